From an optimization exercise on the open Yosys and OpenROAD flow, aimed at small area; shortcuts taken in it are not production practice. Function was checked by simulation only, so behaviour that the tests miss may differ from the original. The runs stand in the order in which they began. Some may have run side by side, so a run need not build on the results above it, and the first need not be the original design. The series may have gaps, and a smaller design here may also do less where the tests do not look. Power and IR drop assume default switching activity.

==> flow/design.v <==
module nerv #(
	parameter [31:0] RESET_ADDR = 32'h 0000_0000,
	parameter integer NUMREGS = 32
) (
	input clock,
	input reset,
	output trap,
    output logic [31:0] x10,
	output [31:0] imem_addr,
	input  [31:0] imem_data,
	output        dmem_valid,
	output [31:0] dmem_addr,
	output [ 3:0] dmem_wstrb,
	output [31:0] dmem_wdata,
	input  [31:0] dmem_rdata
);
	logic mem_wr_enable;
	logic [31:0] mem_wr_addr;
	logic [31:0] mem_wr_data;
	logic [3:0] mem_wr_strb;
	logic mem_rd_enable;
	logic [31:0] mem_rd_addr;
	logic [4:0] mem_rd_reg;
	logic [4:0] mem_rd_func;
	logic mem_rd_enable_q;
	logic [4:0] mem_rd_reg_q;
	logic [4:0] mem_rd_func_q;
	always @(posedge clock) begin
		mem_rd_enable_q <= mem_rd_enable;
		mem_rd_reg_q <= mem_rd_reg;
		mem_rd_func_q <= mem_rd_func;
		if (reset) begin
			mem_rd_enable_q <= 0;
		end
	end
	assign dmem_valid = mem_wr_enable || mem_rd_enable;
	assign dmem_addr  = mem_wr_enable ? mem_wr_addr : mem_rd_enable ? mem_rd_addr : 32'h 0;
	assign dmem_wstrb = mem_wr_enable ? mem_wr_strb : mem_rd_enable ? 4'h 0 : 4'h 0;
	assign dmem_wdata = mem_wr_enable ? mem_wr_data : 32'h 0;
	logic [31:0] regfile [0:NUMREGS-1];
	wire [31:0] insn;
	logic [31:0] npc;
	logic [31:0] pc;
	logic [31:0] imem_addr_q;  
	always @(posedge clock) begin
		imem_addr_q <= imem_addr;
	end
	assign imem_addr = (trap || mem_rd_enable) ? imem_addr_q : npc;
	assign insn = imem_data;
	logic isPCload;  
	logic load_freeze;  
	always_comb begin
		isPCload = (insn_opcode == 7'b0000011 && !load_freeze) ? 1:0;
	end
	always @(posedge clock) begin
		if (isPCload && !load_freeze)
			load_freeze <= 1;
		else if (load_freeze)  
			load_freeze <= 0;  
	end
	logic stall;
	always_comb begin
		case (insn_opcode)  
			7'b0100011:  
			begin
				stall = insn_rd_q == 0 ? 0 :((insn_rd_q == insn_rs1) || (insn_rd_q == insn_rs2));
				if (insn_opcode_q == 7'b1100011 || insn_opcode_q == 7'b0100011) stall = 0;
			end 
			7'b0000011,  
			7'b1100111:  
			begin
				stall = insn_rd_q == 0 ? 0 :(insn_rd_q == insn_rs1);
				if (insn_opcode_q == 7'b1100011 || insn_opcode_q == 7'b0100011) stall = 0;
			end
			default: stall = 0;
		endcase
	end
	logic Asrc;
	logic Bsrc;
	always_comb begin
		Asrc = 0;
		Bsrc = 0;
		case (insn_opcode)  
			7'b0110011,  
			7'b1100011:  
			begin
				if ( (insn_rd_q != 0 && mem_rd_enable_q == 0 ) && !(insn_opcode_q == 7'b1100011 || insn_opcode_q == 7'b0100011) )begin
					Asrc = (insn_rd_q == insn_rs1) ? 1 : 0;
					Bsrc = (insn_rd_q == insn_rs2) ? 1 : 0;
				end
			end 
			7'b0010011:  
			begin
				if ( (insn_rd_q != 0 && mem_rd_enable_q == 0 ) && !(insn_opcode_q == 7'b1100011 || insn_opcode_q == 7'b0100011) )begin
					Asrc = (insn_rd_q == insn_rs1) ? 1 : 0;
					Bsrc = 0;
				end
			end
		endcase
	end
	logic kill;
	logic [31:0] insn_q;  
	logic [31:0] ppc;
	always @(posedge clock) begin
		if ((stall || kill) && !reset && !reset_q) begin
			insn_q <= 32'h 00000013;
		end else begin
			insn_q <= insn;
			ppc <= pc;
		end
	end
	logic [31:0] rs1_value_q;
	logic [31:0] rs2_value_q;
	always @(posedge clock) begin
		if (Asrc) begin
			rs1_value_q <= next_rd;
			if (insn_opcode_q == OPCODE_LOAD)
				rs1_value_q <= mem_rdata;
		end else begin
			rs1_value_q <= !insn_rs1 ? 0 : regfile[insn_rs1];
		end 
		if (Bsrc) begin
			rs2_value_q <= next_rd;
			if (insn_opcode_q == OPCODE_LOAD)
				rs2_value_q <= mem_rdata;
		end else begin
			rs2_value_q <= !insn_rs2 ? 0 : regfile[insn_rs2];
		end 
	end
	wire [6:0] insn_funct7;
	wire [4:0] insn_rs2;
	wire [4:0] insn_rs1;
	wire [2:0] insn_funct3;
	wire [4:0] insn_rd;
	wire [6:0] insn_opcode;
	assign {insn_funct7, insn_rs2, insn_rs1, insn_funct3, insn_rd, insn_opcode} = insn;
	wire [6:0] insn_funct7_q;
	wire [4:0] insn_rs2_q;
	wire [4:0] insn_rs1_q;
	wire [2:0] insn_funct3_q;
	wire [4:0] insn_rd_q;
	wire [6:0] insn_opcode_q;
	assign {insn_funct7_q, insn_rs2_q, insn_rs1_q, insn_funct3_q, insn_rd_q, insn_opcode_q} = insn_q;
	wire [11:0] imm_i;
	assign imm_i = insn[31:20];
	wire [11:0] imm_s;
	assign imm_s[11:5] = insn_funct7, imm_s[4:0] = insn_rd;
	wire [12:0] imm_b;
	assign {imm_b[12], imm_b[10:5]} = insn_funct7, {imm_b[4:1], imm_b[11]} = insn_rd, imm_b[0] = 1'b0;
	wire [20:0] imm_j;
	assign {imm_j[20], imm_j[10:1], imm_j[11], imm_j[19:12], imm_j[0]} = {insn[31:12], 1'b0};
	logic [31:0] imm_i_sext_q;  
	logic [31:0] imm_s_sext_q;  
	logic [31:0] imm_b_sext_q;  
	logic [31:0] imm_j_sext_q;  
	always @(posedge clock) begin
		imm_i_sext_q <= $signed(imm_i);
		imm_s_sext_q <= $signed(imm_s);
		imm_b_sext_q <= $signed(imm_b);
		imm_j_sext_q <= $signed(imm_j);
	end
	localparam OPCODE_LOAD       = 7'b 00_000_11;
	localparam OPCODE_STORE      = 7'b 01_000_11;
	localparam OPCODE_MADD       = 7'b 10_000_11;
	localparam OPCODE_BRANCH     = 7'b 11_000_11;
	localparam OPCODE_LOAD_FP    = 7'b 00_001_11;
	localparam OPCODE_STORE_FP   = 7'b 01_001_11;
	localparam OPCODE_MSUB       = 7'b 10_001_11;
	localparam OPCODE_JALR       = 7'b 11_001_11;
	localparam OPCODE_CUSTOM_0   = 7'b 00_010_11;
	localparam OPCODE_CUSTOM_1   = 7'b 01_010_11;
	localparam OPCODE_NMSUB      = 7'b 10_010_11;
	localparam OPCODE_RESERVED_0 = 7'b 11_010_11;
	localparam OPCODE_MISC_MEM   = 7'b 00_011_11;
	localparam OPCODE_AMO        = 7'b 01_011_11;
	localparam OPCODE_NMADD      = 7'b 10_011_11;
	localparam OPCODE_JAL        = 7'b 11_011_11;
	localparam OPCODE_OP_IMM     = 7'b 00_100_11;
	localparam OPCODE_OP         = 7'b 01_100_11;
	localparam OPCODE_OP_FP      = 7'b 10_100_11;
	localparam OPCODE_SYSTEM     = 7'b 11_100_11;
	localparam OPCODE_AUIPC      = 7'b 00_101_11;
	localparam OPCODE_LUI        = 7'b 01_101_11;
	localparam OPCODE_RESERVED_1 = 7'b 10_101_11;
	localparam OPCODE_RESERVED_2 = 7'b 11_101_11;
	localparam OPCODE_OP_IMM_32  = 7'b 00_110_11;
	localparam OPCODE_OP_32      = 7'b 01_110_11;
	localparam OPCODE_CUSTOM_2   = 7'b 10_110_11;
	localparam OPCODE_CUSTOM_3   = 7'b 11_110_11;
	logic next_wr;
	logic [31:0] next_rd;
	logic illinsn;
	logic trapped;
	logic trapped_q;
	assign trap = trapped;
	always_comb begin
		npc = pc + 4;
		next_wr = 0;
		next_rd = 0;
		illinsn = 0;
		mem_wr_enable = 0;
		mem_wr_addr = 'h0;
		mem_wr_data = 'h0;
		mem_wr_strb = 'h0;
		mem_rd_enable = 0;
		mem_rd_addr = 'h0;
		mem_rd_reg = 'h0;
		mem_rd_func = 'h0;
		kill = 0;
		case (insn_opcode_q)
			OPCODE_LUI: begin
				next_wr = 1;
				next_rd = insn_q[31:12] << 12;
			end
			OPCODE_AUIPC: begin
				next_wr = 1;
				next_rd = (insn_q[31:12] << 12) + pc;
			end
			OPCODE_JAL: begin
				kill = 1;
				next_wr = 1;
				next_rd = ppc+4;
				npc = ppc + imm_j_sext_q;
				if (npc & 32'b 11) begin
					illinsn = 1;
					npc = npc & ~32'b 11;
				end
			end
			OPCODE_JALR: begin
				case (insn_funct3_q)
					3'b 000  : begin
						kill = 1;
						next_wr = 1;
						next_rd = ppc+4;
						npc = (rs1_value_q + imm_i_sext_q) & ~32'b 1;
					end
					default: illinsn = 1;
				endcase
				if (npc & 32'b 11) begin
					illinsn = 1;
					npc = npc & ~32'b 11;
				end
			end
			OPCODE_BRANCH: begin
				case (insn_funct3_q)
					3'b 000  : begin if (rs1_value_q == rs2_value_q) begin kill = 1; npc = ppc + imm_b_sext_q; end end
					3'b 001  : begin if (rs1_value_q != rs2_value_q) begin kill = 1; npc = ppc + imm_b_sext_q; end end
					3'b 100  : begin if ($signed(rs1_value_q) < $signed(rs2_value_q)) begin kill = 1; npc = ppc + imm_b_sext_q; end end
					3'b 101  : begin if ($signed(rs1_value_q) >= $signed(rs2_value_q)) begin kill = 1; npc = ppc + imm_b_sext_q; end end
					3'b 110  : begin if (rs1_value_q < rs2_value_q) begin kill = 1; npc = ppc + imm_b_sext_q; end end
					3'b 111  : begin if (rs1_value_q >= rs2_value_q) begin kill = 1; npc = ppc + imm_b_sext_q; end end
					default: illinsn = 1;
				endcase
				if (npc & 32'b 11) begin
					illinsn = 1;
					npc = npc & ~32'b 11;
				end
			end
			OPCODE_LOAD: begin
				mem_rd_addr = rs1_value_q + imm_i_sext_q;
				casez ({insn_funct3_q, mem_rd_addr[1:0]})
					5'b 000_zz  ,
					5'b 001_z0  ,
					5'b 010_00  ,
					5'b 100_zz  ,
					5'b 101_z0  : begin
						mem_rd_enable = 1;
						mem_rd_reg = insn_rd_q;
						mem_rd_func = {mem_rd_addr[1:0], insn_funct3_q};
						mem_rd_addr = {mem_rd_addr[31:2], 2'b 00};
					end
					default: illinsn = 1;
				endcase
			end
			OPCODE_STORE: begin
				mem_wr_addr = rs1_value_q + imm_s_sext_q;
				casez ({insn_funct3_q, mem_wr_addr[1:0]})
					5'b 000_zz  ,
					5'b 001_z0  ,
					5'b 010_00  : begin
						mem_wr_enable = 1;
						mem_wr_data = rs2_value_q;
						mem_wr_strb = 4'b 1111;
						case (insn_funct3_q)
							3'b 000  : begin mem_wr_strb = 4'b 0001; end
							3'b 001  : begin mem_wr_strb = 4'b 0011; end
							3'b 010  : begin mem_wr_strb = 4'b 1111; end
						endcase
						mem_wr_data = mem_wr_data << (8*mem_wr_addr[1:0]);
						mem_wr_strb = mem_wr_strb << mem_wr_addr[1:0];
						mem_wr_addr = {mem_wr_addr[31:2], 2'b 00};
					end
					default: illinsn = 1;
				endcase
			end
			OPCODE_OP_IMM: begin
				if ((stall && !reset && !reset_q))
					npc = npc - 4;  
				casez ({insn_funct7_q, insn_funct3_q})
					10'b zzzzzzz_000  : begin next_wr = 1; next_rd = rs1_value_q + imm_i_sext_q; end
					10'b zzzzzzz_010  : begin next_wr = 1; next_rd = $signed(rs1_value_q) < $signed(imm_i_sext_q); end
					10'b zzzzzzz_011  : begin next_wr = 1; next_rd = rs1_value_q < imm_i_sext_q; end
					10'b zzzzzzz_100  : begin next_wr = 1; next_rd = rs1_value_q ^ imm_i_sext_q; end
					10'b zzzzzzz_110  : begin next_wr = 1; next_rd = rs1_value_q | imm_i_sext_q; end
					10'b zzzzzzz_111  : begin next_wr = 1; next_rd = rs1_value_q & imm_i_sext_q; end
					10'b 0000000_001  : begin next_wr = 1; next_rd = rs1_value_q << insn_q[24:20]; end
					10'b 0000000_101  : begin next_wr = 1; next_rd = rs1_value_q >> insn_q[24:20]; end
					10'b 0100000_101  : begin next_wr = 1; next_rd = $signed(rs1_value_q) >>> insn_q[24:20]; end
					default: illinsn = 1;
				endcase
			end
			OPCODE_OP: begin
				if ((stall && !reset && !reset_q))
					npc = npc - 4;  
				case ({insn_funct7_q, insn_funct3_q})
					10'b 0000000_000  : begin next_wr = 1; next_rd = rs1_value_q + rs2_value_q; end
					10'b 0100000_000  : begin next_wr = 1; next_rd = rs1_value_q - rs2_value_q; end
					10'b 0000000_001  : begin next_wr = 1; next_rd = rs1_value_q << rs2_value_q[4:0]; end
					10'b 0000000_010  : begin next_wr = 1; next_rd = $signed(rs1_value_q) < $signed(rs2_value_q); end
					10'b 0000000_011  : begin next_wr = 1; next_rd = rs1_value_q < rs2_value_q; end
					10'b 0000000_100  : begin next_wr = 1; next_rd = rs1_value_q ^ rs2_value_q; end
					10'b 0000000_101  : begin next_wr = 1; next_rd = rs1_value_q >> rs2_value_q[4:0]; end
					10'b 0100000_101  : begin next_wr = 1; next_rd = $signed(rs1_value_q) >>> rs2_value_q[4:0]; end
					10'b 0000000_110  : begin next_wr = 1; next_rd = rs1_value_q | rs2_value_q; end
					10'b 0000000_111  : begin next_wr = 1; next_rd = rs1_value_q & rs2_value_q; end
					default: illinsn = 1;
				endcase
			end
			default: illinsn = 1;
		endcase
		if (!isPCload && load_freeze) begin
			npc = pc ;
		end 
		if (mem_rd_enable_q) begin
			next_wr = 0;
			illinsn = 0;
			mem_rd_enable = 0;
			mem_wr_enable = 0;
		end
		if (reset || reset_q) begin
			npc = RESET_ADDR;
			next_wr = 0;
			illinsn = 0;
			mem_rd_enable = 0;
			mem_wr_enable = 0;
		end
	end
	logic reset_q;
	logic [31:0] mem_rdata;
	always_comb begin
		mem_rdata = dmem_rdata >> (8*mem_rd_func_q[4:3]);
		case (mem_rd_func_q[2:0])
			3'b 000  : begin mem_rdata = $signed(mem_rdata[7:0]); end
			3'b 001  : begin mem_rdata = $signed(mem_rdata[15:0]); end
			3'b 100  : begin mem_rdata = mem_rdata[7:0]; end
			3'b 101  : begin mem_rdata = mem_rdata[15:0]; end
		endcase
	end
	always @(posedge clock) begin
		reset_q <= reset;
		trapped_q <= trapped;
		if (!trapped && !reset && !reset_q) begin
			if (illinsn)
				trapped <= 1;
			if (!stall ) begin
				pc <= npc;
			end 
			if (mem_rd_enable_q || next_wr)
				regfile[mem_rd_enable_q ? mem_rd_reg_q : insn_rd_q] <= mem_rd_enable_q ? mem_rdata : next_rd;
			x10 <= regfile[10];
		end
		if (reset || reset_q) begin
			pc <= RESET_ADDR - (reset ? 4 : 0);
			trapped <= 0;
		end
	end
endmodule
==> flow/run.sh <==
#!/bin/bash
# synth_recipe.tcl (not shown) runs the flow's synth.tcl, then flattens the netlist and writes it again
# the make line also repeats each setting of config.mk as NAME=value (left out here)
make -C /OpenROAD-flow-scripts/flow DESIGN_CONFIG=/design/flow/config.mk WORK_HOME=/design/flow/orfs CLKGATE_MAP_FILE= SYNTH_SCRIPT=/design/flow/synth_recipe.tcl finish
==> flow/config.mk <==
export PLATFORM = sky130hd
export DESIGN_NAME = nerv
export DESIGN_NICKNAME = nerv
export VERILOG_FILES = /design/flow/design.v
export SDC_FILE = /design/flow/constraint.sdc
export NUM_CORES = 4
export LEC_CHECK = 0
export CAP_MARGIN = 20
export CORE_MARGIN = 2
export CORE_UTILIZATION = 40
export SLEW_MARGIN = 20
==> flow/constraint.sdc <==
create_clock -name core_clock -period 10.0 [get_ports {clock}]
set_input_delay 2.0000 -clock core_clock [delete_from_list [all_inputs] [get_ports {clock}]]
set_output_delay 2.0000 -clock core_clock [all_outputs]
set_load 0.01 [all_outputs]
==> key figures, run 1 <==
Routing
  – Routed wire length: 389 mm
  – Remaining antenna violation count: 0
  – 1st-iter DRT viols: 10,600
  – Via count: 71,600
  – Drt pass-1 iters: 7
  – Vias per cell: 6.88
  – Routed WL per cell: 37.4 µm
  – Detailed-route DRC error count: 0

Die
  – Starting Density: 40.3%
  – Die Y: 461 µm
  – Num ports: 200
  – # rows: 167
  – Die ar.: 212,000 µm²
  – Core ar.: 207,000 µm²
  – Die width: 461 µm

Global routing
  – Global-route usage over all layers: 35.8%
  – Global route overflow: 0
  – First-pass GRT wire length: 536 mm
  – Initial antenna violation count: 30
  – Largest net degree at the start of global routing: 91
  – Vias in the first global route: 68,200

Place
  – Area after DPL: 89,200 µm²
  – GP Congestion: 1.06
  – Port buffer count: 197
  – Detailed Place HPWL: 270 mm

STA
  – Slew headroom: 11.3%
  – Final worst path period share: 89.7%
  – Clk_skew: 0.0610 ns
  – Least-Margin Pin Slew: 1.32 ns
  – Fmax: 111 MHz
  – Final Max Tran Viols: 0
  – Setup TNS Final: 0 ns
  – Final Setup Violations: 0
  – Hold Worst Slack: 0.449 ns
  – Tmin final: 8.97 ns
  – RSZ-0062 raised after global routing: no
  – Final hold viol count: 0

CTS
  – Worst-path clk slew: 0.08 ns
  – CTS sink cnt: 1,287
  – Postcts setup bufs: 0
  – H-tree levels: 4
  – Clock Latency Late Sink: 0.82 ns
  – CTS tree: done
  – CTS Hold Buffers Added: 0
  – Clock Tree Buf Depth: 3
  – Root Buffer: clkbuf_16
  – PostCTS Resize Cnt: 0
  – Cts bufs inserted: 146

Yosys
  – Ys flop type: edfxtp_1
  – Seq/Total Area, Yosys: 44.4%
  – Count of cell types in the netlist: 96
  – #FFs+latches synth: 1,287
  – Post-Syn Area: 83,400 µm²
  – Cell taking the most area after synthesis: edfxtp_1
  – Post-synth EDFFs: 1,120
  – Top post-synthesis cells by area: edfxtp_1 (40%), mux4_2 (11%), mux2i_1 (5.9%), dfxtp_1 (4.0%), ha_1 (3.9%)
  – Mean post-synth cell area: 11.1 µm²
  – Asr flop ratio synth: 0%
  – Top-count cell post-synth: edfxtp_1
  – Syn Inst Count: 7,478
  – Synthesis Warnings: 1
  – Synth top cells by count: edfxtp_1 (1,120), nor2_1 (628), o21ai_0 (583)
  – Area share of the largest cell type after synthesis: 40.3%

Worst setup path
  – Crit path largest cell delay: 0.83 ns
  – Critical path arrival: 6.97 ns
  – Crit path buf inv count: 2
  – Worst-path cell chain: inv_1 -> ha_1 -> or3_1 -> or4_1 -> nor3_1 -> nand2_1 -> o21ai_0 -> a211oi_1 -> o21a_1 -> a31oi_2 -> a2111oi_0 -> o41ai_1 -> clkdlybuf4s50_1
  – Worst Setup Path Type: reg -> out
  – Critical Path RT: 8.00 ns
  – CP max FO: 10
  – Top delay family on crit path: compound AO/OA/AOI/OAI gates
  – Worst path slowest cell: a31oi_2
  – Worst Setup Start Kind: register
  – CP endpoint kind: primary output

Pwr
  – Power per cell area: 163 nW/µm²
  – Seq pwr share: 39.0%
  – VDD IR max: 0.000173 V
  – Logic gate share of total power: 25.5%
  – Switching pwr: 0.00511 W
  – Internal power: 0.0103 W
  – Switching Fraction: 33.3%
  – Power share of the clock group: 35.4%
  – Power Total: 0.0154 W
  – Leak Pwr: 32.6 nW

Final layout
  – Core Util, Final: 45.4%
  – Layout Nets: 7,822
  – Fillers: 19,000
  – Fraction of layout cells with a size suffix above 1: 16.3%
  – Synthesis-to-finish area growth: 12.8%
  – Cell area after layout: 94,000 µm²

Run
  – MaxCap Viol Count: 0

Outcome
  – Status: finished clean

Worst hold path
  – Worst min path class: reg -> reg
## power groups by stage
stage | sequential (W) | clock [W] | combinational, W
after global routing | 0.00600 | 0.00569 | 0.00404
after detailed placement | 0.00610 | 0 | 0.00375
after global placement | 0.00610 | 0 | 0.00377
final | 0.00600 | 0.00544 | 0.00393
after floorplan | 0.00606 | 0 | 0.00226
after CTS | 0.00599 | 0.00550 | 0.00377
## registers in the layout, indices dropped and copies added, names as in the netlist
signal / cells
regfile: 1024
imem_addr_q: 32
insn_q: 32
pc: 32
ppc: 32
rs1_value_q: 32
rs2_value_q: 32
x10: 32
imm_s_sext_q: 11
imm_j_sext_q: 8
imm_i_sext_q: 5
mem_rd_func_q: 5
mem_rd_reg_q: 5
imm_b_sext_q: 1
load_freeze: 1
mem_rd_enable_q: 1
reset_q: 1
trapped: 1
## layer usage
| layer | vias up | part of all wire, % | global-route usage [%] |
|---|---|---|---|
| met5 | - | 0.025 | 0 |
| met4 | 14 | 7.7 | 23.1 |
| met3 | 1111 | 10 | 7.79 |
| met2 | 4818 | 45 | 55.0 |
| met1 | 36300 | 38 | 45.5 |
| li1 | 29400 | - | - |
## final timing paths
kind                                      start               to  slack [ns]  cells past startpoint
worst max-delay path             rs2_value_q[5]    imem_addr[17]        1.03                     13
worst min-delay path            imem_addr_q[25]  imem_addr_q[25]        0.45                      2
worst max register to register   rs1_value_q[1]  regfile[30][23]        3.17                     16
worst min register to register  imem_addr_q[25]  imem_addr_q[25]        0.45                      2
## worst reg2reg max path, delay by kind of cell (launching register included)
kind                     cells  cell delay, ns
XOR/XNOR                     1            0.29
flip-flops                   1            0.31
AO/OA/AOI/OAI                8            3.86
buffers and inverters        4            1.23
AND/OR/NAND/NOR              1            0.18
multiplexers                 1            0.24
adder cells (fa/ha/maj)      1            0.45
## cells in the final DEF (no fill, tap or decap), drive strengths merged, types with 54 or more instances in the layout
cell type      synthesis  layout
a31oi                 57      57
clkdlybuf4s50          0     187
a21o                  72      72
a211oi                74      74
o221ai                60      60
a22oi                154     154
o21ai                591     591
nand4                 54      54
mux4                 414     414
dfxtp                167     167
mux2                 157     157
nor2                 628     628
nand2                410     410
edfxtp              1120    1120
nor3                 108     108
and2                  61      61
a21oi                522     522
o211ai               135     135
clkinv                 5      58
xor2                  69      69
buf                  129     276
inv                  175     182
a221oi               180     180
clkbuf               474     183
ha                   262     262
mux2i                492     492
xnor2                130     130
nand3                101     101
## cell families after synthesis
group,Yosys count,share of synthesized area [%]
fa+ha+maj,269,4.10
xor+xnor,199,2.09
mux,1063,19.2
other cells,1,0.00450
flops,1287,44.4
buf+inv,783,3.59
compound gates,2268,17.9
simple gates,1608,8.78
## stage by stage
stage | setup WS, ns | std cells
after floorplan | 3.02 | 7479
after global placement | 1.34 | 10100
after detailed placement | 1.40 | 10100
after CTS | 1.08 | 10400
after global routing | 0.847 | 10400
final | 1.03 | 10400
## area by class of cell
cell class              instances  area (µm²)  share of cell area (%)
multi-input cells            5409       44000                    46.8
flip-flops and latches       1287       37000                    39.3
repair buffers                463        4040                    4.30
clock buffers                 183        3900                    4.14
well taps                    2788        3490                    3.71
clock inverters                82         858                   0.913
inverters                     180         676                   0.718
diodes                         16        40.0                  0.0426
==> inputs of run 2 (changes only) <==
==> flow/design.v (replaced) <==
module nerv #(
	parameter [31:0] RESET_ADDR = 32'h 0000_0000,
	parameter integer NUMREGS = 32
) (
	input clock,
	input reset,
	output trap,
	output logic [31:0] x10,
	output [31:0] imem_addr,
	input  [31:0] imem_data,
	output        dmem_valid,
	output [31:0] dmem_addr,
	output [ 3:0] dmem_wstrb,
	output [31:0] dmem_wdata,
	input  [31:0] dmem_rdata
);
	localparam OPCODE_LOAD   = 7'b 00_000_11;
	localparam OPCODE_STORE  = 7'b 01_000_11;
	localparam OPCODE_BRANCH = 7'b 11_000_11;
	localparam OPCODE_JALR   = 7'b 11_001_11;
	localparam OPCODE_JAL    = 7'b 11_011_11;
	localparam OPCODE_OP_IMM = 7'b 00_100_11;
	localparam OPCODE_OP     = 7'b 01_100_11;
	localparam OPCODE_AUIPC  = 7'b 00_101_11;
	localparam OPCODE_LUI    = 7'b 01_101_11;
	logic        reset_q;
	logic        trapped;
	logic [31:2] pc;           
	logic [31:2] ppc;          
	logic [31:2] imem_addr_q;
	logic [31:0] insn_q;       
	logic [31:0] rs1_value_q;
	logic [31:0] rs2_value_q;
	logic        load_freeze;
	logic        mem_rd_enable_q;
	logic [4:0]  mem_rd_reg_q;
	logic [4:0]  mem_rd_func_q;
	logic [31:0] regfile [1:31];
	wire running = !trapped && !reset && !reset_q;
	wire in_reset = reset || reset_q;
	assign trap = trapped;
	wire [31:0] insn = imem_data;
	wire [6:0] f_opcode = insn[6:0];
	wire [4:0] f_rs1 = insn[19:15];
	wire [4:0] f_rs2 = insn[24:20];
	wire [6:0] opcode_q = insn_q[6:0];
	wire [4:0] rd_q     = insn_q[11:7];
	wire [2:0] funct3_q = insn_q[14:12];
	wire [6:0] funct7_q = insn_q[31:25];
	wire q_lui    = opcode_q == OPCODE_LUI;
	wire q_auipc  = opcode_q == OPCODE_AUIPC;
	wire q_jal    = opcode_q == OPCODE_JAL;
	wire q_jalr   = opcode_q == OPCODE_JALR;
	wire q_branch = opcode_q == OPCODE_BRANCH;
	wire q_load   = opcode_q == OPCODE_LOAD;
	wire q_store  = opcode_q == OPCODE_STORE;
	wire q_opimm  = opcode_q == OPCODE_OP_IMM;
	wire q_op     = opcode_q == OPCODE_OP;
	wire q_nowrite = q_branch || q_store;
	wire hz1 = rd_q != 0 && rd_q == f_rs1 && !q_nowrite;
	wire hz2 = rd_q != 0 && rd_q == f_rs2 && !q_nowrite;
	wire f_store = f_opcode == OPCODE_STORE;
	wire f_lj    = f_opcode == OPCODE_LOAD || f_opcode == OPCODE_JALR;
	wire f_rr    = f_opcode == OPCODE_OP || f_opcode == OPCODE_BRANCH;
	wire f_ri    = f_opcode == OPCODE_OP_IMM;
	wire stall = f_store ? (hz1 || hz2) : f_lj ? hz1 : 1'b0;
	wire Asrc = (f_rr || f_ri) && hz1 && !mem_rd_enable_q;
	wire Bsrc = f_rr && hz2 && !mem_rd_enable_q;
	wire [31:0] imm_i = {{20{insn_q[31]}}, insn_q[31:20]};
	wire [31:0] imm_s = {{20{insn_q[31]}}, insn_q[31:25], insn_q[11:7]};
	wire [31:2] imm_b = {{20{insn_q[31]}}, insn_q[7], insn_q[30:25], insn_q[11:9]};
	wire        imm_b1 = insn_q[8];
	wire [31:2] imm_j = {{12{insn_q[31]}}, insn_q[19:12], insn_q[20], insn_q[30:22]};
	wire        imm_j1 = insn_q[21];
	wire use_rs2 = q_op || q_branch;
	wire [31:0] op2 = use_rs2 ? rs2_value_q : q_store ? imm_s : imm_i;
	wire is_sub = q_branch || ((q_op || q_opimm) && funct3_q[2:1] == 2'b01) ||
	              (q_op && funct3_q == 3'b000 && funct7_q[5]);
	wire [32:0] sum = {1'b0, rs1_value_q} + {1'b0, op2 ^ {32{is_sub}}} + {32'b0, is_sub};
	wire [31:0] add_res = sum[31:0];
	wire ltu = !sum[32];
	wire lt  = (rs1_value_q[31] != op2[31]) ? rs1_value_q[31] : sum[31];
	wire eq  = add_res == 32'b0;
	wire [4:0] shamt = q_op ? rs2_value_q[4:0] : insn_q[24:20];
	wire sh_left = !funct3_q[2];
	logic [31:0] sh_in, sh_out, sh_res;
	always_comb begin
		for (int k = 0; k < 32; k++)
			sh_in[k] = sh_left ? rs1_value_q[31-k] : rs1_value_q[k];
		sh_out = $signed({funct7_q[5] && !sh_left && rs1_value_q[31], sh_in}) >>> shamt;
		for (int k = 0; k < 32; k++)
			sh_res[k] = sh_left ? sh_out[31-k] : sh_out[k];
	end
	logic alu_valid;
	logic [31:0] alu_res;
	always_comb begin
		case (funct3_q)
			3'b000: alu_res = add_res;
			3'b001: alu_res = sh_res;
			3'b010: alu_res = {31'b0, lt};
			3'b011: alu_res = {31'b0, ltu};
			3'b100: alu_res = rs1_value_q ^ op2;
			3'b101: alu_res = sh_res;
			3'b110: alu_res = rs1_value_q | op2;
			3'b111: alu_res = rs1_value_q & op2;
		endcase
		if (q_op)
			alu_valid = funct7_q == 7'b0000000 ||
			            (funct7_q == 7'b0100000 && (funct3_q == 3'b000 || funct3_q == 3'b101));
		else
			alu_valid = (funct3_q != 3'b001 && funct3_q != 3'b101) ||
			            funct7_q == 7'b0000000 ||
			            (funct7_q == 7'b0100000 && funct3_q == 3'b101);
	end
	wire [31:2] tgt_base = q_auipc ? pc : ppc;
	wire [31:2] tgt_imm  = q_auipc ? {insn_q[31:12], 10'b0} : q_jal ? imm_j : imm_b;
	wire [31:2] tgt = tgt_base + tgt_imm;
	wire [31:2] pc_inc  = pc + 30'd1;
	wire [31:2] ppc_inc = ppc + 30'd1;
	logic branch_taken;
	always_comb begin
		case (funct3_q)
			3'b000: branch_taken = eq;
			3'b001: branch_taken = !eq;
			3'b100: branch_taken = lt;
			3'b101: branch_taken = !lt;
			3'b110: branch_taken = ltu;
			3'b111: branch_taken = !ltu;
			default: branch_taken = 1'b0;
		endcase
	end
	wire branch_f3_ok = funct3_q[2:1] != 2'b01;
	wire ld_ok = (funct3_q == 3'b000 || funct3_q == 3'b100) ||
	             ((funct3_q == 3'b001 || funct3_q == 3'b101) && !add_res[0]) ||
	             (funct3_q == 3'b010 && add_res[1:0] == 2'b00);
	wire st_ok = funct3_q == 3'b000 ||
	             (funct3_q == 3'b001 && !add_res[0]) ||
	             (funct3_q == 3'b010 && add_res[1:0] == 2'b00);
	wire jalr_ok = funct3_q == 3'b000;
	wire q_jump = q_jal || (q_jalr && jalr_ok) || (q_branch && branch_f3_ok && branch_taken);
	wire kill = q_jump;
	wire [31:2] jump_tgt = q_jalr ? add_res[31:2] : tgt;
	wire jump_mis = q_jal ? imm_j1 : q_jalr ? add_res[1] : imm_b1;
	logic illinsn;
	logic next_wr;
	logic [31:0] next_rd;
	always_comb begin
		illinsn = 1'b0;
		next_wr = 1'b0;
		next_rd = 32'b0;
		if (q_lui) begin
			next_wr = 1'b1;
			next_rd = {insn_q[31:12], 12'b0};
		end else if (q_auipc) begin
			next_wr = 1'b1;
			next_rd = {tgt, 2'b00};
		end else if (q_jal) begin
			next_wr = 1'b1;
			next_rd = {ppc_inc, 2'b0};
			illinsn = jump_mis;
		end else if (q_jalr) begin
			if (jalr_ok) begin
				next_wr = 1'b1;
				next_rd = {ppc_inc, 2'b0};
				illinsn = jump_mis;
			end else
				illinsn = 1'b1;
		end else if (q_branch) begin
			illinsn = !branch_f3_ok || (branch_taken && jump_mis);
		end else if (q_load) begin
			illinsn = !ld_ok;
		end else if (q_store) begin
			illinsn = !st_ok;
		end else if (q_op || q_opimm) begin
			next_wr = alu_valid;
			next_rd = alu_valid ? alu_res : 32'b0;
			illinsn = !alu_valid;
		end else
			illinsn = 1'b1;
	end
	wire mem_rd = q_load && ld_ok;
	wire mem_wr = q_store && st_ok;
	wire mem_rd_enable = mem_rd && !mem_rd_enable_q && !in_reset;
	wire mem_wr_enable = mem_wr && !mem_rd_enable_q && !in_reset;
	logic [31:2] npc;
	always_comb begin
		if (in_reset)
			npc = RESET_ADDR[31:2];
		else if (load_freeze)
			npc = pc;
		else if (q_jump)
			npc = jump_tgt;
		else if (stall && (q_op || q_opimm))
			npc = pc;
		else
			npc = pc_inc;
	end
	assign imem_addr = {(trapped || mem_rd_enable) ? imem_addr_q : npc, 2'b00};
	assign dmem_valid = mem_rd_enable || mem_wr_enable;
	assign dmem_addr  = {add_res[31:2], 2'b00};
	logic [3:0] wstrb;
	always_comb begin
		case (funct3_q[1:0])
			2'b00: wstrb = 4'b0001 << add_res[1:0];
			2'b01: wstrb = add_res[1] ? 4'b1100 : 4'b0011;
			default: wstrb = 4'b1111;
		endcase
	end
	assign dmem_wstrb = mem_wr_enable ? wstrb : 4'b0000;
	assign dmem_wdata[7:0]   = rs2_value_q[7:0];
	assign dmem_wdata[15:8]  = funct3_q[1:0] == 2'b00 ? rs2_value_q[7:0] : rs2_value_q[15:8];
	assign dmem_wdata[23:16] = funct3_q[1] ? rs2_value_q[23:16] : rs2_value_q[7:0];
	assign dmem_wdata[31:24] = funct3_q[1] ? rs2_value_q[31:24] :
	                           funct3_q[0] ? rs2_value_q[15:8] : rs2_value_q[7:0];
	logic [31:0] mem_rdata;
	always_comb begin
		logic [15:0] h;
		logic [7:0] b;
		h = mem_rd_func_q[4] ? dmem_rdata[31:16] : dmem_rdata[15:0];
		b = mem_rd_func_q[3] ? h[15:8] : h[7:0];
		case (mem_rd_func_q[2:0])
			3'b000: mem_rdata = {{24{b[7]}}, b};
			3'b001: mem_rdata = {{16{h[15]}}, h};
			3'b100: mem_rdata = {24'b0, b};
			3'b101: mem_rdata = {16'b0, h};
			default: mem_rdata = dmem_rdata;
		endcase
	end
	wire [31:0] fwd = q_load ? mem_rdata : next_rd;
	logic [31:0] rs1_rd, rs2_rd;
	always_comb begin
		rs1_rd = {32{Asrc}} & fwd;
		rs2_rd = {32{Bsrc}} & fwd;
		for (int i = 1; i < 32; i++) begin
			rs1_rd = rs1_rd | ({32{!Asrc && f_rs1 == i}} & regfile[i]);
			rs2_rd = rs2_rd | ({32{!Bsrc && f_rs2 == i}} & regfile[i]);
		end
	end
	wire bubble = (stall || kill) && !in_reset;
	wire        rf_we    = running && (mem_rd_enable_q || next_wr);
	wire [4:0]  rf_waddr = mem_rd_enable_q ? mem_rd_reg_q : rd_q;
	wire [31:0] rf_wdata = mem_rd_enable_q ? mem_rdata : next_rd;
	always @(posedge clock) begin
		for (int i = 1; i < 32; i++)
			if (rf_we && rf_waddr == i)
				regfile[i] <= rf_wdata;
	end
	always @(posedge clock) begin
		reset_q <= reset;
		imem_addr_q <= imem_addr[31:2];
		rs1_value_q <= rs1_rd;
		rs2_value_q <= rs2_rd;
		mem_rd_reg_q <= rd_q;
		mem_rd_func_q <= mem_rd ? {add_res[1:0], funct3_q} : 5'b0;
		mem_rd_enable_q <= mem_rd_enable;
		load_freeze <= !load_freeze && f_opcode == OPCODE_LOAD;
		ppc <= pc;
		insn_q <= bubble ? 32'h 00000013 : insn;
		if (running) begin
			if (illinsn && !mem_rd_enable_q)
				trapped <= 1'b1;
			if (!stall)
				pc <= npc;
			x10 <= regfile[10];
		end
		if (in_reset) begin
			pc <= reset ? RESET_ADDR[31:2] - 30'd1 : RESET_ADDR[31:2];
			trapped <= 1'b0;
		end
	end
endmodule
==> key figures, run 2 <==
Worst setup path
  – Setup crit start: insn_q[0] (was rs2_value_q[5])
  – Worst path slowest cell: o21ai_0 (was a31oi_2)
  – CP max FO: 22 (was 10)
  – Critical path arrival: 7.70 ns (was 6.97 ns)
  – Top delay family on crit path: compound AO/OA/AOI/OAI gates (unchanged)
  – Worst r2r src: insn_q[0] (was rs1_value_q[1])
  – Worst Setup Path Type: reg -> out (unchanged)
  – Worst Setup Start Kind: register (unchanged)
  – Critical Path RT: 8.00 ns (about the same)
  – Crit path largest cell delay: 0.58 ns (was 0.83 ns)
  – Crit path buf inv count: 5 (was 2)
  – CP endpoint kind: primary output (unchanged)
  – Most used cell, CP: buf_4

Die
  – # rows: 145 (was 167)
  – Starting Density: 40.2% (was 40.3%)
  – Num ports: 200 (unchanged)
  – Die ar.: 160,000 µm² (was 212,000 µm²)
  – Die width: 400 µm (was 461 µm)
  – Core ar.: 156,000 µm² (was 207,000 µm²)
  – Die Y: 400 µm (was 461 µm)

Final layout
  – Fillers: 14,000 (was 19,000)
  – Layout Nets: 5,839 (was 7,822)
  – Synthesis-to-finish area growth: 17.4% (was 12.8%)
  – Commonest non-fill, non-tap cells in the layout: edfxtp_1 (1,054), a22oi_1 (522), nand2_1 (366) (was edfxtp_1 (1,120), nor2_1 (587), o21ai_0 (579))
  – Fraction of layout cells with a size suffix above 1: 13.8% (was 16.3%)
  – Cell area after layout: 73,600 µm² (was 94,000 µm²)
  – Reg with most FFs: regfile (unchanged)
  – Max FFs per register: 992 (was 1,024)
  – Commonest non-fill, non-tap cell in the layout: edfxtp_1 (unchanged)
  – Sequential cell area: 35,100 µm² (was 37,000 µm²)
  – Multi-input gate area: 26,500 µm² (was 44,000 µm²)

Yosys
  – Ys flop type: edfxtp_1 (unchanged)
  – Post-synth EDFFs: 1,054 (was 1,120)
  – Seq/Total Area, Yosys: 55.9% (was 44.4%)
  – Asr flop ratio synth: 0% (unchanged)
  – Top-count cell post-synth: edfxtp_1 (unchanged)
  – Cell taking the most area after synthesis: edfxtp_1 (unchanged)
  – Top post-synthesis cells by area: edfxtp_1 (50%), a22oi_1 (6.2%), dfxtp_1 (5.4%), a221oi_1 (3.3%), a22o_1 (2.9%) (was edfxtp_1 (40%), mux4_2 (11%), mux2i_1 (5.9%), dfxtp_1 (4.0%), ha_1 (3.9%))
  – Synthesis Warnings: 2 (was 1)
  – Post-Syn Area: 62,700 µm² (was 83,400 µm²)
  – Count of cell types in the netlist: 92 (was 96)
  – Syn Inst Count: 5,447 (was 7,478)
  – Synth top cells by count: edfxtp_1 (1,054), a22oi_1 (522), nand2_1 (367) (was edfxtp_1 (1,120), nor2_1 (628), o21ai_0 (583))
  – Area share of the largest cell type after synthesis: 50.4% (was 40.3%)
  – Mean post-synth cell area: 11.5 µm² (was 11.1 µm²)
  – #FFs+latches synth: 1,224 (was 1,287)

Global routing
  – Global-route usage over all layers: 41.5% (was 35.8%)
  – Vias in the first global route: 53,900 (was 68,200)
  – First-pass GRT wire length: 454 mm (was 536 mm)
  – Largest net degree at the start of global routing: 56 (was 91)
  – Global route overflow: 0 (unchanged)
  – Initial antenna violation count: 21 (was 30)

Routing
  – Routed wire length: 344 mm (was 389 mm)
  – Routed WL per cell: 44.0 µm (was 37.4 µm)
  – Vias per cell: 7.61 (was 6.88)
  – Detailed-route DRC error count: 0 (unchanged)
  – Via count: 59,600 (was 71,600)
  – 1st-iter DRT viols: 13,800 (was 10,600)
  – Remaining antenna violation count: 0 (unchanged)
  – Drt pass-1 iters: 16 (was 7)

CTS
  – CTS sink cnt: 1,224 (was 1,287)
  – H-tree levels: 4 (unchanged)
  – Root Buffer: clkbuf_16 (unchanged)
  – Clock Tree Buf Depth: 3 (unchanged)
  – Worst-path clk slew: 0.06 ns (was 0.08 ns)
  – Cts bufs inserted: 134 (was 146)
  – CTS tree: done (unchanged)
  – CTS Hold Buffers Added: 0 (unchanged)
  – Clock Latency Late Sink: 0.83 ns (was 0.82 ns)

Place
  – Port buffer count: 195 (was 197)
  – GP Congestion: 1.07 (was 1.06)
  – Detailed Place HPWL: 217 mm (was 270 mm)
  – Area after DPL: 68,600 µm² (was 89,200 µm²)

Pwr
  – Leak Pwr: 25.3 nW (was 32.6 nW)
  – VDD IR max: 0.000199 V (was 0.000173 V)
  – Power per cell area: 184 nW/µm² (was 163 nW/µm²)

STA
  – Slew headroom: 10.5% (was 11.3%)
  – Final worst path period share: 97.0% (was 89.7%)
  – Fmax: 103 MHz (was 111 MHz)
  – Setup TNS Final: 0 ns (unchanged)
  – Final Setup Violations: 0 (unchanged)
  – Final hold viol count: 0 (unchanged)
  – Tmin final: 9.70 ns (was 8.97 ns)
  – Least-Margin Pin Slew: 1.33 ns (was 1.32 ns)
  – RSZ-0062 raised after global routing: no (unchanged)
  – Clk_skew: 0.0746 ns (was 0.0610 ns)
  – Final Max Tran Viols: 0 (unchanged)

Outcome
  – Status: finished clean (unchanged)

Worst hold path
  – Worst min path class: reg -> reg (unchanged)
  – Worst hold path startpoint: pc[22] (was imem_addr_q[25])

Run
  – MaxCap Viol Count: 0 (unchanged)
run 2: layer usage:
layer	part of all wire, %	GRT usage, %
met4	9.8	30.2
met3	17	18.2
met2	40	58.0
met1	33	50.5
met5	0.22	2.09
run 2: logic make-up after synthesis:
family          after synthesis  share of synthesized area (%)
simple gates               1342                           10.4
compound gates             1867                           21.8
mux                         217                           4.15
other cells                   1                        0.00598
flops                      1224                           55.9
xor+xnor                    123                           1.72
fa+ha+maj                   128                           2.58
buf+inv                     545                           3.57
run 2: stage by stage:
stage | instances | hold slack [ns] | utilization, % | worst slack, ns | power [W]
CTS | 7805 | 0.394 | 47.0 | 0.0180 | 0.0134
global placement | 7553 | 0.363 | 43.9 | 0.548 | 0.00817
floorplan | 5450 | 0.329 | - | 1.89 | 0.00699
global route | 7814 | 0.406 | 47.2 | 0.00644 | 0.0137
finish | 7829 | 0.389 | 47.2 | 0.296 | 0.0135
detailed placement | 7555 | 0.377 | 43.9 | 0.504 | 0.00816
run 2: worst register-to-register path, cell delays in order, from the launching register on:
cell	delay (ns)
dfxtp_1	0.35
nor4bb_2	0.29
buf_4	0.21
and3_1	0.24
nor2b_2	0.12
buf_4	0.22
a21oi_1	0.41
xnor2_1	0.12
ha_1	0.31
buf_4	0.17
and4_1	0.29
nand3_1	0.25
or3_1	0.45
o2bb2ai_2	0.28
o211ai_1	0.19
a31oi_1	0.26
xor2_1	0.32
buf_4	0.24
o21ai_0	0.39
a31oi_1	1.02
a21oi_1	0.08
nand2_1	0.17
nor2_1	0.06
a21oi_2	0.14
buf_4	0.34
run 2: final cells by class:
class / count / share of cell area [%]
timing repair buffer: 499 / 5.88
inverter: 105 / 0.535
clock inverter: 86 / 1.59
multi-input combinational: 3681 / 36.0
antenna: 16 / 0.0544
sequential: 1224 / 47.6
clock buffer: 160 / 4.77
tap: 2058 / 3.50
run 2: worst paths after layout:
path | to | slack (ns) | depth (start not counted)
setup / recovery | imem_addr[14] | 0.30 | 25
hold / removal | ppc[22] | 0.39 | 0
setup reg to reg | regfile[29][29] | 2.84 | 24
hold reg to reg | ppc[22] | 0.39 | 0
run 2: timing repair:
| item | CTS | global route |
|---|---|---|
| setup buffers | 4 | 2 |
| pin swaps | 1 | 2 |
| cloned | 0 | 0 |
| gates resized for setup | 4 | 26 |
| setup endpoints to repair | 26 | 30 |
run 2: power breakdown:
| part | switching (W) | internal [W] |
|---|---|---|
| Combinational | 0.00157 | 0.000856 |
| Clock | 0.00231 | 0.00301 |
| Sequential | 0.000212 | 0.00558 |
==> inputs of run 3 (changes only) <==
--- a/flow/design.v
+++ b/flow/design.v
@@ -27,7 +27,6 @@
 	logic        trapped;
 	logic [31:2] pc;           
 	logic [31:2] ppc;          
-	logic [31:2] imem_addr_q;
 	logic [31:0] insn_q;       
 	logic [31:0] rs1_value_q;
 	logic [31:0] rs2_value_q;
@@ -72,35 +71,41 @@
 	wire        imm_b1 = insn_q[8];
 	wire [31:2] imm_j = {{12{insn_q[31]}}, insn_q[19:12], insn_q[20], insn_q[30:22]};
 	wire        imm_j1 = insn_q[21];
-	wire use_rs2 = q_op || q_branch;
-	wire [31:0] op2 = use_rs2 ? rs2_value_q : q_store ? imm_s : imm_i;
-	wire is_sub = q_branch || ((q_op || q_opimm) && funct3_q[2:1] == 2'b01) ||
-	              (q_op && funct3_q == 3'b000 && funct7_q[5]);
+	logic use_rs2_q, use_imm_s_q, is_sub_q;
+	wire [31:0] op2 = use_rs2_q ? rs2_value_q : use_imm_s_q ? imm_s : imm_i;
+	wire is_sub = is_sub_q;
 	wire [32:0] sum = {1'b0, rs1_value_q} + {1'b0, op2 ^ {32{is_sub}}} + {32'b0, is_sub};
 	wire [31:0] add_res = sum[31:0];
 	wire ltu = !sum[32];
 	wire lt  = (rs1_value_q[31] != op2[31]) ? rs1_value_q[31] : sum[31];
-	wire eq  = add_res == 32'b0;
+	wire [31:0] xor_res = rs1_value_q ^ op2;
+	wire eq  = (rs1_value_q ^ rs2_value_q) == 32'b0;
 	wire [4:0] shamt = q_op ? rs2_value_q[4:0] : insn_q[24:20];
 	wire sh_left = !funct3_q[2];
-	logic [31:0] sh_in, sh_out, sh_res;
+	wire sh_fill = funct7_q[5] && !sh_left && rs1_value_q[31];
+	logic [31:0] sh_in, sh_out, sh_rev;
 	always_comb begin
 		for (int k = 0; k < 32; k++)
 			sh_in[k] = sh_left ? rs1_value_q[31-k] : rs1_value_q[k];
-		sh_out = $signed({funct7_q[5] && !sh_left && rs1_value_q[31], sh_in}) >>> shamt;
+		sh_out = sh_in;
+		if (shamt[0]) sh_out = {{ 1{sh_fill}}, sh_out[31:1]};
+		if (shamt[1]) sh_out = {{ 2{sh_fill}}, sh_out[31:2]};
+		if (shamt[2]) sh_out = {{ 4{sh_fill}}, sh_out[31:4]};
+		if (shamt[3]) sh_out = {{ 8{sh_fill}}, sh_out[31:8]};
+		if (shamt[4]) sh_out = {{16{sh_fill}}, sh_out[31:16]};
 		for (int k = 0; k < 32; k++)
-			sh_res[k] = sh_left ? sh_out[31-k] : sh_out[k];
+			sh_rev[k] = sh_out[31-k];
 	end
 	logic alu_valid;
 	logic [31:0] alu_res;
 	always_comb begin
 		case (funct3_q)
 			3'b000: alu_res = add_res;
-			3'b001: alu_res = sh_res;
+			3'b001: alu_res = sh_rev;
 			3'b010: alu_res = {31'b0, lt};
 			3'b011: alu_res = {31'b0, ltu};
-			3'b100: alu_res = rs1_value_q ^ op2;
-			3'b101: alu_res = sh_res;
+			3'b100: alu_res = xor_res;
+			3'b101: alu_res = sh_out;
 			3'b110: alu_res = rs1_value_q | op2;
 			3'b111: alu_res = rs1_value_q & op2;
 		endcase
@@ -195,7 +200,7 @@
 		else
 			npc = pc_inc;
 	end
-	assign imem_addr = {(trapped || mem_rd_enable) ? imem_addr_q : npc, 2'b00};
+	assign imem_addr = {(trapped || mem_rd_enable) ? pc : npc, 2'b00};
 	assign dmem_valid = mem_rd_enable || mem_wr_enable;
 	assign dmem_addr  = {add_res[31:2], 2'b00};
 	logic [3:0] wstrb;
@@ -226,20 +231,27 @@
 			default: mem_rdata = dmem_rdata;
 		endcase
 	end
-	wire [31:0] fwd = q_load ? mem_rdata : next_rd;
-	logic [31:0] rs1_rd, rs2_rd;
-	always_comb begin
-		rs1_rd = {32{Asrc}} & fwd;
-		rs2_rd = {32{Bsrc}} & fwd;
-		for (int i = 1; i < 32; i++) begin
-			rs1_rd = rs1_rd | ({32{!Asrc && f_rs1 == i}} & regfile[i]);
-			rs2_rd = rs2_rd | ({32{!Bsrc && f_rs2 == i}} & regfile[i]);
-		end
-	end
+	wire [31:0] fwd = (q_load || mem_rd_enable_q) ? mem_rdata : next_rd;
+	wire [31:0] sel1, sel2;
+	wire [32*32-1:0] rdv;
+	assign sel1[0] = Asrc;
+	assign sel2[0] = Bsrc;
+	assign rdv[31:0] = fwd;
+	for (genvar i = 1; i < 32; i++) begin : g_sel
+		assign sel1[i] = !Asrc && f_rs1 == i;
+		assign sel2[i] = !Bsrc && f_rs2 == i;
+		assign rdv[32*i +: 32] = regfile[i];
+	end
+	wire [31:0] rs1_rd, rs2_rd;
+	nerv_rdport rp1 (.sel(sel1), .d(rdv), .q(rs1_rd));
+	nerv_rdport rp2 (.sel(sel2), .d(rdv), .q(rs2_rd));
 	wire bubble = (stall || kill) && !in_reset;
+	wire [31:0] insn_next = bubble ? 32'h 00000013 : insn;
+	wire [6:0] n_opcode = insn_next[6:0];
+	wire [2:0] n_funct3 = insn_next[14:12];
 	wire        rf_we    = running && (mem_rd_enable_q || next_wr);
 	wire [4:0]  rf_waddr = mem_rd_enable_q ? mem_rd_reg_q : rd_q;
-	wire [31:0] rf_wdata = mem_rd_enable_q ? mem_rdata : next_rd;
+	wire [31:0] rf_wdata = fwd;
 	always @(posedge clock) begin
 		for (int i = 1; i < 32; i++)
 			if (rf_we && rf_waddr == i)
@@ -247,7 +259,6 @@
 	end
 	always @(posedge clock) begin
 		reset_q <= reset;
-		imem_addr_q <= imem_addr[31:2];
 		rs1_value_q <= rs1_rd;
 		rs2_value_q <= rs2_rd;
 		mem_rd_reg_q <= rd_q;
@@ -255,11 +266,16 @@
 		mem_rd_enable_q <= mem_rd_enable;
 		load_freeze <= !load_freeze && f_opcode == OPCODE_LOAD;
 		ppc <= pc;
-		insn_q <= bubble ? 32'h 00000013 : insn;
+		insn_q <= insn_next;
+		use_rs2_q <= n_opcode == OPCODE_OP || n_opcode == OPCODE_BRANCH;
+		use_imm_s_q <= n_opcode == OPCODE_STORE;
+		is_sub_q <= n_opcode == OPCODE_BRANCH ||
+		            ((n_opcode == OPCODE_OP || n_opcode == OPCODE_OP_IMM) && n_funct3[2:1] == 2'b01) ||
+		            (n_opcode == OPCODE_OP && n_funct3 == 3'b000 && insn_next[30]);
 		if (running) begin
 			if (illinsn && !mem_rd_enable_q)
 				trapped <= 1'b1;
-			if (!stall)
+			if (!stall || (illinsn && !mem_rd_enable_q))
 				pc <= npc;
 			x10 <= regfile[10];
 		end
@@ -269,3 +285,39 @@
 		end
 	end
 endmodule
+module nerv_rdport (
+	input  [31:0] sel,
+	input  [32*32-1:0] d,
+	output [31:0] q
+);
+	wire [32*11-1:0] n;
+	for (genvar g = 0; g < 10; g++) begin : g_aoi
+		nerv_aoi3 u (.s0(sel[3*g]), .s1(sel[3*g+1]), .s2(sel[3*g+2]),
+		             .d0(d[32*(3*g) +: 32]), .d1(d[32*(3*g+1) +: 32]), .d2(d[32*(3*g+2) +: 32]),
+		             .y_n(n[32*g +: 32]));
+	end
+	nerv_aoi2 u10 (.s0(sel[30]), .s1(sel[31]), .d0(d[32*30 +: 32]), .d1(d[32*31 +: 32]),
+	               .y_n(n[32*10 +: 32]));
+	nerv_nand11 uo (.n(n), .y(q));
+endmodule
+module nerv_aoi3 (
+	input s0, s1, s2,
+	input [31:0] d0, d1, d2,
+	output [31:0] y_n
+);
+	assign y_n = ~(({32{s0}} & d0) | ({32{s1}} & d1) | ({32{s2}} & d2));
+endmodule
+module nerv_aoi2 (
+	input s0, s1,
+	input [31:0] d0, d1,
+	output [31:0] y_n
+);
+	assign y_n = ~(({32{s0}} & d0) | ({32{s1}} & d1));
+endmodule
+module nerv_nand11 (
+	input [32*11-1:0] n,
+	output [31:0] y
+);
+	assign y = ~(n[0+:32] & n[32+:32] & n[64+:32] & n[96+:32] & n[128+:32] & n[160+:32] &
+	             n[192+:32] & n[224+:32] & n[256+:32] & n[288+:32] & n[320+:32]);
+endmodule
--- a/flow/config.mk
+++ b/flow/config.mk
@@ -9,3 +9,4 @@
 export CORE_MARGIN = 2
 export CORE_UTILIZATION = 40
 export SLEW_MARGIN = 20
+export SYNTH_HIERARCHICAL = 1
==> key figures, run 3 <==
Outcome
  – Status: finished clean (unchanged)

Final layout
  – Layout Nets: 5,324 (was 5,839)
  – Fraction of layout cells with a size suffix above 1: 12.7% (was 13.8%)
  – Sequential cell area: 34,500 µm² (was 35,100 µm²)
  – Multi-input gate area: 24,300 µm² (was 26,500 µm²)
  – Core Util, Final: 45.9% (was 47.2%)
  – Synthesis-to-finish area growth: 13.8% (was 17.4%)
  – Reg with most FFs: regfile (unchanged)
  – Fillers: 13,700 (was 14,000)
  – Commonest non-fill, non-tap cells in the layout: edfxtp_1 (1,054), a222oi_1 (641), nand2_1 (310) (was edfxtp_1 (1,054), a22oi_1 (522), nand2_1 (366))
  – Commonest non-fill, non-tap cell in the layout: edfxtp_1 (unchanged)
  – Max FFs per register: 992 (unchanged)

STA
  – Setup TNS Final: 0 ns (unchanged)
  – Final Max Tran Viols: 0 (unchanged)
  – RSZ-0062 raised after global routing: no (unchanged)
  – Tmin final: 9.38 ns (was 9.70 ns)
  – Final hold viol count: 0 (unchanged)
  – Final Setup Violations: 0 (unchanged)
  – Clk_skew: 0.0683 ns (was 0.0746 ns)
  – Least-Margin Pin Slew: 1.21 ns (was 1.33 ns)
  – Slew headroom: 17.2% (was 10.5%)
  – Fmax: 107 MHz (was 103 MHz)
  – Final worst path period share: 93.8% (was 97.0%)
  – Hold Worst Slack: 0.398 ns (was 0.389 ns)

Die
  – Die Y: 396 µm (was 400 µm)
  – # rows: 143 (was 145)
  – Die ar.: 157,000 µm² (was 160,000 µm²)
  – Starting Density: 40.3% (was 40.2%)
  – Core ar.: 152,000 µm² (was 156,000 µm²)
  – Num ports: 200 (unchanged)
  – Die width: 396 µm (was 400 µm)

Yosys
  – Count of cell types in the netlist: 101 (was 92)
  – Asr flop ratio synth: 0% (unchanged)
  – Top-count cell post-synth: edfxtp_1 (unchanged)
  – Syn Inst Count: 4,984 (was 5,447)
  – Seq/Total Area, Yosys: 56.3% (was 55.9%)
  – Synth top cells by count: edfxtp_1 (1,054), a222oi_1 (641), nand2_1 (310) (was edfxtp_1 (1,054), a22oi_1 (522), nand2_1 (367))
  – Ys flop type: edfxtp_1 (unchanged)
  – Synthesis Warnings: 8 (was 2)
  – #FFs+latches synth: 1,197 (was 1,224)
  – Post-synth EDFFs: 1,054 (unchanged)
  – Post-Syn Area: 61,400 µm² (was 62,700 µm²)
  – Cell taking the most area after synthesis: edfxtp_1 (unchanged)
  – Mean post-synth cell area: 12.3 µm² (was 11.5 µm²)
  – Area share of the largest cell type after synthesis: 51.6% (was 50.4%)
  – Top post-synthesis cells by area: edfxtp_1 (52%), a222oi_1 (10%), dfxtp_1 (4.7%), ha_1 (2.6%), buf_6 (2.5%) (was edfxtp_1 (50%), a22oi_1 (6.2%), dfxtp_1 (5.4%), a221oi_1 (3.3%), a22o_1 (2.9%))

Routing
  – Via count: 52,500 (was 59,600)
  – Vias per cell: 7.21 (was 7.61)
  – DRT met1 WL: 101 mm (was 115 mm)
  – 1st-iter DRT viols: 12,800 (was 13,800)
  – Met3 routed WL: 45.1 mm (was 58.3 mm)
  – Drt pass-1 iters: 14 (was 16)
  – Detailed-route DRC error count: 0 (unchanged)
  – Routed wire length: 285 mm (was 344 mm)
  – Remaining antenna violation count: 0 (unchanged)
  – Met2 wire length: 119 mm (was 136 mm)
  – Top layer reached by signal wires: met5 (unchanged)
  – Routed WL per cell: 39.1 µm (was 44.0 µm)

Place
  – Detailed Place HPWL: 188 mm (was 217 mm)
  – Port buffer count: 195 (unchanged)
  – GP Congestion: 1.04 (was 1.07)

CTS
  – H-tree levels: 4 (unchanged)
  – CTS Hold Buffers Added: 0 (unchanged)
  – CTS sink cnt: 1,197 (was 1,224)
  – CTS tree: done (unchanged)
  – Clock Tree Buf Depth: 3 (unchanged)
  – Root Buffer: clkbuf_16 (unchanged)
  – Worst-path clk slew: 0.06 ns (about the same)
  – Clock Latency Late Sink: 0.82 ns (was 0.83 ns)
  – PostCTS Resize Cnt: 0 (was 4)
  – Cts bufs inserted: 130 (was 134)
  – Postcts setup bufs: 0 (was 4)

Global routing
  – Global route overflow: 0 (unchanged)
  – First-pass GRT wire length: 386 mm (was 454 mm)
  – Global-route usage over all layers: 35.0% (was 41.5%)
  – Vias in the first global route: 48,000 (was 53,900)
  – Initial antenna violation count: 48 (was 21)
  – Largest net degree at the start of global routing: 74 (was 56)

Worst setup path
  – Critical path arrival: 7.38 ns (was 7.70 ns)
  – Critical Path RT: 8.00 ns (about the same)
  – CP endpoint kind: primary output (unchanged)
  – Worst Setup Path Type: reg -> out (unchanged)
  – Worst Setup Start Kind: register (unchanged)
  – CP max FO: 19 (was 22)

Pwr
  – Power share of the clock group: 37.4% (was 39.3%)
  – Power per cell area: 181 nW/µm² (was 184 nW/µm²)
  – Logic gate share of total power: 18.3% (was 17.9%)
  – VDD IR max: 0.000179 V (was 0.000199 V)
  – Switching Fraction: 29.9% (was 30.2%)
  – Switching pwr: 0.00379 W (was 0.00409 W)
  – Leak Pwr: 23.4 nW (was 25.3 nW)
  – Internal power: 0.00887 W (was 0.00945 W)
  – Seq pwr share: 44.4% (was 42.8%)

Worst hold path
  – Worst min path class: reg -> reg (unchanged)

Run
  – MaxCap Viol Count: 0 (unchanged)
[run 3: cell count changes after synthesis, sizes merged, moves of 56 or more]
| cell | previous run | this run |
|---|---|---|
| buf | 101 | 290 |
| a22o | 209 | 7 |
| clkbuf | 339 | 134 |
| a22oi | 522 | 70 |
| or3 | 20 | 79 |
| a221oi | 237 | 20 |
| mux2i | 162 | 100 |
| nand2 | 367 | 310 |
| o21ai | 284 | 197 |
| a222oi | 31 | 641 |
| nor3 | 105 | 49 |
[run 3: through the flow]
stage / cells / total power [W] / instance area [µm²] / setup WS (ns)
final: 7286 / 0.0127 / 69800 / 0.622
after detailed placement: 7028 / 0.00791 / 65600 / 1.67
after floorplan: 4987 / 0.00679 / 61400 / 2.87
after global routing: 7265 / 0.0129 / 69800 / 0.453
after CTS: 7262 / 0.0126 / 69800 / 0.821
after global placement: 7026 / 0.00792 / 65600 / 1.64
[run 3: worst max-delay path, cell delays in order, from the launching register on]
cell             delay (ns)
dfxtp_1                0.48
mux2i_2                0.36
o21a_1                 0.26
mux2_2                 0.38
fa_1                   0.46
a211oi_1               0.29
nor2_1                 0.18
a21oi_1                0.34
a211oi_2               0.17
o21ai_1                0.40
mux2i_1                0.79
a31oi_2                0.59
nor2_4                 0.67
mux2_1                 0.41
a221o_1                0.34
clkdlybuf4s50_1        0.50
[run 3: power groups by stage]
stage                     combinational, W  clock, W  sequential [W]
after floorplan                    0.00115         0         0.00564
after global placement             0.00221         0         0.00571
after detailed placement           0.00220         0         0.00571
after CTS                          0.00221   0.00476         0.00560
after global routing               0.00235   0.00497         0.00561
final                              0.00231   0.00473         0.00562
[run 3: final timing paths]
path	startpoint	end	slack [ns]	cells after the start
max	use_imm_s_q	imem_addr[31]	0.62	15
min reg2reg	pc[13]	ppc[13]	0.40	0
min	pc[13]	ppc[13]	0.40	0
max reg2reg	insn_q[4]	rs2_value_q[30]	2.03	19
[run 3: area by class of cell]
type                    count  area share, %
diodes                     24         0.0860
clock buffers             185           5.11
clock inverters            49          0.846
inverters                 111          0.597
multi-input cells        3255           34.9
flip-flops and latches   1197           49.4
well taps                2030           3.64
repair buffers            435           5.43
[run 3: logic make-up (layout without fill, tap and decap cells)]
| group | after synthesis | in the layout | synth area share [%] |
|---|---|---|---|
| flip-flops | 1197 | 1197 | 56.3 |
| multiplexers | 152 | 152 | 2.94 |
| AND/OR/NAND/NOR | 1250 | 1250 | 10.1 |
| other | 1 | 28 | 0.00611 |
| buffers and inverters | 535 | 780 | 5.43 |
| adder cells (fa/ha/maj) | 128 | 128 | 2.63 |
| AO/OA/AOI/OAI | 1558 | 1558 | 20.3 |
| XOR/XNOR | 163 | 163 | 2.33 |
[run 3: per-module statistics from Yosys (local to each module, per instance), a selection]
| module | cell area (µm²) | cells inside | flip-flops and latches | times used |
|---|---|---|---|---|
| nerv_nand11 | 761 | 128 | 0 | 2 |
| nerv_aoi2 | 289 | 38 | 0 | 2 |
| nerv | 51200 | 3832 | 1197 | 1 |
| nerv_aoi3 | 403 | 41 | 0 | 20 |
[run 3: metal layers]
layer  GRT usage [%]  vias up
met2            50.0     4648
met4            20.5       28
met3            12.9      828
li1                -    21100
met5          0.0616        -
met1            45.3    25900
==> inputs of run 4 (changes only) <==
--- a/flow/config.mk
+++ b/flow/config.mk
@@ -7,6 +7,9 @@
 export LEC_CHECK = 0
 export CAP_MARGIN = 20
 export CORE_MARGIN = 2
-export CORE_UTILIZATION = 40
+export CORE_UTILIZATION = 65
+export CTS_CLUSTER_DIAMETER = 60
+export CTS_CLUSTER_SIZE = 30
+export PLACE_DENSITY = 0.8
 export SLEW_MARGIN = 20
 export SYNTH_HIERARCHICAL = 1
==> key figures, run 4 <==
Global routing
  – Met1 GRT Util: 64.7% (was 45.3%)
  – GR Util met2: 76.7% (was 50.0%)
  – First-pass GRT wire length: 367 mm (was 386 mm)
  – Initial antenna violation count: 23 (was 48)
  – Busiest grt layer: met2 (unchanged)
  – Global route overflow: 0 (unchanged)
  – Largest net degree at the start of global routing: 55 (was 74)
  – Vias in the first global route: 49,800 (was 48,000)
  – Global-route usage over all layers: 52.4% (was 35.0%)
  – Met3 Use GR: 19.7% (was 12.9%)

Pwr
  – Internal power: 0.00793 W (was 0.00887 W)
  – Switching Fraction: 31.8% (was 29.9%)
  – Logic gate share of total power: 18.3% (about the same)
  – VDD IR max: 0.000299 V (was 0.000179 V)
  – Power per cell area: 172 nW/µm² (was 181 nW/µm²)
  – Power Total: 0.0116 W (was 0.0127 W)
  – Leak Pwr: 22.7 nW (was 23.4 nW)
  – Switching pwr: 0.00369 W (was 0.00379 W)
  – Power share of the clock group: 32.8% (was 37.4%)
  – Seq pwr share: 48.9% (was 44.4%)

CTS
  – Clock Tree Buf Depth: 3 (unchanged)
  – CTS sink cnt: 1,197 (unchanged)
  – PostCTS Resize Cnt: 0 (unchanged)
  – Worst-path clk slew: 0.08 ns (was 0.06 ns)
  – Root Buffer: clkbuf_16 (unchanged)
  – CTS tree: done (unchanged)
  – H-tree levels: 3 (was 4)
  – Cts bufs inserted: 80 (was 130)
  – Postcts setup bufs: 0 (unchanged)
  – CTS Hold Buffers Added: 0 (unchanged)
  – Clock Latency Late Sink: 0.74 ns (was 0.82 ns)

Routing
  – Vias per cell: 8.57 (was 7.21)
  – Detailed-route DRC error count: 0 (unchanged)
  – Routed WL per cell: 41.2 µm (was 39.1 µm)
  – Drt pass-1 iters: 22 (was 14)
  – Via count: 54,700 (was 52,500)
  – 1st-iter DRT viols: 16,900 (was 12,800)
  – Remaining antenna violation count: 0 (unchanged)
  – Routed wire length: 263 mm (was 285 mm)

Final layout
  – Commonest non-fill, non-tap cells in the layout: edfxtp_1 (1,054), a222oi_1 (641), nand2_1 (310) (unchanged)
  – Commonest non-fill, non-tap cell in the layout: edfxtp_1 (unchanged)
  – Synthesis-to-finish area growth: 9.76% (was 13.8%)
  – Fraction of layout cells with a size suffix above 1: 11.7% (was 12.7%)
  – Reg with most FFs: regfile (unchanged)
  – Post-Layout Cell Count: 6,385 (was 7,286)
  – Layout Nets: 5,238 (was 5,324)
  – Max FFs per register: 992 (unchanged)

Yosys
  – Top post-synthesis cells by area: edfxtp_1 (52%), a222oi_1 (10%), dfxtp_1 (4.7%), ha_1 (2.6%), buf_6 (2.5%) (unchanged)
  – Synth Area in Simple Gates: 10.1% (unchanged)
  – Syn Inst Count: 4,984 (unchanged)
  – Synth top cells by count: edfxtp_1 (1,054), a222oi_1 (641), nand2_1 (310) (unchanged)
  – Post-synth EDFFs: 1,054 (unchanged)
  – Post-Syn Area: 61,400 µm² (unchanged)
  – Synthesis Warnings: 8 (unchanged)
  – Post-Synth XOR/XNOR Area: 2.33% (unchanged)
  – Top-count cell post-synth: edfxtp_1 (unchanged)
  – Mux contribution to synthesized area: 2.94% (unchanged)
  – Synth Area in Compound Gates: 20.3% (unchanged)
  – Cell taking the most area after synthesis: edfxtp_1 (unchanged)
  – Mean post-synth cell area: 12.3 µm² (unchanged)
  – Ys flop type: edfxtp_1 (unchanged)
  – Seq/Total Area, Yosys: 56.3% (unchanged)
  – Asr flop ratio synth: 0% (unchanged)
  – #FFs+latches synth: 1,197 (unchanged)
  – Post-Synth Adder-Cell Area: 2.63% (unchanged)
  – Largest family of logic cells by synthesized area: compound AO/OA/AOI/OAI gates (unchanged)
  – Count of cell types in the netlist: 101 (unchanged)
  – Area share of the largest cell type after synthesis: 51.6% (unchanged)

Place
  – DP Cell Count: 6,215 (was 7,028)
  – Detailed Place HPWL: 174 mm (was 188 mm)
  – Port buffer count: 195 (unchanged)
  – GP Congestion: 1.08 (was 1.04)
  – Place WS: 1.68 ns (was 1.67 ns)

Die
  – Core ar.: 93,500 µm² (was 152,000 µm²)
  – Die width: 311 µm (was 396 µm)
  – # rows: 112 (was 143)
  – Num ports: 200 (unchanged)
  – Die ar.: 96,900 µm² (was 157,000 µm²)
  – Starting Density: 65.6% (was 40.3%)
  – Die Y: 311 µm (was 396 µm)

Worst hold path
  – Worst hold path startpoint: pc[13] (unchanged)
  – Worst hold endpoint: ppc[13] (unchanged)
  – Worst Hold Path Cells: 0 (unchanged)
  – Worst min path class: reg -> reg (unchanged)

STA
  – Final Max Tran Viols: 0 (unchanged)
  – Tmin final: 9.16 ns (was 9.38 ns)
  – Clk_skew: 0.0663 ns (was 0.0683 ns)
  – Final Setup Violations: 0 (unchanged)
  – Setup TNS Final: 0 ns (unchanged)
  – Hold Worst Slack: 0.373 ns (was 0.398 ns)
  – Slew headroom: 13.4% (was 17.2%)
  – Fmax: 109 MHz (was 107 MHz)
  – Final hold viol count: 0 (unchanged)
  – Least-Margin Pin Slew: 1.29 ns (was 1.21 ns)
  – Final worst path period share: 91.6% (was 93.8%)
  – RSZ-0062 raised after global routing: no (unchanged)
  – PnR worst setup slack: 0.844 ns (was 0.622 ns)

Worst setup path
  – Top delay family on crit path: compound AO/OA/AOI/OAI gates (unchanged)
  – Crit path largest cell delay: 0.80 ns (was 0.79 ns)
  – Critical path arrival: 7.16 ns (was 7.38 ns)
  – R2R depth: 21 (was 19)
  – CP max FO: 36 (was 19)
  – Worst Setup Path Type: reg -> out (unchanged)
  – Worst path slowest cell: a2111oi_0 (was mux2i_1)
  – CP endpoint kind: primary output (unchanged)
  – Worst r2r src: insn_q[4] (unchanged)
  – Worst-path cell chain: nand4b_1 -> nor3b_2 -> buf_4 -> nor2b_4 -> nor2_1 -> ha_1 -> fa_1 -> a21oi_1 -> nand4b_1 -> a21oi_1 -> o311a_1 -> a211oi_1 -> a21oi_1 -> xnor2_1 -> nand2_1 -> a2111oi_0 -> o31a_1 -> clkdlybuf4s50_1 (was mux2i_2 -> o21a_1 -> mux2_2 -> fa_1 -> a211oi_1 -> nor2_1 -> a21oi_1 -> a211oi_2 -> o21ai_1 -> mux2i_1 -> a31oi_2 -> nor2_4 -> mux2_1 -> a221o_1 -> clkdlybuf4s50_1)
  – Worst reg2reg setup slack: 2.55 ns (was 2.03 ns)
  – Most used cell, CP: a21oi_1
  – FF-to-FF End: rs1_value_q[27] (was rs2_value_q[30])
  – Crit path buf inv count: 2 (was 1)
  – Critical Path RT: 8.00 ns (about the same)
  – Worst Setup Start Kind: register (unchanged)
  – Setup crit start: insn_q[4] (was use_imm_s_q)

Outcome
  – Status: finished clean (unchanged)

Run
  – MaxCap Viol Count: 0 (unchanged)
## run 4: changes by cell type in the layout (fill, tap and decap cells not counted), sizes merged
cell      delta
bufinv       -3
buf         -36
clkinv      -16
clkinvlp     +2
diode        -5
inv         +34
clkbuf     -101
## run 4: cell type report
type | instances | area (µm²)
repair buffers | 399 | 3500
clock inverters | 66 | 1010
diodes | 19 | 47.5
well taps | 1254 | 1570
multi-input cells | 3255 | 24200
inverters | 111 | 417
fillers | 6220 | 26100
flip-flops and latches | 1197 | 34500
clock buffers | 84 | 2060
## run 4: Yosys stat by module, one instance, submodules excluded, excerpt
module	times used	cells inside	flip-flops and latches	cell area, µm²
nerv	1	3832	1197	51200
nerv_aoi3	20	41	0	403
nerv_nand11	2	128	0	761
nerv_aoi2	2	38	0	289
## run 4: logic make-up after synthesis
| kind of cell | count (synthesis) |
|---|---|
| AO/OA/AOI/OAI | 1558 |
| AND/OR/NAND/NOR | 1250 |
| other | 1 |
| adder cells (fa/ha/maj) | 128 |
| buffers and inverters | 535 |
| XOR/XNOR | 163 |
| multiplexers | 152 |
| flip-flops | 1197 |
## run 4: metal layers
| metal | vias up | part of all wire [%] |
|---|---|---|
| li1 | 20900 | - |
| met1 | 25400 | 31 |
| met2 | 6548 | 41 |
| met3 | 1806 | 17 |
| met4 | 26 | 10 |
| met5 | - | 0.12 |
## run 4: how the worst max path moves through the flow
| stage | to | cells after the start |
|---|---|---|
| floorplan | imem_addr[30] | 19 |
| detailed placement | imem_addr[30] | 18 |
| finish | imem_addr[30] | 18 |
| CTS | imem_addr[30] | 18 |
| global route | imem_addr[30] | 19 |
| global placement | imem_addr[30] | 18 |
## run 4: power groups by stage
stage          Combinational [W]  Clock (W)  Sequential, W
6_report                 0.00213    0.00381        0.00567
5_1_grt                  0.00216    0.00395        0.00566
4_1_cts                  0.00201    0.00377        0.00565
3_5_place_dp             0.00200          0        0.00576
3_3_place_gp             0.00199          0        0.00576
2_1_floorplan            0.00115          0        0.00564
## run 4: metrics by stage
step	utilization, %	instance area (µm²)
2_1_floorplan	-	61400
3_3_place_gp	68.7	64200
3_5_place_dp	68.7	64200
4_1_cts	71.9	67300
5_1_grt	72.0	67300
6_report	72.1	67300
==> inputs of run 5 (changes only) <==
==> flow/flow/run.sh (new file) <==
#!/bin/bash
set -euo pipefail
export BUFFER_PORTS_ARGS="-buffer_cell sky130_fd_sc_hd__buf_2"
export CTS_ARGS="-sink_clustering_enable -repair_clock_nets -sink_clustering_size 30 -sink_clustering_max_diameter 60 -dont_use_dummy_load"
export RECOVER_POWER=100
bash standard.sh > flow.log 2>&1
==> flow/standard.sh (new file) <==
#!/bin/bash
# synth_recipe.tcl (not shown) runs the flow's synth.tcl, then flattens the netlist and writes it again
# the make line also repeats each setting of config.mk as NAME=value (left out here)
make -C /OpenROAD-flow-scripts/flow DESIGN_CONFIG=/design/flow/config.mk WORK_HOME=/design/flow/orfs CLKGATE_MAP_FILE= SYNTH_SCRIPT=/design/flow/synth_recipe.tcl "${@:-finish}"
--- a/flow/config.mk
+++ b/flow/config.mk
@@ -8,8 +8,6 @@
 export CAP_MARGIN = 20
 export CORE_MARGIN = 2
 export CORE_UTILIZATION = 65
-export CTS_CLUSTER_DIAMETER = 60
-export CTS_CLUSTER_SIZE = 30
 export PLACE_DENSITY = 0.8
 export SLEW_MARGIN = 20
 export SYNTH_HIERARCHICAL = 1
removed: flow/run.sh
==> key figures, run 5 <==
STA
  – Final Setup Violations: 0 (unchanged)
  – Fmax: 102 MHz (was 109 MHz)
  – Tmin final: 9.76 ns (was 9.16 ns)
  – Least-Margin Pin Slew: 3.47 ns (was 1.29 ns)
  – RSZ-0062 raised after global routing: no (unchanged)
  – Setup TNS Final: 0 ns (unchanged)
  – Final worst path period share: 97.6% (was 91.6%)
  – Slew headroom: -132% (was 13.4%)
  – Final hold viol count: 0 (unchanged)
  – Final Max Tran Viols: 2,166 (was 0)
  – Clk_skew: 0.129 ns (was 0.0663 ns)

Worst setup path
  – Worst reg2reg setup slack: 0.99 ns (was 2.55 ns)
  – CP max FO: 33 (was 36)
  – Crit path largest cell delay: 2.04 ns (was 0.80 ns)
  – Top delay family on crit path: buffers and inverters (was compound AO/OA/AOI/OAI gates)
  – R2R depth: 13 (was 21)
  – Crit path buf inv count: 4 (was 2)
  – Worst r2r src: use_rs2_q (was insn_q[4])
  – Critical Path RT: 10.20 ns (was 8.00 ns)
  – Worst path slowest cell: clkbuf_1 (was a2111oi_0)
  – FF-to-FF End: insn_q[2] (was rs1_value_q[27])
  – Critical path arrival: 9.96 ns (was 7.16 ns)
  – Most used cell, CP: clkbuf_1 (was a21oi_1)
  – Worst Setup Start Kind: input pin (was register)
  – Worst-path cell chain: clkbuf_1 -> inv_1 -> nand2_1 -> nor2_4 -> clkbuf_1 -> o41a_1 -> nand2_1 -> or2_0 -> nor2_1 -> clkbuf_1 (was nand4b_1 -> nor3b_2 -> buf_4 -> nor2b_4 -> nor2_1 -> ha_1 -> fa_1 -> a21oi_1 -> nand4b_1 -> a21oi_1 -> o311a_1 -> a211oi_1 -> a21oi_1 -> xnor2_1 -> nand2_1 -> a2111oi_0 -> o31a_1 -> clkdlybuf4s50_1)
  – Worst Setup Path Type: in -> reg (was reg -> out)
  – CP endpoint kind: register (was primary output)

Global routing
  – Initial antenna violation count: 30 (was 23)
  – Global-route usage over all layers: 51.2% (was 52.4%)
  – Vias in the first global route: 49,700 (was 49,800)
  – Global route overflow: 0 (unchanged)
  – First-pass GRT wire length: 357 mm (was 367 mm)
  – Largest net degree at the start of global routing: 66 (was 55)

Yosys
  – Largest family of logic cells by synthesized area: compound AO/OA/AOI/OAI gates (unchanged)
  – Synth Area in Simple Gates: 10.1% (unchanged)
  – Mean post-synth cell area: 12.3 µm² (unchanged)
  – Area share of the largest cell type after synthesis: 51.6% (unchanged)
  – Post-Synth XOR/XNOR Area: 2.33% (unchanged)
  – Seq/Total Area, Yosys: 56.3% (unchanged)
  – Post-synth EDFFs: 1,054 (unchanged)
  – Post-Synth Adder-Cell Area: 2.63% (unchanged)
  – #FFs+latches synth: 1,197 (unchanged)
  – Cell taking the most area after synthesis: edfxtp_1 (unchanged)
  – Synth Area in Compound Gates: 20.3% (unchanged)
  – Top post-synthesis cells by area: edfxtp_1 (52%), a222oi_1 (10%), dfxtp_1 (4.7%), ha_1 (2.6%), buf_6 (2.5%) (unchanged)
  – Synthesis Warnings: 8 (unchanged)
  – Count of cell types in the netlist: 101 (unchanged)
  – Post-Syn Area: 61,400 µm² (unchanged)
  – Ys flop type: edfxtp_1 (unchanged)
  – Synth top cells by count: edfxtp_1 (1,054), a222oi_1 (641), nand2_1 (310) (unchanged)
  – Syn Inst Count: 4,984 (unchanged)
  – Top-count cell post-synth: edfxtp_1 (unchanged)
  – Mux contribution to synthesized area: 2.94% (unchanged)
  – Asr flop ratio synth: 0% (unchanged)

CTS
  – CTS tree: done (unchanged)
  – Root Buffer: clkbuf_16 (unchanged)
  – CTS sink cnt: 1,197 (unchanged)
  – CTS Hold Buffers Added: 0 (unchanged)
  – Postcts setup bufs: 0 (unchanged)
  – H-tree levels: 3 (unchanged)
  – Clock Tree Buf Depth: 3 (unchanged)
  – Worst-path clk slew: 0.08 ns (about the same)
  – Cts bufs inserted: 86 (was 80)
  – PostCTS Resize Cnt: 0 (unchanged)
  – Clock Latency Late Sink: 0.74 ns (about the same)

Outcome
  – Failing Checks: capacitance limit, slew limit
  – Status: failed layout checks (was finished clean)

Final layout
  – Core Util, Final: 69.3% (was 72.1%)
  – Fraction of layout cells with a size suffix above 1: 9.73% (was 11.7%)
  – Commonest non-fill, non-tap cell in the layout: edfxtp_1 (unchanged)
  – Commonest non-fill, non-tap cells in the layout: edfxtp_1 (1,054), a222oi_1 (641), nand2_1 (310) (unchanged)
  – Cell area after layout: 64,800 µm² (was 67,300 µm²)
  – Reg with most FFs: regfile (unchanged)
  – Synthesis-to-finish area growth: 5.54% (was 9.76%)
  – Layout Nets: 5,251 (was 5,238)
  – Max FFs per register: 992 (unchanged)

Routing
  – Vias per cell: 8.52 (was 8.57)
  – Drt pass-1 iters: 22 (unchanged)
  – Via count: 53,800 (was 54,700)
  – Routed WL per cell: 40.6 µm (was 41.2 µm)
  – Routed wire length: 257 mm (was 263 mm)
  – 1st-iter DRT viols: 15,300 (was 16,900)
  – Detailed-route DRC error count: 0 (unchanged)
  – Remaining antenna violation count: 0 (unchanged)

Die
  – Core ar.: 93,500 µm² (unchanged)
  – Die width: 311 µm (unchanged)
  – # rows: 112 (unchanged)
  – Die Y: 311 µm (unchanged)
  – Die ar.: 96,900 µm² (unchanged)
  – Starting Density: 65.6% (unchanged)
  – Num ports: 200 (unchanged)

Pwr
  – Power Total: 0.0108 W (was 0.0116 W)
  – VDD IR max: 0.000165 V (was 0.000299 V)
  – Power per cell area: 166 nW/µm² (was 172 nW/µm²)
  – Leak Pwr: 21.7 nW (was 22.7 nW)

Worst hold path
  – Worst Hold Path Cells: 0 (unchanged)
  – Worst hold endpoint: ppc[13] (unchanged)
  – Worst hold path startpoint: pc[13] (unchanged)
  – Worst min path class: reg -> reg (unchanged)

Run
  – MaxCap Viol Count: 77 (was 0)

Place
  – GP Congestion: 1.14 (was 1.08)
  – Port buffer count: 195 (unchanged)
  – Area after DPL: 63,300 µm² (was 64,200 µm²)
  – Detailed Place HPWL: 168 mm (was 174 mm)
[run 5: cell counts after synthesis]
No cell type changed its count.
[run 5: worst register-to-register path, cell delays in order (launching register included)]
cell	delay (ns)
dfxtp_1	0.93
o21a_1	0.33
mux2_1	0.36
fa_1	0.45
a211oi_1	0.26
nor2_1	0.17
a21oi_1	0.43
a211oi_1	0.21
o21ai_0	0.65
mux2i_1	0.36
a31oi_1	1.14
nor2_4	0.33
a21oi_1	2.47
nor2b_1	0.56
[run 5: per-module statistics from Yosys (local to each module, per instance), excerpt]
module / flip-flops and latches / times used
nerv_aoi2: 0 / 2
nerv: 1197 / 1
nerv_nand11: 0 / 2
nerv_aoi3: 0 / 20
[run 5: cell families after synthesis]
group	count (synthesis)
simple gates	1250
fa+ha+maj	128
compound gates	1558
flops	1197
mux	152
buf+inv	535
other cells	1
xor+xnor	163
[run 5: layout make-up]
class,instances,area (µm²)
Tap cell,1254,1570
Inverter,111,417
Multi-Input combinational cell,3255,24000
Timing Repair Buffer,406,2110
Sequential cell,1197,34500
Fill cell,6899,28700
Clock buffer,86,2150
Antenna cell,11,27.5
[run 5: metal layers]
layer  vias up  wire, µm  GRT usage (%)
met5         -       233          0.445
met1     25100     78300           61.9
met2      6194    105000           73.5
met4        26     27000           37.0
li1      20800         -              -
met3      1718     46300           21.7
[run 5: per-stage QoR]
step,hold slack [ns],std cells,worst slack (ns)
2_1_floorplan,0.326,4987,2.87
3_5_place_dp,0.365,6222,1.97
3_3_place_gp,0.354,6222,2.07
5_1_grt,0.412,6309,0.450
6_report,0.396,6320,0.236
4_1_cts,0.395,6308,1.29
[run 5: worst max-delay path by stage]
stage	startpoint	end	slack [ns]	depth (start not counted)
after global routing	reset	regfile[9][19]	0.45	10
after floorplan	insn_q[4]	imem_addr[30]	2.87	19
after CTS	use_rs2_q	imem_addr[14]	1.29	14
after detailed placement	use_rs2_q	imem_addr[14]	1.97	14
after global placement	use_rs2_q	imem_addr[14]	2.07	14
final	reset	regfile[9][19]	0.24	10
[run 5: where the power goes]
group / total [W] / switching, W / internal [W] / leakage [nW]
clock: 0.00312 / 0.00161 / 0.00151 / 1.06
sequential: 0.00566 / 0.000199 / 0.00546 / 10.6
combinational: 0.00199 / 0.00138 / 0.000609 / 10.0
==> inputs of run 6 (changes only) <==
--- a/flow/design.v
+++ b/flow/design.v
@@ -23,10 +23,36 @@
 	localparam OPCODE_OP     = 7'b 01_100_11;
 	localparam OPCODE_AUIPC  = 7'b 00_101_11;
 	localparam OPCODE_LUI    = 7'b 01_101_11;
+	function automatic [32:0] bk_add32(input [31:0] a, input [31:0] b, input cin);
+		logic [31:0] g, p, G, P;
+		logic [32:0] r;
+		g = a & b;
+		p = a ^ b;
+		G = g;
+		P = p;
+		G[0] = g[0] | (p[0] & cin);
+		for (int lv = 0; lv < 5; lv++)
+			for (int i = 0; i < 32; i++)
+				if (i % (2 << lv) == (2 << lv) - 1) begin
+					G[i] = G[i] | (P[i] & G[i - (1 << lv)]);
+					P[i] = P[i] & P[i - (1 << lv)];
+				end
+		for (int lv = 3; lv >= 0; lv--)
+			for (int i = 0; i < 32; i++)
+				if (i >= 3 * (1 << lv) - 1 && i % (2 << lv) == (1 << lv) - 1) begin
+					G[i] = G[i] | (P[i] & G[i - (1 << lv)]);
+					P[i] = P[i] & P[i - (1 << lv)];
+				end
+		r[0] = p[0] ^ cin;
+		for (int i = 1; i < 32; i++)
+			r[i] = p[i] ^ G[i-1];
+		r[32] = G[31];
+		bk_add32 = r;
+	endfunction
 	logic        reset_q;
 	logic        trapped;
 	logic [31:2] pc;           
-	logic [31:2] ppc;          
+	logic        ppc_same;     
 	logic [31:0] insn_q;       
 	logic [31:0] rs1_value_q;
 	logic [31:0] rs2_value_q;
@@ -74,12 +100,12 @@
 	logic use_rs2_q, use_imm_s_q, is_sub_q;
 	wire [31:0] op2 = use_rs2_q ? rs2_value_q : use_imm_s_q ? imm_s : imm_i;
 	wire is_sub = is_sub_q;
-	wire [32:0] sum = {1'b0, rs1_value_q} + {1'b0, op2 ^ {32{is_sub}}} + {32'b0, is_sub};
+	wire [32:0] sum = bk_add32(rs1_value_q, op2 ^ {32{is_sub}}, is_sub);
 	wire [31:0] add_res = sum[31:0];
 	wire ltu = !sum[32];
 	wire lt  = (rs1_value_q[31] != op2[31]) ? rs1_value_q[31] : sum[31];
 	wire [31:0] xor_res = rs1_value_q ^ op2;
-	wire eq  = (rs1_value_q ^ rs2_value_q) == 32'b0;
+	wire eq  = xor_res == 32'b0;
 	wire [4:0] shamt = q_op ? rs2_value_q[4:0] : insn_q[24:20];
 	wire sh_left = !funct3_q[2];
 	wire sh_fill = funct7_q[5] && !sh_left && rs1_value_q[31];
@@ -117,11 +143,13 @@
 			            funct7_q == 7'b0000000 ||
 			            (funct7_q == 7'b0100000 && funct3_q == 3'b101);
 	end
-	wire [31:2] tgt_base = q_auipc ? pc : ppc;
+	wire [31:2] pc_dec  = pc - 30'd1;
+	wire [31:2] tgt_base = (q_auipc || ppc_same) ? pc : pc_dec;
 	wire [31:2] tgt_imm  = q_auipc ? {insn_q[31:12], 10'b0} : q_jal ? imm_j : imm_b;
-	wire [31:2] tgt = tgt_base + tgt_imm;
+	wire [32:0] tgt_sum = bk_add32({2'b0, tgt_base}, {2'b0, tgt_imm}, 1'b0);
+	wire [31:2] tgt = tgt_sum[29:0];
 	wire [31:2] pc_inc  = pc + 30'd1;
-	wire [31:2] ppc_inc = ppc + 30'd1;
+	wire [31:2] ppc_inc = ppc_same ? pc_inc : pc;
 	logic branch_taken;
 	always_comb begin
 		case (funct3_q)
@@ -265,7 +293,7 @@
 		mem_rd_func_q <= mem_rd ? {add_res[1:0], funct3_q} : 5'b0;
 		mem_rd_enable_q <= mem_rd_enable;
 		load_freeze <= !load_freeze && f_opcode == OPCODE_LOAD;
-		ppc <= pc;
+		ppc_same <= in_reset ? reset : load_freeze || stall;
 		insn_q <= insn_next;
 		use_rs2_q <= n_opcode == OPCODE_OP || n_opcode == OPCODE_BRANCH;
 		use_imm_s_q <= n_opcode == OPCODE_STORE;
==> flow/flow/run.sh (replaced) <==
#!/bin/bash
set -euo pipefail
export BUFFER_PORTS_ARGS="-buffer_cell sky130_fd_sc_hd__buf_2"
export CTS_ARGS="-sink_clustering_enable -repair_clock_nets -sink_clustering_size 30 -sink_clustering_max_diameter 60 -dont_use_dummy_load"
bash standard.sh > flow.log 2>&1
==> key figures, run 6 <==
Outcome
  – Status: finished clean (was failed layout checks)

Routing
  – 1st-iter DRT viols: 15,700 (was 15,300)
  – Routed WL per cell: 41.3 µm (was 40.6 µm)
  – Routed wire length: 243 mm (was 257 mm)
  – Remaining antenna violation count: 0 (unchanged)
  – Detailed-route DRC error count: 0 (unchanged)
  – Vias per cell: 8.54 (was 8.52)
  – Via count: 50,300 (was 53,800)
  – Drt pass-1 iters: 17 (was 22)

Global routing
  – Global-route usage over all layers: 50.5% (was 51.2%)
  – Global route overflow: 0 (unchanged)
  – Vias in the first global route: 46,300 (was 49,700)
  – First-pass GRT wire length: 338 mm (was 357 mm)
  – Initial antenna violation count: 30 (unchanged)
  – Largest net degree at the start of global routing: 71 (was 66)

Run
  – MaxCap Viol Count: 0 (was 77)

Die
  – # rows: 110 (was 112)
  – Starting Density: 65.8% (was 65.6%)
  – Num ports: 200 (unchanged)
  – Core ar.: 90,300 µm² (was 93,500 µm²)
  – Die width: 306 µm (was 311 µm)
  – Die Y: 306 µm (was 311 µm)
  – Die ar.: 93,900 µm² (was 96,900 µm²)

Worst setup path
  – Most used cell, CP: nand2_1 (was clkbuf_1)
  – Worst r2r src: insn_q[5] (was use_rs2_q)
  – FF-to-FF End: rs1_value_q[29] (was insn_q[2])
  – CP max FO: 9 (was 33)
  – Critical Path End: imem_addr[31] (was regfile[9][19])
  – Worst reg2reg setup slack: 1.52 ns (was 0.99 ns)
  – Crit path largest cell delay: 0.65 ns (was 2.04 ns)
  – Worst Setup Start Kind: register (was input pin)
  – Setup crit start: insn_q[5] (was reset)
  – R2R depth: 29 (was 13)
  – CP endpoint kind: primary output (was register)
  – Worst Setup Path Type: reg -> out (was in -> reg)
  – Critical Path RT: 8.00 ns (was 10.20 ns)
  – Critical path arrival: 7.46 ns (was 9.96 ns)
  – Worst path slowest cell: dfxtp_1 (was clkbuf_1)

STA
  – Final worst path period share: 94.6% (was 97.6%)
  – Final Max Tran Viols: 0 (was 2,166)
  – Clk_skew: 0.120 ns (was 0.129 ns)
  – Setup TNS Final: 0 ns (unchanged)
  – Slew headroom: 16.6% (was -132%)
  – Tmin final: 9.46 ns (was 9.76 ns)
  – Final hold viol count: 0 (unchanged)
  – Fmax: 106 MHz (was 102 MHz)
  – Least-Margin Pin Slew: 1.25 ns (was 3.47 ns)
  – Final Setup Violations: 0 (unchanged)
  – RSZ-0062 raised after global routing: no (unchanged)

CTS
  – CTS tree: done (unchanged)
  – CTS Hold Buffers Added: 0 (unchanged)
  – Worst-path clk slew: 0.08 ns (about the same)
  – CTS sink cnt: 1,168 (was 1,197)
  – Cts bufs inserted: 78 (was 86)
  – Clock Latency Late Sink: 0.72 ns (was 0.74 ns)
  – PostCTS Resize Cnt: 0 (unchanged)
  – Postcts setup bufs: 0 (unchanged)
  – Root Buffer: clkbuf_16 (unchanged)
  – Clock Tree Buf Depth: 3 (unchanged)
  – H-tree levels: 3 (unchanged)

Yosys
  – Syn Inst Count: 4,657 (was 4,984)
  – Top-count cell post-synth: edfxtp_1 (unchanged)
  – Asr flop ratio synth: 0% (unchanged)
  – Post-synth EDFFs: 1,054 (unchanged)
  – Top post-synthesis cells by area: edfxtp_1 (53%), a222oi_1 (11%), dfxtp_1 (3.8%), mux2i_1 (2.6%), ha_1 (2.6%) (was edfxtp_1 (52%), a222oi_1 (10%), dfxtp_1 (4.7%), ha_1 (2.6%), buf_6 (2.5%))
  – Ys flop type: edfxtp_1 (unchanged)
  – Synth top cells by count: edfxtp_1 (1,054), a222oi_1 (643), nor2_1 (287) (was edfxtp_1 (1,054), a222oi_1 (641), nand2_1 (310))
  – Post-Syn Area: 59,400 µm² (was 61,400 µm²)
  – Area share of the largest cell type after synthesis: 53.2% (was 51.6%)
  – Cell taking the most area after synthesis: edfxtp_1 (unchanged)
  – Count of cell types in the netlist: 88 (was 101)
  – Synthesis Warnings: 8 (unchanged)
  – Mean post-synth cell area: 12.8 µm² (was 12.3 µm²)
  – Seq/Total Area, Yosys: 57.1% (was 56.3%)
  – #FFs+latches synth: 1,168 (was 1,197)

Place
  – DP Cell Count: 5,799 (was 6,222)
  – Port buffer count: 195 (unchanged)
  – Detailed Place HPWL: 166 mm (was 168 mm)
  – GP Congestion: 1.09 (was 1.14)

Final layout
  – Sequential cell area: 33,900 µm² (was 34,500 µm²)
  – Fillers: 6,104 (was 6,899)
  – Commonest non-fill, non-tap cell in the layout: edfxtp_1 (unchanged)
  – Reg with most FFs: regfile (unchanged)
  – Commonest non-fill, non-tap cells in the layout: edfxtp_1 (1,054), a222oi_1 (643), nand2_1 (209) (was edfxtp_1 (1,054), a222oi_1 (641), nand2_1 (310))
  – Layout Nets: 4,924 (was 5,251)
  – Post-Layout Cell Count: 5,892 (was 6,320)
  – Synthesis-to-finish area growth: 6.35% (was 5.54%)
  – Max FFs per register: 992 (unchanged)
  – Fraction of layout cells with a size suffix above 1: 15.3% (was 9.73%)
  – Multi-input gate area: 23,000 µm² (was 24,000 µm²)

Worst hold path
  – Worst min path class: reg -> reg (unchanged)

Pwr
  – Power per cell area: 163 nW/µm² (was 166 nW/µm²)
  – VDD IR max: 0.000154 V (was 0.000165 V)
  – Leak Pwr: 21.4 nW (was 21.7 nW)
## run 6: area by class of cell
cell class / instances / share of cell area, %
Sequential cell: 1168 / 53.7
Clock buffer: 78 / 3.09
Multi-Input combinational cell: 2960 / 36.3
Tap cell: 1176 / 2.33
Inverter: 99 / 0.588
Timing Repair Buffer: 397 / 3.95
Antenna cell: 14 / 0.0554
## run 6: cells by family after synthesis
group	count (synthesis)	synth area share [%]
AOI/OAI and AO/OA	1398	19.0
xor gates and xnor gates	156	2.31
adders and majority gates	154	3.63
buffers and inverters	532	5.44
DFF	1168	57.1
muxes	206	3.77
other	1	0.00631
and+or+nand+nor	1042	8.73
## run 6: Yosys stat by module (local to each module, per instance), a selection
module,cells,times used
nerv,3505,1
nerv_aoi3,41,20
nerv_aoi2,38,2
nerv_nand11,128,2
## run 6: worst min path at each step
stage                                from         endpoint  cells past startpoint  slack [ns]
after detailed placement  regfile[10][19]          x10[19]                      0        0.47
after global placement    regfile[10][18]          x10[18]                      0        0.46
final                     regfile[10][23]          x10[23]                      0        0.48
after floorplan                 insn_q[7]  mem_rd_reg_q[0]                      0        0.33
after global routing      regfile[10][19]          x10[19]                      0        0.50
after CTS                 regfile[10][23]          x10[23]                      0        0.48
## run 6: routing by layer
layer	wire length [µm]	vias up	track usage [%]
li1	-	19400	-
met1	77500	23400	64.2
met2	99900	6052	72.6
met3	44300	1405	20.2
met4	21300	32	30.8
met5	322	-	0.827
## run 6: worst max-delay path, delay by kind of cell (launching register included)
family | cells | cell delay [ns]
simple gates | 13 | 2.64
buf+inv | 2 | 0.36
flops | 1 | 0.65
fa+ha+maj | 2 | 0.72
compound gates | 8 | 1.69
xor+xnor | 3 | 0.70
## run 6: where the power goes
part	switching (W)	leakage [nW]	internal [W]
registers	0.000152	10.3	0.00533
clock network	0.00153	0.961	0.00138
logic	0.00131	10.2	0.000610
## run 6: per-stage QoR
step                      util (%)  worst slack (ns)  hold slack [ns]  power [W]  area (µm²)
after floorplan                  -              2.15            0.329    0.00655       59500
after global placement        67.8              1.36            0.460    0.00738       61200
after detailed placement      67.8              1.37            0.468    0.00737       61200
after CTS                     69.9             0.665            0.478     0.0101       63100
after global routing          70.0             0.131            0.501     0.0104       63200
final                         70.0             0.539            0.482     0.0103       63200

## what the ideal ports hide
Ports are ideal in the flow. The routed layouts listed here were re-timed in OpenROAD. Step 1 (the two cells are an assumption about what drives the block):
set clk [get_ports {clock}]
set_driving_cell -lib_cell sky130_fd_sc_hd__clkbuf_16 $clk
set_driving_cell -lib_cell sky130_fd_sc_hd__buf_2 [delete_from_list [all_inputs] $clk]
Step 2 also shifts input and output timing later by t, the mid clock arrival at the registers, as if the neighbouring blocks saw the same clock. a / b / c = no drivers / after step 1 / after step 2; a / b = the first two.
| run | t (ns) | slack for setup (ns) | worst setup path at the end | pins driven straight from the clock port |
|---|---|---|---|---|
| run 1 | 0.875 | 1.030 / 0.943 / 1.132 | input to output | 1 |
| run 2 | 0.882 | 0.296 / 0.211 / 0.983 | input to output | 1 |
| run 3 | 0.871 | 0.622 / 0.535 / 1.406 | register to output | 1 |
| run 4 | 0.782 | 0.844 / 0.771 / 1.553 | register to output | 1 |
| run 5 | 0.755 | 0.236 / 0.293 / -0.462 | input to register | 1 |
| run 6 | 0.739 | 0.539 / 0.462 / 1.201 | register to output | 1 |
For run 5, which loses most, drivers alone change the setup slack by +0.057 ns; drivers and shift together by -0.698 ns.
